From an optimization exercise on the open Yosys and OpenROAD flow, aimed at small area; shortcuts taken in it are not production practice.
Function was checked by simulation only, so behaviour that the tests miss may differ from the original.
Runs are listed by start time; runs that overlapped did not see each other's results, and the first one shown may already differ from the original design.
Not every run is shown, and edits may drop behaviour that the tests do not exercise.
The clock port is modelled as an ideal driver; clocking choices that lean on that would not hold on a real chip.

### config.mk
export PLATFORM = sky130hd
export DESIGN_NAME = system_top
export DESIGN_NICKNAME = system_top
export VERILOG_FILES = /design/flow/design.v
export SDC_FILE = /design/flow/constraint.sdc
export NUM_CORES = 4
export LEC_CHECK = 0
export ABC_AREA = 1
export CAP_MARGIN = 20
export CORE_MARGIN = 2
export CORE_UTILIZATION = 40
export SLEW_MARGIN = 20
### constraint.sdc
create_clock -name core_clock -period 28.0 [get_ports {clk}]
set_input_delay 5.6000 -clock core_clock [delete_from_list [all_inputs] [get_ports {clk}]]
set_output_delay 5.6000 -clock core_clock [all_outputs]
set_load 0.01 [all_outputs]
### design.v
module system_top (
    input  clk,
    input  reset,
    input  serial_data_in,
    output serial_data_out,
    output parity_error,
    output frame_error
);
    wire line = serial_data_in;
    reg [7:0] rf [0:15];
    wire [7:0] A = rf[0];
    wire [7:0] B = rf[1];
    wire pe   = rf[2][0];            
    wire podd = rf[2][1];            
    wire p8   = rf[3][3];            
    wire p16  = rf[3][4];            
    reg        busy;       
    reg        txm;        
    reg        more;       
    reg        exec;       
    reg        calc;       
    reg [2:0]  cs;         
    reg [4:0]  cnt;        
    reg [3:0]  bitn;       
    reg        par;        
    reg [3:0]  arg;        
    reg [15:0] R;          
    localparam [2:0] C_IDLE = 3'd0, C_WADDR = 3'd1, C_WDATA = 3'd2,
                     C_RADDR = 3'd3, C_OPA = 3'd4, C_OPB = 3'd5,
                     C_FUNC = 3'd6;
    wire bit_end  = (&cnt[2:0]) & (p8 | cnt[3] & (p16 | cnt[4]));
    wire is_data  = ~bitn[3];
    wire is_start = bitn[3] & bitn[1];
    wire is_par   = bitn[3] & ~bitn[1] & ~bitn[0] & pe;
    wire is_last  = bitn[3] & ~bitn[1] & (bitn[0] | ~pe);
    wire [7:0] rbyte = R[15:8];      
    wire [3:0] f    = R[11:8];       
    wire c_div  = arg[0] & ~arg[2];  
    wire c_shr  = arg[2];            
    wire c_mul  = ~arg[0];           
    reg  [7:0] X, Y;
    reg        sub;
    always @(*) begin
        if (calc) begin
            X   = c_div ? R[14:7] : R[15:8];
            Y   = c_div ? B : (A & {8{R[0] & c_mul}});
            sub = c_div;
        end
        else begin
            X   = A;
            Y   = (f == 4'd14) ? A : B;
            sub = (f != 4'd0) & (f != 4'd14);
        end
    end
    wire [8:0] sum = {1'b0, X} + {1'b0, Y ^ {8{sub}}} + {8'b0, sub};
    wire [7:0] S = sum[7:0];
    wire       c = sum[8];
    wire       eq = (S == 8'd0);
    reg [15:0] V;                    
    always @(*) begin
        case (f)
            4'd0, 4'd14: V = {7'b0, c, S};
            4'd1:  V = {{8{~c}}, S};
            4'd2:  V = {8'b0, B};
            4'd3:  V = {8'b0, A};
            4'd4:  V = {8'h00, A & B};
            4'd5:  V = {8'h00, A | B};
            4'd6:  V = {8'hff, ~(A & B)};
            4'd7:  V = {8'hff, ~(A | B)};
            4'd8:  V = {8'h00, A ^ B};
            4'd9:  V = {8'hff, ~(A ^ B)};
            4'd10: V = {15'b0, eq};
            4'd11: V = {15'b0, c & ~eq};
            4'd12: V = {15'b0, ~c};
            default: V = {8'b0, A};      
        endcase
        if (cs == C_RADDR) V[7:0] = rf[rbyte[3:0]];
    end
    wire calc_last = c_shr | (&bitn[2:0]);
    wire q = R[15] | c;
    wire rx_start  = ~busy & ~line;
    wire fr_end    = busy & bit_end & is_last;
    wire perr      = busy & ~txm & bit_end & is_par & (par ^ line);
    wire ferr      = busy & ~txm & bit_end & is_last & ~line;
    wire rx_abort  = perr & p8;
    wire deliver   = fr_end & ~txm & (line | ~p8);
    wire f_none    = (f == 4'd15);
    wire f_calc    = (f == 4'd2) | (f == 4'd3) | (f == 4'd13);
    wire go_read   = exec & (cs == C_RADDR);
    wire go_func   = exec & (cs == C_FUNC);
    wire tx_start  = go_read | go_func & ~f_none & ~f_calc | calc & calc_last;
    wire tx_next   = fr_end & txm & more;
    assign parity_error    = perr;
    assign frame_error     = ferr;
    assign serial_data_out = ~txm | (is_data ? R[0] : is_par ? par : ~is_start);
    always @(posedge clk or negedge reset) begin
        if (~reset) begin
            busy <= 1'b0;
            txm  <= 1'b0;
            more <= 1'b0;
            exec <= 1'b0;
            calc <= 1'b0;
            cs   <= C_IDLE;
        end
        else begin
            exec <= deliver;
            if (rx_start | tx_start)
                busy <= 1'b1;
            else if (fr_end & ~tx_next | rx_abort)
                busy <= 1'b0;
            if (tx_start)
                txm <= 1'b1;
            else if (fr_end & ~more)
                txm <= 1'b0;
            if (tx_start)
                more <= ~go_read;
            else if (tx_next)
                more <= 1'b0;
            if (go_func & f_calc)
                calc <= 1'b1;
            else if (calc_last)
                calc <= 1'b0;
            if (exec) begin
                case (cs)
                    C_IDLE: begin
                        if (rbyte == 8'hAA) cs <= C_WADDR;
                        else if (rbyte == 8'hBB) cs <= C_RADDR;
                        else if (rbyte == 8'hCC) cs <= C_OPA;
                        else if (rbyte == 8'hDD) cs <= C_FUNC;
                    end
                    C_WADDR: cs <= C_WDATA;
                    C_OPA:   cs <= C_OPB;
                    C_OPB:   cs <= C_FUNC;
                    default: cs <= C_IDLE;
                endcase
            end
        end
    end
    integer i;
    always @(posedge clk or negedge reset) begin
        if (~reset) begin
            for (i = 0; i < 16; i = i + 1)
                rf[i] <= 8'h00;
            rf[2] <= 8'h01;
            rf[3] <= 8'h08;
        end
        else if (exec) begin
            if (cs == C_WDATA)
                rf[arg] <= rbyte;
            else if (cs == C_OPA)
                rf[0] <= rbyte;
            else if (cs == C_OPB)
                rf[1] <= rbyte;
        end
    end
    always @(posedge clk) begin
        if (busy)
            cnt <= cnt + 5'd1;
        else
            cnt <= {4'b0, ~line};
        if (rx_start | tx_start | tx_next)
            bitn <= 4'd15;
        else if (go_func)
            bitn <= 4'd8;
        else if (busy & bit_end | calc)
            bitn <= bitn + 4'd1;
        if (busy & bit_end) begin
            if (is_start)
                par <= podd;
            else if (is_data)
                par <= par ^ (txm ? R[0] : line);
        end
        if (exec & ((cs == C_WADDR) | (cs == C_FUNC)))
            arg <= f;
        if (busy & bit_end & is_data)
            R <= {line, R[15:1]};
        else if (go_read | go_func)
            R <= V;
        else if (calc) begin
            if (c_div)
                R <= {(q ? S : R[14:7]) & {8{~calc_last}}, R[6:0], q};
            else
                R <= {c, S, R[7:1]};
        end
    end
endmodule
### run.sh
#!/bin/bash
# synth_recipe.tcl (not shown) runs the flow's synth.tcl, then flattens the netlist and writes it again
# the make line also repeats each setting of config.mk as NAME=value (left out here)
make -C /OpenROAD-flow-scripts/flow DESIGN_CONFIG=/design/flow/config.mk WORK_HOME=/design/flow/orfs CLKGATE_MAP_FILE= SYNTH_SCRIPT=/design/flow/synth_recipe.tcl finish
==> impl_metrics.yaml, run 1 <==
status:
  status: "no timing/DRC/antenna violations"
timing:
  clock.fmax_ghz: 0.0785
  skew_ns: 0.0110
  min_period_over_period_pct: 45.5
  setup_viol: 0
  fin_setup_tns_ns: 0
  timing.final.ws_setup_ns: 15.25
  hold_viol: 0
  slew-limit-headroom_pct: 31.4
  tightest_slew_ns: 1.03
  fin_crit_ns: 12.75
  timing_max_transition_violations_final: 0
  rsz0062_at_grt: "false"
floorplanning:
  io-pin-count: 6
  core_area_um2: 22700
  die_w_um: 157
  rows: 55
  die_area_um2: 24500
  fp.dieH_um: 157
  initial_core_util_pct: 41.0
layout:
  diodes: 0
  fillers: 2330
  layout.area.seq_um2: 4220
  layout_commonest_cell: "nand2_1"
  multi_input_area_um2: 4490
  syn2layout_area_growth_pct: 8.97
  layout_common_cells: "nand2_1, o21ai_0, dfrtp_1"
  fin_area_um2: 10100
  utilization_pct: 44.6
  drive_above_1_share_pct: 6.80
  num-nets-final: 1165
detailed_routing:
  vias_per_cell: 5.93
  wl_um: 29200
  drtIter0Drc: 978
  antenna_left: 0
  first_pass_iters: 6
  route.detailed.drc: 0
  vias: 8497
  wl_per_cell_um: 20.4
synth:
  synth_cells: 1156
  synth_cell_types: 50
  syn_nets: 1187
  ys_ff_latch: 166
  yosysWarnings: 2
  ys_seq_area_share_pct: 45.3
  ys.flop_type: "dfrtp_1"
  synthArstFlopShare_pct: 81.9
  avgSynthCellArea_um2: 8.05
  syn_area_um2: 9300
  synth_edf_count: 21
hold_path:
  hold_class: "reg2reg"
global_routing:
  grt_pass1_vias: 7902
  grt_max_degree: 76
  grt_antenna_before_repair: 0
  grt_first_pass_wirelength_um: 46100
  grt_usage_pct: 24.9
  globalRoute.totalOverflow: 0
critical_path:
  crit_arrival_ns: 7.15
  required_ns: 22.40
  critPathKind: "in2out"
  worstPathMaxFanout: 4
  worst_setup_path_start_kind: "input port"
  worstSetupEndpointType: "output pin"
cts:
  cts_resized: 0
  clk-insertion-delay-late_ns: 0.44
  numCtsBuffers: 17
  htree_levels: 4
  cts_hold_buf: 0
  cts_sinks: 166
  cts_tree: "yes"
  root_buffer: "clkbuf_16"
  clk_path_buf_depth: 2
  clk_pin_slew_ns: 0.07
  postCtsSetupRepairBufs: 0
placement:
  pre_cts_ws_ns: 15.24
  port-buffer-count: 5
  placed_area_um2: 9530
  globalplace.congestion: 0.942
  dp_hpwl_um: 20300
flow_run:
  drv_cap: 0
-- layer usage --
| metal | track usage, % | wire length [um] |
|---|---|---|
| met4 | 9.17 | 854 |
| met5 | 0 | 0 |
| met2 | 37.1 | 12900 |
| met1 | 35.4 | 12900 |
| met3 | 5.95 | 2430 |
-- registers in the layout, indices dropped and copies added, names as in the netlist, 3 cells and up --
| register | cells |
|---|---|
| bitn | 4 |
| cnt | 5 |
| R | 16 |
| cs | 3 |
| rf | 128 |
| arg | 4 |
-- layout make-up --
| type | instances | area share, % |
|---|---|---|
| sequential | 166 | 41.6 |
| clock buffer | 19 | 4.27 |
| inverter | 102 | 3.78 |
| tap | 285 | 3.52 |
| clock inverter | 13 | 1.64 |
| timing repair buffer | 11 | 0.950 |
| multi-input combinational | 836 | 44.2 |
-- path summary, 6_finish.rpt --
path / from / end / slack, ns / depth (start not counted)
worst max-delay path: serial_data_in / parity_error / 15.25 / 4
worst min-delay path: cnt[4] / cnt[4] / 0.46 / 2
worst max register to register: R[9] / R[14] / 22.82 / 21
worst min register to register: cnt[4] / cnt[4] / 0.46 / 2
max in group asynchronous: reset / rf[14][5] / 21.53 / 2
min in group asynchronous: reset / rf[6][6] / 5.18 / 1
-- cells in the mapped netlist, drive strengths merged, types with 3 or more instances --
cell | n | area [um2]
o21ai | 194 | 975
nor3 | 10 | 60.1
a32o | 5 | 50.1
xor2 | 12 | 113
a22o | 9 | 78.8
dfrtp | 134 | 3350
dfxtp | 9 | 180
o211ai | 12 | 90.1
o22ai | 10 | 62.6
edfxtp | 21 | 631
nor4 | 3 | 18.8
clkbuf | 43 | 161
buf | 9 | 60.1
o32ai | 6 | 52.6
a21oi | 68 | 344
nand4 | 22 | 138
a221oi | 39 | 342
nand2 | 278 | 1080
nor2 | 74 | 303
inv | 102 | 383
nand3 | 47 | 260
ha | 27 | 338
-- through the flow --
stage,hold WS [ns],std cells
floorplan,0.436,1156
global placement,0.446,1400
detailed placement,0.458,1400
CTS,0.468,1432
global route,0.498,1432
finish,0.463,1432
-- logic make-up after synthesis --
kind of cell | after synthesis | share of synthesized area [%]
buffers and inverters | 154 | 6.50
adders and majority gates | 28 | 3.85
DFF | 166 | 45.3
xor gates and xnor gates | 14 | 1.40
and+or+nand+nor | 435 | 20.1
AOI/OAI and AO/OA | 359 | 22.8
-- worst max-delay path, stage by stage --
cell             delay [ns]
clkdlybuf4s50_1        0.47
xnor2_1                0.15
nor4_1                 0.32
clkdlybuf4s50_1        0.60
Power of run 1 is not shown: the default activity estimate is doubtful for this run.
==> run 2, diff against run 1 <==
--- a/design.v
+++ b/design.v
@@ -138,18 +138,11 @@
     end
+    wire [7:0] wd = rbyte & {8{reset}};
+    wire       wsel = exec & ((cs == C_WDATA) | (cs == C_OPA) | (cs == C_OPB));
+    wire [3:0] waddr = (cs == C_WDATA) ? arg : {3'b000, cs[0]};
     integer i;
-    always @(posedge clk or negedge reset) begin
-        if (~reset) begin
-            for (i = 0; i < 16; i = i + 1)
-                rf[i] <= 8'h00;
-            rf[2] <= 8'h01;
-            rf[3] <= 8'h08;
-        end
-        else if (exec) begin
-            if (cs == C_WDATA)
-                rf[arg] <= rbyte;
-            else if (cs == C_OPA)
-                rf[0] <= rbyte;
-            else if (cs == C_OPB)
-                rf[1] <= rbyte;
-        end
+    always @(posedge clk) begin
+        for (i = 0; i < 16; i = i + 1)
+            if (~reset | wsel & (waddr == i))
+                rf[i] <= (i == 2) ? {wd[7:1], wd[0] | ~reset} :
+                         (i == 3) ? {wd[7:4], wd[3] | ~reset, wd[2:0]} : wd;
     end
==> flow/run.sh (new file) <==
#!/bin/bash
# Own layout flow: the standard synthesis, then the combinational logic is
# re-mapped with an area-oriented ABC script (flip-flops are kept untouched:
# same instances, names and cell types), then the standard layout.
set -euo pipefail
here=$(pwd)
res=$here/orfs/results/$FLOW_PLATFORM/system_top/base

bash standard.sh synth > synth_standard.log 2>&1

lib=$FLOW_HOME/platforms/$FLOW_PLATFORM/lib/sky130_fd_sc_hd__tt_025C_1v80.lib
yosys_exe=$(command -v yosys || echo "$FLOW_HOME/../tools/install/yosys/bin/yosys")
cp "$res/1_2_yosys.v" "$here/1_2_yosys_standard.v"
LIB=$lib IN_V=$here/1_2_yosys_standard.v OUT_V=$here/1_2_yosys_resynth.v \
  ABC_SCRIPT=$here/flow/area.abc PLATFORM_CONFIG=$FLOW_HOME/platforms/$FLOW_PLATFORM/config.mk \
  "$yosys_exe" -c flow/resynth.tcl > resynth.log 2>&1
cp "$here/1_2_yosys_resynth.v" "$res/1_2_yosys.v"
touch "$res/1_2_yosys.v"
rm -f "$res/1_synth.odb"

bash standard.sh finish > layout.log 2>&1
==> flow/area.abc (new file) <==
strash
dc2
&get -n
&dch -f
&nf -a -R 1000
&put
==> flow/resynth.tcl (new file) <==
# Re-map the combinational logic of the standard synthesis netlist for area.
yosys -import
set lib $::env(LIB)

# the platform's don't-use cells
set dont_use {}
set fh [open $::env(PLATFORM_CONFIG) r]
set in_list 0
while {[gets $fh line] >= 0} {
  if {[regexp {^\s*export\s+DONT_USE_CELLS\s*\+?=} $line]} { set in_list 1 }
  if {$in_list} {
    foreach w [split [regsub -all {\\} $line " "] " \t"] {
      if {[string match "sky130_*" $w]} { lappend dont_use -dont_use $w }
    }
    if {![regexp {\\\s*$} $line]} { set in_list 0 }
  }
}
close $fh
puts "dont_use: $dont_use"

read_liberty -ignore_miss_func $lib
read_verilog $::env(IN_V)
hierarchy -top system_top
# flip-flops stay as they are
setattr -mod -set keep_hierarchy 1 sky130_fd_sc_hd__df* sky130_fd_sc_hd__edf*
flatten
opt_clean -purge
abc -liberty $lib {*}$dont_use -script $::env(ABC_SCRIPT)
opt_clean -purge
hilomap -singleton -hicell sky130_fd_sc_hd__conb_1 HI -locell sky130_fd_sc_hd__conb_1 LO
select system_top
write_verilog -noattr -nohex -nodec -selected $::env(OUT_V)

# check the result against the library's cells
design -reset
read_liberty -lib $lib
read_verilog $::env(OUT_V)
hierarchy -check -top system_top
check -assert -mapped
tee -o resynth_stat.txt stat -liberty $lib
==> standard.sh (new file) <==
#!/bin/bash
# synth_recipe.tcl (not shown) runs the flow's synth.tcl, then flattens the netlist and writes it again
# the make line also repeats each setting of config.mk as NAME=value (left out here)
make -C /OpenROAD-flow-scripts/flow DESIGN_CONFIG=/design/flow/config.mk WORK_HOME=/design/flow/orfs CLKGATE_MAP_FILE= SYNTH_SCRIPT=/design/flow/synth_recipe.tcl "${@:-finish}"
removed: run.sh
==> impl_metrics.yaml, run 2 <==
global_routing:
  grt_max_degree: 35
  grt_usage_pct: 24.0
  grt_pass1_vias: 5844
  grt_first_pass_wirelength_um: 36400
  grt_antenna_before_repair: 0
  globalRoute.totalOverflow: 0
hold_path:
  hold_class: "reg2reg"
timing:
  rsz0062_at_grt: "false"
  timing_max_transition_violations_final: 0
  hold_slack_ns: 0.472
  slew-limit-headroom_pct: 21.8
  fin_setup_tns_ns: 0
  skew_ns: 0.0118
  fin_crit_ns: 12.89
  clock.fmax_ghz: 0.0776
  hold_viol: 0
  tightest_slew_ns: 1.16
  setup_viol: 0
  min_period_over_period_pct: 46.0
detailed_routing:
  wl_per_cell_um: 24.3
  vias: 6495
  first_pass_iters: 6
  drtIter0Drc: 1093
  wl_um: 24400
  route.detailed.drc: 0
  antenna_left: 0
  vias_per_cell: 6.49
layout:
  fillers: 1785
  num-nets-final: 726
  layout_common_cells: "edfxtp_1, nand2_1, nor2_1"
  layout.area.seq_um2: 4850
  drive_above_1_share_pct: 7.74
  final_cell_count_no_fill: 1001
  diodes: 0
  reg.largest.list: "rf: 128 flops, R: 16 flops, cnt: 5 flops"
  syn2layout_area_growth_pct: 14.9
  layout_commonest_cell: "edfxtp_1"
  fin_area_um2: 9030
  largest_reg_flops: 128
  multi_input_area_um2: 2980
  top_register: "rf"
cts:
  postCtsSetupRepairBufs: 0
  cts_hold_buf: 0
  clk_path_buf_depth: 2
  root_buffer: "clkbuf_16"
  clk_pin_slew_ns: 0.06
  cts_sinks: 166
  numCtsBuffers: 17
  cts_tree: "yes"
  clk-insertion-delay-late_ns: 0.43
  htree_levels: 4
  cts_resized: 0
placement:
  dp_cells: 968
  placed_area_um2: 8410
  port-buffer-count: 5
  globalplace.congestion: 0.895
  dp_hpwl_um: 16400
critical_path:
  critPathKind: "in2out"
  required_ns: 22.40
  cp_cell_sequence: "clkdlybuf4s50_1 > xnor2_1 > nor4_1 > clkdlybuf4s50_1"
  slowest_stage: "clkdlybuf4s50_1"
  worstPathMaxFanout: 7
  worst_setup_path_start_kind: "input port"
  slowest_delay_ns: 0.61
  worstSetupEndpointType: "output pin"
  cp_common_cell: "clkdlybuf4s50_1"
  crit_arrival_ns: 7.29
flow_run:
  drv_cap: 0
synth:
  syn_area_um2: 7860
  synth_cells: 677
  yosysWarnings: 2
  avgSynthCellArea_um2: 11.6
  syn_nets: 680
floorplanning:
  core_area_um2: 19400
  io-pin-count: 6
  fp.dieH_um: 144
  rows: 51
  die_w_um: 144
  die_area_um2: 20800
  initial_core_util_pct: 40.5
status:
  status: "no timing/DRC/antenna violations"
[run 2: cell type report]
cell class,count,area share (%)
Clock buffer,18,4.75
Timing Repair Buffer,27,2.38
Clock inverter,14,1.91
Tap cell,265,3.67
Inverter,12,0.499
Sequential cell,166,53.8
Multi-Input combinational cell,499,33.0
[run 2: per-layer routing]
layer	vias to the layer above	track usage (%)	share of wire (%)
met3	66	3.64	9.4
met5	-	0	0
met4	0	8.43	3.1
met1	3211	34.0	41
li1	2828	-	-
met2	390	38.0	47
[run 2: final timing paths]
path                                     end  cells past startpoint            from  slack (ns)
min in group asynchronous               exec                      2           reset        5.53
worst min-delay path                  cnt[1]                      1          cnt[1]        0.47
worst min register to register        cnt[1]                      1          cnt[1]        0.47
max in group asynchronous               busy                      2           reset       22.22
worst max-delay path            parity_error                      4  serial_data_in       15.11
worst max register to register         R[15]                     16            R[8]       22.02
[run 2: critical path, delay by kind of cell]
kind / cells / cell delay (ns)
XOR/XNOR: 1 / 0.19
buffers and inverters: 2 / 1.17
AND/OR/NAND/NOR: 1 / 0.32
[run 2: through the flow]
step / setup slack (ns) / util, %
6_report: 15.11 / 46.5
5_1_grt: 15.04 / 46.5
4_1_cts: 15.11 / 46.5
3_5_place_dp: 15.12 / 43.4
3_3_place_gp: 15.16 / 43.3
2_1_floorplan: 16.22 / -
Power of run 2 is not shown: the default activity estimate is doubtful for this run.
==> run 3, diff against run 2 <==
--- a/config.mk
+++ b/config.mk
@@ -11,2 +11,3 @@
 export CORE_UTILIZATION = 40
+export CTS_BUF_LIST = sky130_fd_sc_hd__clkbuf_8
 export SLEW_MARGIN = 20
==> impl_metrics.yaml, run 3 <==
hold_path:
  worstHoldStart: "cnt[1]"
  hold_class: "reg2reg"
  holdPathEnd: "cnt[1]"
  worstHoldPathCells: 1
floorplanning:
  initial_core_util_pct: 40.5
  die_area_um2: 20800
  io-pin-count: 6
  core_area_um2: 19400
  fp.dieH_um: 144
  die_w_um: 144
  rows: 51
timing:
  clock.fmax_ghz: 0.0775
  timing_max_transition_violations_final: 0
  skew_ns: 0.0169
  fin_setup_tns_ns: 0
  rsz0062_at_grt: "false"
  tightest_slew_ns: 1.17
  fin_crit_ns: 12.90
  hold_viol: 0
  min_period_over_period_pct: 46.1
  setup_viol: 0
  slew-limit-headroom_pct: 21.9
cts:
  clk_path_buf_depth: 2
  htree_levels: 4
  cts_tree: "yes"
  cts_resized: 0
  root_buffer: "clkbuf_8"
  postCtsSetupRepairBufs: 0
  numCtsBuffers: 17
  cts_sinks: 166
  clk-insertion-delay-late_ns: 0.45
  clk_pin_slew_ns: 0.08
  cts_hold_buf: 0
layout:
  reg.largest.list: "rf: 128 flops, R: 16 flops, cnt: 5 flops"
  layout_commonest_cell: "edfxtp_1"
  syn2layout_area_growth_pct: 12.3
  diodes: 0
  largest_reg_flops: 128
  num-nets-final: 725
  drive_above_1_share_pct: 7.62
  top_register: "rf"
  fillers: 1812
  fin_area_um2: 8830
  layout_common_cells: "edfxtp_1, nand2_1, nor2_1"
synth:
  avgSynthCellArea_um2: 11.6
  synth_cells: 677
  syn_nets: 680
  yosysWarnings: 2
  syn_area_um2: 7860
detailed_routing:
  vias: 6365
  first_pass_iters: 6
  antenna_left: 0
  wl_per_cell_um: 24.2
  wl_um: 24200
  vias_per_cell: 6.37
  drtIter0Drc: 1107
  route.detailed.drc: 0
global_routing:
  grt_usage_pct: 24.0
  grt_max_degree: 35
  grt_antenna_before_repair: 0
  grt_first_pass_wirelength_um: 36300
  grt-busiest-layer: "met2"
  use_met3_pct: 4.01
  met2_usage_pct: 38.1
  globalRoute.totalOverflow: 0
  gr-usage-met1_pct: 33.5
  grt_pass1_vias: 5857
critical_path:
  r2r-start: "R[8]"
  worstPathMaxFanout: 7
  cp_common_cell: "clkdlybuf4s50_1"
  slowest_stage: "clkdlybuf4s50_1"
  slowest_delay_ns: 0.62
  reg2reg_depth: 16
  cp_cell_sequence: "clkdlybuf4s50_1 > xnor2_1 > nor4_1 > clkdlybuf4s50_1"
  reg2reg_slack_ns: 22.02
  crit_path_start: "serial_data_in"
  required_ns: 22.40
  worstSetupEndpointType: "output pin"
  critPathKind: "in2out"
  crit-reg2reg-capture: "R[15]"
  crit_arrival_ns: 7.30
  worst_setup_path_start_kind: "input port"
placement:
  dp_hpwl_um: 16400
  placed_area_um2: 8410
  port-buffer-count: 5
  globalplace.congestion: 0.895
flow_run:
  drv_cap: 0
status:
  status: "no timing/DRC/antenna violations"
run 3: cell count changes in the layout (fill, tap and decap cells not counted):
cell / change
clkbuf_16: -17
clkbuf_8: +17
buf_4: -1
clkbuf_1: -1
inv_1: +1
run 3: how the worst max path moves through the flow:
stage	endpoint	slack [ns]
after detailed placement	parity_error	15.12
final	parity_error	15.10
after global placement	parity_error	15.16
after CTS	parity_error	15.11
after floorplan	parity_error	16.22
after global routing	parity_error	15.04
run 3: per-layer routing:
metal / up-vias / wire, um
met1: 3075 / 9690
li1: 2821 / -
met5: - / 0
met2: 401 / 11300
met3: 68 / 2450
met4: 0 / 787
run 3: cell type report:
type                       count  area (um2)  share of cell area, %
sequential                   166        4850                   55.0
multi-input combinational    499        2980                   33.7
tap                          265         332                   3.76
clock buffer                  17         234                   2.65
timing repair buffer          26         208                   2.35
clock inverter                15         176                   2.00
inverter                      12        45.0                  0.510
run 3: critical path: cells and delay by family:
family                 cells  cell delay, ns
AND/OR/NAND/NOR            1            0.33
XOR/XNOR                   1            0.19
buffers and inverters      2            1.18
run 3: through the flow:
step                setup WS [ns]  hold slack (ns)  instances  util [%]
floorplan                   16.22            0.436        677         -
global placement            15.16            0.445        968      43.3
detailed placement          15.12            0.467        968      43.4
CTS                         15.11            0.476       1000      45.5
global route                15.04            0.513       1000      45.5
finish                      15.10            0.475       1000      45.5
Power of run 3 is not shown: the default activity estimate is doubtful for this run.
==> run 4, diff against run 3 <==
==> design.v (replaced) <==
module system_top (
    input  clk,
    input  reset,
    input  serial_data_in,
    output serial_data_out,
    output parity_error,
    output frame_error
);
    wire line = serial_data_in;
    reg [7:0] rf [0:1];              
    reg [7:0] ring [0:13];           
    reg [3:0] ph;                    
    reg       pe, podd, p8, p16;     
    reg       clr;                   
    reg       wp;                    
    reg       rp;                    
    wire [7:0] A = rf[0];
    wire [7:0] B = rf[1];
    reg        busy;       
    reg        txm;        
    reg        more;       
    reg        exec;       
    reg        calc;       
    reg [2:0]  cs;         
    reg [4:0]  cnt;        
    reg [3:0]  bitn;       
    reg        par;        
    reg        cy;         
    reg        dly;        
    reg [3:0]  arg;        
    reg [15:0] R;          
    localparam [2:0] C_IDLE = 3'd0, C_WADDR = 3'd1, C_WDATA = 3'd2,
                     C_RADDR = 3'd3, C_OPA = 3'd4, C_OPB = 3'd5,
                     C_FUNC = 3'd6;
    wire bit_end  = (&cnt[2:0]) & (p8 | cnt[3] & (p16 | cnt[4]));
    wire is_data  = ~bitn[3];
    wire is_start = bitn[3] & bitn[1];
    wire is_par   = bitn[3] & ~bitn[1] & ~bitn[0] & pe;
    wire is_last  = bitn[3] & ~bitn[1] & (bitn[0] | ~pe);
    wire [7:0] rbyte = R[15:8];      
    wire [3:0] f     = R[11:8];      
    wire o_sub  = (arg == 4'd1);
    wire o_mul  = (arg == 4'd2);
    wire o_div  = (arg == 4'd3);
    wire o_cmp  = (arg == 4'd10) | (arg == 4'd11) | (arg == 4'd12);
    wire o_shr  = (arg == 4'd13);
    wire o_shl  = (arg == 4'd14);
    wire o_arith = (arg == 4'd0) | o_sub | o_mul | o_cmp | o_shl;
    wire pass2  = o_cmp & cnt[0];    
    reg [3:0] tt;                    
    always @(*) begin
        case (arg)
            4'd4:  tt = 4'b1000;
            4'd5:  tt = 4'b1110;
            4'd6:  tt = 4'b0111;
            4'd7:  tt = 4'b0001;
            4'd8:  tt = 4'b0110;
            4'd9:  tt = 4'b1001;
            default: tt = 4'b1100;   
        endcase
    end
    wire ahi  = bitn[3];             
    wire a    = o_div ? ((bitn == 4'd0) ? R[7] : dly) :
                (o_mul ? R[8] : o_shr ? R[1] : R[0]) & ~ahi;
    wire b    = B[bitn[2:0]] & ~ahi & (~o_mul | R[0]);
    wire bb   = o_shl ? a : b ^ (o_sub | o_cmp | o_div & par);
    wire sum  = a ^ bb ^ cy;
    wire cyn  = a & bb | a & cy | bb & cy;
    wire cond = (arg[1:0] == 2'd2) ? par : (arg[1:0] == 2'd3) ? cy & ~par : ~cy;
    wire last_step = (cnt[2:0] == 3'd7);
    wire r    = pass2 ? (bitn == 4'd0) & cond :
                o_div ? sum & ~last_step :   
                o_arith ? sum : tt[{a, b}];
    wire md       = o_mul | o_div;
    wire mul_step = calc & md & (bitn == 4'd8);      
    wire pass_end = (bitn == 4'd15);
    wire calc_last = md ? mul_step & last_step :
                     pass_end & (~o_cmp | cnt[0]);
    wire rx_start  = ~busy & ~line;
    wire fr_end    = busy & bit_end & is_last;
    wire perr      = busy & ~txm & bit_end & is_par & (par ^ line);
    wire ferr      = busy & ~txm & bit_end & is_last & ~line;
    wire rx_abort  = perr & p8;
    wire deliver   = fr_end & ~txm & (line | ~p8);
    wire arg_ring  = arg[3] | arg[2] | arg[1];
    wire at_head   = (ph == arg);
    wire go_read   = rp & (~arg_ring | at_head);
    wire go_func   = exec & (cs == C_FUNC);
    wire tx_start  = go_read | calc & calc_last;
    wire tx_next   = fr_end & txm & more;
    assign parity_error    = perr;
    assign frame_error     = ferr;
    assign serial_data_out = ~txm | (is_data ? R[0] : is_par ? par : ~is_start);
    always @(posedge clk or negedge reset) begin
        if (~reset) begin
            busy <= 1'b0;
            txm  <= 1'b0;
            more <= 1'b0;
            exec <= 1'b0;
            calc <= 1'b0;
            rp   <= 1'b0;
            wp   <= 1'b0;
            cs   <= C_IDLE;
        end
        else begin
            exec <= deliver;
            if (exec & (cs == C_RADDR))
                rp <= 1'b1;
            else if (go_read)
                rp <= 1'b0;
            if (exec & (cs == C_WDATA) & arg_ring)
                wp <= 1'b1;
            else if (at_head)
                wp <= 1'b0;
            if (rx_start | tx_start)
                busy <= 1'b1;
            else if (fr_end & ~tx_next | rx_abort)
                busy <= 1'b0;
            if (tx_start)
                txm <= 1'b1;
            else if (fr_end & ~more)
                txm <= 1'b0;
            if (tx_start)
                more <= ~go_read;
            else if (tx_next)
                more <= 1'b0;
            if (go_func & (f != 4'd15))
                calc <= 1'b1;
            else if (calc_last)
                calc <= 1'b0;
            if (exec) begin
                case (cs)
                    C_IDLE: begin
                        if (rbyte == 8'hAA) cs <= C_WADDR;
                        else if (rbyte == 8'hBB) cs <= C_RADDR;
                        else if (rbyte == 8'hCC) cs <= C_OPA;
                        else if (rbyte == 8'hDD) cs <= C_FUNC;
                    end
                    C_WADDR: cs <= C_WDATA;
                    C_OPA:   cs <= C_OPB;
                    C_OPB:   cs <= C_FUNC;
                    default: cs <= C_IDLE;
                endcase
            end
        end
    end
    wire [7:0] wd = rbyte & {8{reset}};
    wire       wsel = exec & ((cs == C_WDATA) & ~arg_ring | (cs == C_OPA) | (cs == C_OPB));
    wire       waddr = (cs == C_WDATA) ? arg[0] : cs[0];
    wire       wcfg  = exec & (cs == C_WDATA) & (arg[3:1] == 3'b001);
    integer i;
    always @(posedge clk) begin
        for (i = 0; i < 2; i = i + 1)
            if (~reset | wsel & (waddr == i))
                rf[i] <= wd;
        if (~reset | wcfg & ~arg[0]) begin
            pe   <= wd[0] | ~reset;
            podd <= wd[1];
        end
        if (~reset | wcfg & arg[0]) begin
            p8   <= wd[3] | ~reset;
            p16  <= wd[4];
        end
    end
    always @(posedge clk or negedge reset) begin
        if (~reset) begin
            ph  <= 4'd2;
            clr <= 1'b1;
        end
        else begin
            ph <= (ph == 4'd15) ? 4'd2 : ph + 4'd1;
            if (ph == 4'd15)
                clr <= 1'b0;
        end
    end
    wire [7:0] ring_rst = {4'b0000, ph == 4'd3, 2'b00, ph == 4'd2};
    always @(posedge clk) begin
        for (i = 0; i < 13; i = i + 1)
            ring[i] <= ring[i + 1];
        ring[13] <= clr ? ring_rst : (wp & at_head) ? rbyte : ring[0];
    end
    always @(posedge clk) begin
        if (busy)
            cnt <= cnt + 5'd1;
        else if (calc & ~calc_last)
            cnt <= cnt + {4'd0, pass_end | mul_step};
        else
            cnt <= {4'b0, ~line};
        if (rx_start | tx_start | tx_next)
            bitn <= 4'd15;
        else if (go_func | mul_step)
            bitn <= 4'd0;
        else if (busy & bit_end | calc)
            bitn <= bitn + 4'd1;
        if (go_func)
            par <= 1'b1;
        else if (calc & o_div) begin
            if (mul_step)
                par <= ~sum;
        end
        else if (calc)
            par <= par & ~(r & ~pass2);
        else if (busy & bit_end) begin
            if (is_start)
                par <= podd;
            else if (is_data)
                par <= par ^ (txm ? R[0] : line);
        end
        if (go_func)
            cy <= (f == 4'd1) | (f == 4'd3) | (f == 4'd10) | (f == 4'd11) | (f == 4'd12);
        else if (calc & o_div & mul_step)
            cy <= ~sum;
        else if (calc & ~pass2)
            cy <= cyn;
        dly <= R[8];
        if (exec & ((cs == C_WADDR) | (cs == C_RADDR) | (cs == C_FUNC)))
            arg <= f;
        if (busy & bit_end & is_data)
            R <= {line, R[15:1]};
        else if (go_read)
            R[7:0] <= arg_ring ? ring[0] : rf[arg[0]];
        else if (go_func)
            R <= {8'h00, A};
        else if (calc) begin
            if (md & ~mul_step)
                R[15:8] <= {r, R[15:9]};
            else if (o_div)
                R[7:0] <= {R[6:0], ~sum};
            else
                R <= {r, R[15:1]};
        end
    end
endmodule
==> impl_metrics.yaml, run 4 <==
cts:
  clk_path_buf_depth: 2
  cts_sinks: 179
  numCtsBuffers: 17
  postCtsSetupRepairBufs: 0
  clk_pin_slew_ns: 0.09
  cts_resized: 0
  cts_tree: "yes"
  clk-insertion-delay-late_ns: 0.46
  root_buffer: "clkbuf_8"
  htree_levels: 4
  cts_hold_buf: 0
flow_run:
  drv_cap: 0
floorplanning:
  core_area_um2: 14600
  io-pin-count: 6
  die_w_um: 127
  fp.dieH_um: 127
  rows: 44
  initial_core_util_pct: 41.3
  die_area_um2: 16100
synth:
  synth_cells: 522
  avgSynthCellArea_um2: 11.6
  syn_nets: 525
  yosysWarnings: 3
  syn_area_um2: 6050
timing:
  setup_viol: 0
  clock.fmax_ghz: 0.0780
  rsz0062_at_grt: "false"
  timing_max_transition_violations_final: 0
  slew-limit-headroom_pct: 39.7
  skew_ns: 0.0171
  hold_viol: 0
  fin_setup_tns_ns: 0
  fin_crit_ns: 12.81
  tightest_slew_ns: 0.904
  min_period_over_period_pct: 45.8
critical_path:
  crit_arrival_ns: 7.21
  worstPathMaxFanout: 7
  r2r-start: "arg[1]"
  critPathKind: "in2out"
  worstSetupEndpointType: "output pin"
  worst_setup_path_start_kind: "input port"
  required_ns: 22.40
  reg2reg_slack_ns: 23.89
  crit_path_start: "serial_data_in"
global_routing:
  grt_first_pass_wirelength_um: 19700
  grt_pass1_vias: 3872
  grt_max_degree: 30
  grt-busiest-layer: "met2"
  met2_usage_pct: 24.3
  globalRoute.totalOverflow: 0
  gr-usage-met1_pct: 20.9
  grt_antenna_before_repair: 1
  grt_usage_pct: 15.8
  use_met3_pct: 4.48
layout:
  fillers: 1330
  layout_commonest_cell: "dfxtp_1"
  layout.area.seq_um2: 4070
  num-nets-final: 553
  multi_input_area_um2: 1940
  top_register: "ring"
  drive_above_1_share_pct: 6.93
  syn2layout_area_growth_pct: 11.9
  largest_reg_flops: 112
  reg.largest.list: "ring: 112 flops, R: 16 flops, rf: 16 flops"
  diodes: 0
  layout_common_cells: "dfxtp_1, nand2_1, edfxtp_1"
status:
  status: "no timing/DRC/antenna violations"
detailed_routing:
  vias: 3969
  antenna_left: 0
  route.detailed.drc: 0
  wl_per_cell_um: 16.0
  drtIter0Drc: 289
  vias_per_cell: 5.31
  wl_um: 11900
  first_pass_iters: 5
placement:
  globalplace.congestion: 0.871
  port-buffer-count: 5
  dp_hpwl_um: 8170
hold_path:
  worstHoldStart: "ring[2][1]"
  hold_class: "reg2reg"
==> run 4: path summary, 6_finish.rpt <==
check	cells past startpoint	end
max	5	parity_error
min in group asynchronous	2	busy
max reg2reg	12	R[15]
max in group asynchronous	2	clr
min reg2reg	0	ring[1][1]
min	0	ring[1][1]
==> run 4: layer usage <==
| layer | up-vias | part of all wire (%) |
|---|---|---|
| met4 | 2 | 2.9 |
| met5 | - | 0.11 |
| met1 | 1891 | 47 |
| li1 | 1926 | - |
| met2 | 113 | 45 |
| met3 | 37 | 5.3 |
==> run 4: final cells by class <==
class / count / area share (%)
well taps: 184 / 3.40
repair buffers: 9 / 1.18
multi-input cells: 332 / 28.7
flip-flops and latches: 179 / 60.1
clock inverters: 13 / 2.14
inverters: 11 / 0.610
clock buffers: 19 / 3.86
==> run 4: stage by stage <==
| stage | std cells | hold WS (ns) | utilization, % | instance area [um2] | worst slack [ns] |
|---|---|---|---|---|---|
| CTS | 747 | 0.329 | 46.2 | 6770 | 15.20 |
| global route | 747 | 0.331 | 46.2 | 6770 | 15.11 |
| detailed placement | 715 | 0.312 | 43.5 | 6360 | 15.20 |
| floorplan | 522 | 0.310 | - | 6050 | 16.37 |
| finish | 747 | 0.325 | 46.2 | 6770 | 15.19 |
| global placement | 715 | 0.310 | 43.5 | 6360 | 15.25 |
==> run 4: critical path: stages <==
cell	delay, ns
clkdlybuf4s50_1	0.62
xnor2_1	0.12
nor3_1	0.12
and3_1	0.21
clkdlybuf4s50_1	0.54
Power of run 4 is not shown: the default activity estimate is doubtful for this run.
==> run 5, diff against run 4 <==
--- a/flow/run.sh
+++ b/flow/run.sh
@@ -3,3 +3,4 @@
 # re-mapped with an area-oriented ABC script (flip-flops are kept untouched:
-# same instances, names and cell types), then the standard layout.
+# same instances, names and cell types), then the standard layout, with
+# clock tree synthesis told not to add dummy loads.
 set -euo pipefail
@@ -20,2 +21,3 @@
 
+export CTS_ARGS="-sink_clustering_enable -repair_clock_nets -dont_use_dummy_load -buf_list sky130_fd_sc_hd__clkbuf_8"
 bash standard.sh finish > layout.log 2>&1
--- a/config.mk
+++ b/config.mk
@@ -12,2 +12,3 @@
 export CTS_BUF_LIST = sky130_fd_sc_hd__clkbuf_8
+export GPL_TIMING_DRIVEN = 0
 export SLEW_MARGIN = 20
==> impl_metrics.yaml, run 5 <==
synth:
  syn_nets: 525
  syn_area_um2: 6050
  synth_cells: 522
  yosysWarnings: 3
  avgSynthCellArea_um2: 11.6
cts:
  numCtsBuffers: 17
  clk_pin_slew_ns: 0.09
  cts_sinks: 179
  cts_tree: "yes"
  clk_path_buf_depth: 2
  cts_hold_buf: 0
  root_buffer: "clkbuf_8"
  clk-insertion-delay-late_ns: 0.44
  cts_resized: 0
  htree_levels: 4
  postCtsSetupRepairBufs: 0
placement:
  port-buffer-count: 5
  dp_cells: 711
  globalplace.congestion: 0.873
  dp_hpwl_um: 8150
detailed_routing:
  first_pass_iters: 7
  wl_per_cell_um: 16.6
  vias: 3923
  drtIter0Drc: 362
  wl_um: 12100
  route.detailed.drc: 0
  vias_per_cell: 5.39
  antenna_left: 0
floorplanning:
  die_area_um2: 16100
  fp.dieH_um: 127
  core_area_um2: 14600
  rows: 44
  initial_core_util_pct: 41.3
  io-pin-count: 6
  die_w_um: 127
critical_path:
  worst_setup_path_start_kind: "input port"
  worstSetupEndpointType: "output pin"
  slowest_delay_ns: 0.56
  required_ns: 22.40
  worstPathMaxFanout: 7
  cp_cell_sequence: "clkdlybuf4s50_1 > xnor2_1 > nor3_1 > and3_1 > clkdlybuf4s50_1"
  critPathKind: "in2out"
  reg2reg_slack_ns: 23.95
  crit_arrival_ns: 7.22
  cp_common_cell: "clkdlybuf4s50_1"
  slowest_stage: "clkdlybuf4s50_1"
timing:
  tightest_slew_ns: 1.03
  slew-limit-headroom_pct: 31.0
  clock.fmax_ghz: 0.0780
  fin_setup_tns_ns: 0
  fin_crit_ns: 12.82
  rsz0062_at_grt: "false"
  timing_max_transition_violations_final: 0
  hold_viol: 0
  setup_viol: 0
  min_period_over_period_pct: 45.8
  skew_ns: 0.0282
layout:
  reg.largest.list: "ring: 112 flops, R: 16 flops, rf: 16 flops"
  diodes: 0
  top_register: "ring"
  drive_above_1_share_pct: 4.60
  final_cell_count_no_fill: 728
  layout_common_cells: "dfxtp_1, nand2_1, edfxtp_1"
  num-nets-final: 549
  largest_reg_flops: 112
  layout_commonest_cell: "dfxtp_1"
  syn2layout_area_growth_pct: 8.58
global_routing:
  grt_max_degree: 30
  globalRoute.totalOverflow: 0
  grt_usage_pct: 15.6
  grt_antenna_before_repair: 0
  grt_first_pass_wirelength_um: 19600
  grt_pass1_vias: 3793
hold_path:
  hold_class: "reg2reg"
status:
  status: "no timing/DRC/antenna violations"
flow_run:
  drv_cap: 0
## run 5: final cells by class
cell class	instances	area (um2)
Clock buffer	17	234
Tap cell	184	230
Multi-Input combinational cell	332	1950
Sequential cell	179	4070
Fill cell	1374	8070
Timing Repair Buffer	5	45.0
Inverter	11	41.3
## run 5: path summary, 6_finish.rpt
check                                to  cells past startpoint      startpoint
min in group asynchronous         cs[1]                      1           reset
min                          ring[4][1]                      0      ring[5][1]
max in group asynchronous          exec                      1           reset
max                        parity_error                      5  serial_data_in
max reg2reg                       R[15]                     12          arg[1]
min reg2reg                  ring[4][1]                      0      ring[5][1]
## run 5: per-stage QoR
step	area (um2)	hold WS (ns)	util (%)	worst slack, ns
floorplan	6050	0.310	-	16.37
global placement	6330	0.310	43.3	15.19
detailed placement	6340	0.312	43.3	15.18
CTS	6570	0.311	44.9	15.18
global route	6570	0.309	44.9	15.09
finish	6570	0.312	44.9	15.18
## run 5: worst max-delay path: cells and delay by family
| kind | cells | cell delay, ns |
|---|---|---|
| simple gates | 2 | 0.33 |
| xor+xnor | 1 | 0.20 |
| buf+inv | 2 | 1.09 |
## run 5: layer usage
metal  global-route usage (%)  wire [um]  part of all wire [%]
met4                     6.98        291                   2.4
met3                     3.89        670                   5.5
met2                     23.4       5230                    43
met1                     21.4       5890                    49
met5                        0          0                     0
Power of run 5 is not shown: the default activity estimate is doubtful for this run.
==> run 6, diff against run 5 <==
--- a/design.v
+++ b/design.v
@@ -9,4 +9,4 @@
     wire line = serial_data_in;
-    reg [7:0] rf [0:1];              
-    reg [7:0] ring [0:13];           
+    reg [7:0] B;                     
+    reg [7:0] ring [0:14];           
     reg [3:0] ph;                    
@@ -16,4 +16,3 @@
     reg       rp;                    
-    wire [7:0] A = rf[0];
-    wire [7:0] B = rf[1];
+    reg       fp;                    
     reg        busy;       
@@ -84,6 +83,6 @@
     wire deliver   = fr_end & ~txm & (line | ~p8);
-    wire arg_ring  = arg[3] | arg[2] | arg[1];
+    wire arg_ring  = (arg != 4'd1);
     wire at_head   = (ph == arg);
     wire go_read   = rp & (~arg_ring | at_head);
-    wire go_func   = exec & (cs == C_FUNC);
+    wire go_func   = fp & (ph == 4'd0);
     wire tx_start  = go_read | calc & calc_last;
@@ -102,2 +101,3 @@
             wp   <= 1'b0;
+            fp   <= 1'b0;
             cs   <= C_IDLE;
@@ -110,3 +110,3 @@
                 rp <= 1'b0;
-            if (exec & (cs == C_WDATA) & arg_ring)
+            if (exec & ((cs == C_WDATA) & arg_ring | (cs == C_OPA)))
                 wp <= 1'b1;
@@ -126,3 +126,7 @@
                 more <= 1'b0;
-            if (go_func & (f != 4'd15))
+            if (exec & (cs == C_FUNC) & (f != 4'd15))
+                fp <= 1'b1;
+            else if (go_func)
+                fp <= 1'b0;
+            if (go_func)
                 calc <= 1'b1;
@@ -147,4 +151,3 @@
     wire [7:0] wd = rbyte & {8{reset}};
-    wire       wsel = exec & ((cs == C_WDATA) & ~arg_ring | (cs == C_OPA) | (cs == C_OPB));
-    wire       waddr = (cs == C_WDATA) ? arg[0] : cs[0];
+    wire       wsel = exec & ((cs == C_WDATA) & ~arg_ring | (cs == C_OPB));
     wire       wcfg  = exec & (cs == C_WDATA) & (arg[3:1] == 3'b001);
@@ -152,5 +155,4 @@
     always @(posedge clk) begin
-        for (i = 0; i < 2; i = i + 1)
-            if (~reset | wsel & (waddr == i))
-                rf[i] <= wd;
+        if (~reset | wsel)
+            B <= wd;
         if (~reset | wcfg & ~arg[0]) begin
@@ -166,3 +168,3 @@
         if (~reset) begin
-            ph  <= 4'd2;
+            ph  <= 4'd0;
             clr <= 1'b1;
@@ -170,3 +172,3 @@
         else begin
-            ph <= (ph == 4'd15) ? 4'd2 : ph + 4'd1;
+            ph <= (ph == 4'd15) ? 4'd0 : (ph == 4'd0) ? 4'd2 : ph + 4'd1;
             if (ph == 4'd15)
@@ -177,5 +179,5 @@
     always @(posedge clk) begin
-        for (i = 0; i < 13; i = i + 1)
+        for (i = 0; i < 14; i = i + 1)
             ring[i] <= ring[i + 1];
-        ring[13] <= clr ? ring_rst : (wp & at_head) ? rbyte : ring[0];
+        ring[14] <= clr ? ring_rst : (wp & at_head) ? rbyte : ring[0];
     end
@@ -209,3 +211,3 @@
         if (go_func)
-            cy <= (f == 4'd1) | (f == 4'd3) | (f == 4'd10) | (f == 4'd11) | (f == 4'd12);
+            cy <= o_sub | o_div | o_cmp;
         else if (calc & o_div & mul_step)
@@ -217,2 +219,4 @@
             arg <= f;
+        else if (exec & (cs == C_OPA))
+            arg <= 4'd0;
         if (busy & bit_end & is_data)
@@ -220,5 +224,5 @@
         else if (go_read)
-            R[7:0] <= arg_ring ? ring[0] : rf[arg[0]];
+            R[7:0] <= arg_ring ? ring[0] : B;
         else if (go_func)
-            R <= {8'h00, A};
+            R <= {8'h00, ring[0]};
         else if (calc) begin
==> impl_metrics.yaml, run 6 <==
status:
  status: "no timing/DRC/antenna violations"
layout:
  layout_commonest_cell: "dfxtp_1"
  reg.largest.list: "ring: 120 flops, R: 16 flops, B: 8 flops"
  final_cell_count_no_fill: 719
  diodes: 0
  largest_reg_flops: 120
  drive_above_1_share_pct: 4.49
  top_register: "ring"
  layout_common_cells: "dfxtp_1, nand2_1, nor2_1"
  fillers: 1376
  num-nets-final: 540
  syn2layout_area_growth_pct: 8.89
  utilization_pct: 44.5
timing:
  hold_viol: 0
  fin_crit_ns: 13.06
  skew_ns: 0.0331
  clock.fmax_ghz: 0.0766
  rsz0062_at_grt: "false"
  timing_max_transition_violations_final: 0
  fin_setup_tns_ns: 0
  min_period_over_period_pct: 46.6
  setup_viol: 0
  slew-limit-headroom_pct: 25.0
  timing.final.ws_setup_ns: 14.94
  tightest_slew_ns: 1.11
hold_path:
  hold_class: "reg2reg"
  worstHoldPathCells: 0
cts:
  postCtsSetupRepairBufs: 0
  htree_levels: 4
  numCtsBuffers: 17
  clk-insertion-delay-late_ns: 0.46
  clk_path_buf_depth: 2
  cts_tree: "yes"
  cts_resized: 0
  clk_pin_slew_ns: 0.10
  cts_hold_buf: 0
  cts_sinks: 180
  root_buffer: "clkbuf_8"
detailed_routing:
  first_pass_iters: 6
  vias_per_cell: 5.39
  wl_um: 11700
  drtIter0Drc: 336
  wl_per_cell_um: 16.2
  antenna_left: 0
  route.detailed.drc: 0
  vias: 3878
critical_path:
  slowest_stage: "clkdlybuf4s50_1"
  worstPathMaxFanout: 7
  cp_common_cell: "clkdlybuf4s50_1"
  endpoint: "parity_error"
  reg2reg_depth: 13
  cp_cell_sequence: "clkdlybuf4s50_1 > o21ai_0 > a2111oi_0 > clkdlybuf4s50_1"
  critPathKind: "in2out"
  crit_arrival_ns: 7.46
  worst_setup_path_start_kind: "input port"
  slowest_delay_ns: 0.64
  crit_path_start: "serial_data_in"
  worstSetupEndpointType: "output pin"
  reg2reg_slack_ns: 23.95
  crit-reg2reg-capture: "R[15]"
  required_ns: 22.40
  r2r-start: "arg[1]"
global_routing:
  grt_pass1_vias: 3669
  grt_antenna_before_repair: 0
  grt_usage_pct: 15.5
  grt_first_pass_wirelength_um: 19100
  grt_max_degree: 30
  globalRoute.totalOverflow: 0
synth:
  avgSynthCellArea_um2: 11.6
  synth_cells: 512
  syn_area_um2: 5940
  yosysWarnings: 2
  syn_nets: 515
floorplanning:
  core_area_um2: 14500
  fp.dieH_um: 126
  die_w_um: 126
  rows: 44
  initial_core_util_pct: 40.9
  io-pin-count: 6
  die_area_um2: 15800
flow_run:
  drv_cap: 0
placement:
  globalplace.congestion: 0.870
  dp_cells: 702
  pre_cts_ws_ns: 14.95
  dp_hpwl_um: 7730
  port-buffer-count: 5
-- run 6: how the worst min path moves through the flow --
| stage | start | endpoint | slack (ns) |
|---|---|---|---|
| 3_3_place_gp | ring[10][4] | ring[9][4] | 0.31 |
| 2_1_floorplan | ring[1][0] | ring[0][0] | 0.31 |
| 3_5_place_dp | ring[12][5] | ring[11][5] | 0.31 |
| 6_report | ring[3][1] | ring[2][1] | 0.31 |
| 5_1_grt | ring[3][1] | ring[2][1] | 0.31 |
| 4_1_cts | ring[12][6] | ring[11][6] | 0.31 |
-- run 6: final cells by class --
cell class | count | area, um2 | share of cell area, %
sequential | 180 | 4020 | 62.1
multi-input combinational | 321 | 1890 | 29.3
clock buffer | 17 | 234 | 3.62
tap | 184 | 230 | 3.56
timing repair buffer | 6 | 52.6 | 0.813
inverter | 11 | 41.3 | 0.638
-- run 6: stage by stage --
step | cell area (um2) | hold slack [ns]
after floorplan | 5940 | 0.310
after global placement | 6220 | 0.310
after detailed placement | 6230 | 0.312
after CTS | 6460 | 0.310
after global routing | 6470 | 0.315
final | 6470 | 0.309
-- run 6: metal layers --
layer	part of all wire (%)	track usage (%)	vias up
met3	5.3	4.76	26
met2	45	23.1	96
met4	2.4	6.46	0
met1	48	21.2	1886
met5	0	0	-
li1	-	-	1870
-- run 6: worst max-delay path, delay by kind of cell --
family                 cells  cell delay (ns)
buffers and inverters      2             1.27
AOI/OAI and AO/OA          2             0.59
Power of run 6 is not shown: the default activity estimate is doubtful for this run.
==> run 7, diff against run 6 <==
--- a/flow/run.sh
+++ b/flow/run.sh
@@ -2,3 +2,3 @@
 # Own layout flow: the standard synthesis, then the combinational logic is
-# re-mapped with an area-oriented ABC script (flip-flops are kept untouched:
+# re-mapped with an area-oriented ABC script (AIG resynthesis with &deepsyn) (flip-flops are kept untouched:
 # same instances, names and cell types), then the standard layout, with
==> flow/area.abc (replaced) <==
strash
&get -n
&deepsyn -I 10 -J 100 -T 900
&dch -f
&nf -a -R 1000
&put
==> impl_metrics.yaml, run 7 <==
synth:
  yosysWarnings: 2
  synth_cells: 455
  avgSynthCellArea_um2: 12.3
  syn_area_um2: 5580
  syn_nets: 458
critical_path:
  cp_cell_sequence: "clkdlybuf4s50_1 > xnor2_1 > nor4_1 > clkdlybuf4s50_1"
  path_delay_family: "buffers and inverters"
  worstSetupEndpointType: "output pin"
  cp_common_cell: "clkdlybuf4s50_1"
  crit_arrival_ns: 7.25
  required_ns: 22.40
  slowest_stage: "clkdlybuf4s50_1"
  slowest_delay_ns: 0.61
  critPathKind: "in2out"
  worstPathMaxFanout: 5
  worst_setup_path_start_kind: "input port"
  cp_num_buf_inv: 2
timing:
  rsz0062_at_grt: "false"
  slew-limit-headroom_pct: 35.1
  min_period_over_period_pct: 45.9
  clock.fmax_ghz: 0.0778
  skew_ns: 0.0352
  setup_viol: 0
  fin_setup_tns_ns: 0
  timing_max_transition_violations_final: 0
  tightest_slew_ns: 0.964
  hold_viol: 0
  fin_crit_ns: 12.85
detailed_routing:
  wl_per_cell_um: 15.0
  vias_per_cell: 5.09
  first_pass_iters: 5
  antenna_left: 0
  vias: 3348
  wl_um: 9840
  route.detailed.drc: 0
  drtIter0Drc: 289
cts:
  cts_hold_buf: 0
  cts_tree: "yes"
  root_buffer: "clkbuf_8"
  clk_pin_slew_ns: 0.07
  postCtsSetupRepairBufs: 0
  htree_levels: 4
  cts_sinks: 180
  clk_path_buf_depth: 2
  clk-insertion-delay-late_ns: 0.45
  numCtsBuffers: 17
  cts_resized: 0
layout:
  largest_reg_flops: 120
  drive_above_1_share_pct: 4.18
  diodes: 0
  layout_commonest_cell: "dfxtp_1"
  final_cell_count_no_fill: 658
  utilization_pct: 44.2
  layout_common_cells: "dfxtp_1, nand2_1, edfxtp_1"
  num-nets-final: 483
  syn2layout_area_growth_pct: 9.12
  top_register: "ring"
  reg.largest.list: "ring: 120 flops, R: 16 flops, B: 8 flops"
global_routing:
  grt_antenna_before_repair: 0
  grt_usage_pct: 14.4
  globalRoute.totalOverflow: 0
  grt_pass1_vias: 3155
  grt_max_degree: 30
  grt_first_pass_wirelength_um: 16100
placement:
  port-buffer-count: 5
  globalplace.congestion: 0.845
  dp_cells: 641
  dp_hpwl_um: 6730
flow_run:
  drv_cap: 0
floorplanning:
  fp.dieH_um: 122
  io-pin-count: 6
  initial_core_util_pct: 40.5
  core_area_um2: 13800
  die_w_um: 122
  rows: 43
  die_area_um2: 14900
hold_path:
  hold_class: "reg2reg"
status:
  status: "no timing/DRC/antenna violations"
run 7: cell count changes in the layout (fill, tap and decap cells not counted), sizes merged, moves of 9 or more:
cell and change:
o21ai -14, a21oi -10, o22ai +14, nand2 -18
nand3 +9, mux2i -13, nor2 -15
run 7: worst paths after layout:
path / slack [ns] / end / from / cells past startpoint
worst max-delay path: 15.15 / parity_error / serial_data_in / 4
worst min-delay path: 0.30 / ring[0][1] / ring[1][1] / 0
worst max register to register: 24.46 / R[15] / arg[2] / 13
worst min register to register: 0.30 / ring[0][1] / ring[1][1] / 0
max in group asynchronous: 22.41 / txm / reset / 1
min in group asynchronous: 5.17 / ph[1] / reset / 1
run 7: metal layers:
metal	share of wire, %	up-vias	GRT usage (%)
met5	0	-	0
met4	1.2	0	5.60
met2	45	65	21.1
met1	48	1615	19.7
li1	-	1661	-
met3	5.0	7	4.96
run 7: cell type report:
| class | instances | area (um2) |
|---|---|---|
| clock buffer | 17 | 234 |
| sequential | 180 | 4020 |
| tap | 180 | 225 |
| timing repair buffer | 6 | 50.0 |
| inverter | 15 | 56.3 |
| multi-input combinational | 260 | 1510 |
| fill | 1306 | 7680 |
run 7: worst register-to-register path, delay by kind of cell (launching register included):
kind | cells | cell delay, ns
compound gates | 5 | 1.31
xor+xnor | 2 | 0.36
buf+inv | 1 | 0.09
flops | 1 | 0.53
simple gates | 5 | 1.03
run 7: per-stage QoR:
step | hold slack (ns) | setup slack, ns | cell area [um2]
2_1_floorplan | 0.310 | 16.22 | 5580
3_5_place_dp | 0.312 | 15.15 | 5860
3_3_place_gp | 0.310 | 15.16 | 5860
4_1_cts | 0.310 | 15.14 | 6090
6_report | 0.304 | 15.15 | 6090
5_1_grt | 0.311 | 15.01 | 6090
Power of run 7 is not shown: the default activity estimate is doubtful for this run.
==> run 8, diff against run 7 <==
--- a/flow/run.sh
+++ b/flow/run.sh
@@ -21,3 +21,3 @@
 
-export CTS_ARGS="-sink_clustering_enable -repair_clock_nets -dont_use_dummy_load -buf_list sky130_fd_sc_hd__clkbuf_8"
+export CTS_ARGS="-sink_clustering_enable -repair_clock_nets -dont_use_dummy_load -buf_list sky130_fd_sc_hd__clkbuf_16 -sink_clustering_size 30"
 bash standard.sh finish > layout.log 2>&1
==> impl_metrics.yaml, run 8 <==
timing:
  skew_ns: 0.0262
  slew-limit-headroom_pct: 37.2
  clock.fmax_ghz: 0.0778
  fin_crit_ns: 12.86
  tightest_slew_ns: 0.933
  hold_viol: 0
  hold_slack_ns: 0.308
  fin_setup_tns_ns: 0
  min_period_over_period_pct: 45.9
  setup_viol: 0
  rsz0062_at_grt: "false"
  timing_max_transition_violations_final: 0
cts:
  cts_tree: "yes"
  clk-insertion-delay-late_ns: 0.42
  root_buffer: "clkbuf_16"
  numCtsBuffers: 17
  clk_path_buf_depth: 2
  postCtsSetupRepairBufs: 0
  cts_sinks: 180
  htree_levels: 4
  cts_hold_buf: 0
  cts_resized: 0
  clk_pin_slew_ns: 0.05
global_routing:
  grt_antenna_before_repair: 0
  globalRoute.totalOverflow: 0
  grt_usage_pct: 14.6
  grt_first_pass_wirelength_um: 16300
  grt-busiest-layer: "met2"
  met2_usage_pct: 21.8
  grt_pass1_vias: 3184
  grt_max_degree: 30
  use_met3_pct: 4.82
  gr-usage-met1_pct: 19.7
detailed_routing:
  route.detailed.drc: 0
  vias_per_cell: 5.10
  antenna_left: 0
  vias: 3358
  drtIter0Drc: 326
  first_pass_iters: 5
  wl_um: 10000
  wl_per_cell_um: 15.2
critical_path:
  required_ns: 22.40
  slowest_stage: "clkdlybuf4s50_1"
  critPathKind: "in2out"
  worst_setup_path_start_kind: "input port"
  worstSetupEndpointType: "output pin"
  slowest_delay_ns: 0.62
  crit_arrival_ns: 7.26
  cp_cell_sequence: "clkdlybuf4s50_1 > xnor2_1 > nor4_1 > clkdlybuf4s50_1"
  cp_common_cell: "clkdlybuf4s50_1"
  worstPathMaxFanout: 5
floorplanning:
  fp.dieH_um: 122
  die_area_um2: 14900
  rows: 43
  io-pin-count: 6
  core_area_um2: 13800
  die_w_um: 122
  initial_core_util_pct: 40.5
synth:
  syn_area_um2: 5580
  avgSynthCellArea_um2: 12.3
  syn_nets: 458
  synth_cells: 455
  yosysWarnings: 2
layout:
  top_register: "ring"
  diodes: 0
  largest_reg_flops: 120
  layout_common_cells: "dfxtp_1, nand2_1, edfxtp_1"
  drive_above_1_share_pct: 4.18
  layout_commonest_cell: "dfxtp_1"
  syn2layout_area_growth_pct: 12.5
  num-nets-final: 483
  reg.largest.list: "ring: 120 flops, R: 16 flops, B: 8 flops"
status:
  status: "no timing/DRC/antenna violations"
placement:
  port-buffer-count: 5
  dp_hpwl_um: 6730
  globalplace.congestion: 0.845
flow_run:
  drv_cap: 0
hold_path:
  hold_class: "reg2reg"
-- run 8: final timing paths --
check                                from           end  slack, ns  cells after the start
max                        serial_data_in  parity_error      15.14                      4
min                            ring[1][1]    ring[0][1]       0.31                      0
max reg2reg                        arg[2]         R[15]      24.43                     13
min reg2reg                    ring[1][1]    ring[0][1]       0.31                      0
max in group asynchronous           reset          busy      22.38                      1
min in group asynchronous           reset         ph[1]       5.20                      1
-- run 8: final cells by class --
| cell class | instances | area [um2] |
|---|---|---|
| fillers | 1283 | 7490 |
| flip-flops and latches | 180 | 4020 |
| multi-input cells | 260 | 1510 |
| clock buffers | 17 | 425 |
| well taps | 180 | 225 |
| inverters | 15 | 56.3 |
| repair buffers | 6 | 50.0 |
-- run 8: critical path: cells and delay by family --
family,cells,cell delay [ns]
XOR/XNOR,1,0.18
buffers and inverters,2,1.14
AND/OR/NAND/NOR,1,0.34
-- run 8: routing by layer --
metal,up-vias,part of all wire (%)
met2,78,45
li1,1661,-
met4,0,1.3
met1,1608,49
met5,-,0
met3,11,4.6
-- run 8: per-stage QoR --
stage          utilization (%)  setup WS, ns  cell area (um2)  std cells
6_report                  45.6         15.14             6280        658
5_1_grt                   45.6         15.01             6280        658
4_1_cts                   45.6         15.14             6280        658
3_5_place_dp              42.5         15.15             5860        641
3_3_place_gp              42.5         15.16             5860        640
2_1_floorplan                -         16.22             5580        455
Power of run 8 is not shown: the default activity estimate is doubtful for this run.
==> run 9, diff against run 8 <==
--- a/design.v
+++ b/design.v
@@ -14,5 +14,2 @@
     reg       clr;                   
-    reg       wp;                    
-    reg       rp;                    
-    reg       fp;                    
     reg        busy;       
@@ -21,3 +18,3 @@
     reg        exec;       
-    reg        calc;       
+    wire       calc = ~busy & txm;
     reg [2:0]  cs;         
@@ -27,3 +24,2 @@
     reg        cy;         
-    reg        dly;        
     reg [3:0]  arg;        
@@ -61,3 +57,3 @@
     wire ahi  = bitn[3];             
-    wire a    = o_div ? ((bitn == 4'd0) ? R[7] : dly) :
+    wire a    = o_div ? ((bitn == 4'd0) ? R[7] : more) :
                 (o_mul ? R[8] : o_shr ? R[1] : R[0]) & ~ahi;
@@ -77,3 +73,3 @@
                      pass_end & (~o_cmp | cnt[0]);
-    wire rx_start  = ~busy & ~line;
+    wire rx_start  = ~busy & ~txm & ~line;
     wire fr_end    = busy & bit_end & is_last;
@@ -83,6 +79,11 @@
     wire deliver   = fr_end & ~txm & (line | ~p8);
-    wire arg_ring  = (arg != 4'd1);
-    wire at_head   = (ph == arg);
-    wire go_read   = rp & (~arg_ring | at_head);
-    wire go_func   = fp & (ph == 4'd0);
+    wire [3:0] target = (cs == C_WDATA) ? arg : (cs == C_RADDR) ? f : 4'd0;
+    wire at_head   = (ph == target);
+    wire in_ring   = (target != 4'd1);
+    wire waits     = in_ring & ((cs == C_WDATA) | (cs == C_OPA) | (cs == C_RADDR) |
+                                (cs == C_FUNC) & (f != 4'd15));
+    wire step      = exec & (~waits | at_head);      
+    wire ring_wr   = step & in_ring & ((cs == C_WDATA) | (cs == C_OPA));
+    wire go_read   = step & (cs == C_RADDR);
+    wire go_func   = step & (cs == C_FUNC) & (f != 4'd15);
     wire tx_start  = go_read | calc & calc_last;
@@ -91,3 +92,3 @@
     assign frame_error     = ferr;
-    assign serial_data_out = ~txm | (is_data ? R[0] : is_par ? par : ~is_start);
+    assign serial_data_out = ~(busy & txm) | (is_data ? R[0] : is_par ? par : ~is_start);
     always @(posedge clk or negedge reset) begin
@@ -98,6 +99,2 @@
             exec <= 1'b0;
-            calc <= 1'b0;
-            rp   <= 1'b0;
-            wp   <= 1'b0;
-            fp   <= 1'b0;
             cs   <= C_IDLE;
@@ -105,11 +102,3 @@
         else begin
-            exec <= deliver;
-            if (exec & (cs == C_RADDR))
-                rp <= 1'b1;
-            else if (go_read)
-                rp <= 1'b0;
-            if (exec & ((cs == C_WDATA) & arg_ring | (cs == C_OPA)))
-                wp <= 1'b1;
-            else if (at_head)
-                wp <= 1'b0;
+            exec <= deliver | exec & ~step;
             if (rx_start | tx_start)
@@ -118,3 +107,3 @@
                 busy <= 1'b0;
-            if (tx_start)
+            if (tx_start | go_func)
                 txm <= 1'b1;
@@ -126,11 +115,5 @@
                 more <= 1'b0;
-            if (exec & (cs == C_FUNC) & (f != 4'd15))
-                fp <= 1'b1;
-            else if (go_func)
-                fp <= 1'b0;
-            if (go_func)
-                calc <= 1'b1;
-            else if (calc_last)
-                calc <= 1'b0;
-            if (exec) begin
+            else if (calc)
+                more <= R[8];
+            if (step) begin
                 case (cs)
@@ -151,4 +134,4 @@
     wire [7:0] wd = rbyte & {8{reset}};
-    wire       wsel = exec & ((cs == C_WDATA) & ~arg_ring | (cs == C_OPB));
-    wire       wcfg  = exec & (cs == C_WDATA) & (arg[3:1] == 3'b001);
+    wire       wsel = step & ((cs == C_WDATA) & (arg == 4'd1) | (cs == C_OPB));
+    wire       wcfg  = step & (cs == C_WDATA) & (arg[3:1] == 3'b001);
     integer i;
@@ -181,3 +164,3 @@
             ring[i] <= ring[i + 1];
-        ring[14] <= clr ? ring_rst : (wp & at_head) ? rbyte : ring[0];
+        ring[14] <= clr ? ring_rst : ring_wr ? rbyte : ring[0];
     end
@@ -210,4 +193,4 @@
         end
-        if (go_func)
-            cy <= o_sub | o_div | o_cmp;
+        if (go_func)     
+            cy <= (f == 4'd1) | (f == 4'd3) | (f == 4'd10) | (f == 4'd11) | (f == 4'd12);
         else if (calc & o_div & mul_step)
@@ -216,7 +199,4 @@
             cy <= cyn;
-        dly <= R[8];
-        if (exec & ((cs == C_WADDR) | (cs == C_RADDR) | (cs == C_FUNC)))
+        if (step & ((cs == C_WADDR) | (cs == C_FUNC)))
             arg <= f;
-        else if (exec & (cs == C_OPA))
-            arg <= 4'd0;
         if (busy & bit_end & is_data)
@@ -224,3 +204,3 @@
         else if (go_read)
-            R[7:0] <= arg_ring ? ring[0] : B;
+            R[7:0] <= in_ring ? ring[0] : B;
         else if (go_func)
--- a/flow/run.sh
+++ b/flow/run.sh
@@ -2,5 +2,6 @@
 # Own layout flow: the standard synthesis, then the combinational logic is
-# re-mapped with an area-oriented ABC script (AIG resynthesis with &deepsyn) (flip-flops are kept untouched:
-# same instances, names and cell types), then the standard layout, with
-# clock tree synthesis told not to add dummy loads.
+# re-mapped with an area-oriented ABC script (AIG resynthesis with &deepsyn;
+# flip-flops are kept untouched: same instances, names and cell types), then
+# the standard layout, with clock tree synthesis told not to add dummy
+# loads and the port buffers made with the smallest buffer cell.
 set -euo pipefail
@@ -21,3 +22,5 @@
 
-export CTS_ARGS="-sink_clustering_enable -repair_clock_nets -dont_use_dummy_load -buf_list sky130_fd_sc_hd__clkbuf_16 -sink_clustering_size 30"
+# ports are buffered as in the standard flow, with the smallest buffer
+export BUFFER_PORTS_ARGS="-buffer_cell sky130_fd_sc_hd__buf_1"
+export CTS_ARGS="-sink_clustering_enable -repair_clock_nets -dont_use_dummy_load -buf_list sky130_fd_sc_hd__clkbuf_8"
 bash standard.sh finish > layout.log 2>&1
==> impl_metrics.yaml, run 9 <==
synth:
  syn_area_um2: 5520
  synth_cells: 454
  avgSynthCellArea_um2: 12.2
  syn_nets: 457
  yosysWarnings: 2
hold_path:
  holdPathEnd: "ring[8][6]"
  worstHoldPathCells: 0
  worstHoldStart: "ring[9][6]"
  hold_class: "reg2reg"
timing:
  clock.fmax_ghz: 0.0816
  fin_crit_ns: 12.26
  slew-limit-headroom_pct: 27.9
  fin_setup_tns_ns: 0
  timing_max_transition_violations_final: 0
  rsz0062_at_grt: "false"
  skew_ns: 0.0229
  hold_viol: 0
  tightest_slew_ns: 1.07
  setup_viol: 0
  min_period_over_period_pct: 43.8
layout:
  reg.largest.list: "ring: 120 flops, R: 16 flops, B: 8 flops"
  syn2layout_area_growth_pct: 8.80
  top_register: "ring"
  largest_reg_flops: 120
  layout_common_cells: "dfxtp_1, nand2_1, edfxtp_1"
  diodes: 0
  fillers: 1238
  layout_commonest_cell: "dfxtp_1"
  num-nets-final: 482
  drive_above_1_share_pct: 4.40
detailed_routing:
  antenna_left: 0
  vias: 3459
  first_pass_iters: 7
  wl_um: 10300
  wl_per_cell_um: 15.8
  vias_per_cell: 5.30
  route.detailed.drc: 0
  drtIter0Drc: 299
critical_path:
  cp_num_buf_inv: 2
  critPathKind: "in2out"
  worst_setup_path_start_kind: "input port"
  cp_cell_sequence: "buf_1 > nand2b_1 > nor2_1 > a21oi_1 > nor3_1 > buf_1"
  reg2reg_slack_ns: 23.55
  worstPathMaxFanout: 6
  crit_arrival_ns: 6.66
  crit-reg2reg-capture: "R[5]"
  path_delay_family: "simple AND/OR/NAND/NOR gates"
  required_ns: 22.40
  cp_common_cell: "buf_1"
  reg2reg_depth: 12
  slowest_stage: "buf_1"
  r2r-start: "cs[0]"
  worstSetupEndpointType: "output pin"
  slowest_delay_ns: 0.29
placement:
  port-buffer-count: 5
  globalplace.congestion: 0.874
  dp_hpwl_um: 7020
floorplanning:
  die_w_um: 121
  die_area_um2: 14700
  core_area_um2: 13300
  initial_core_util_pct: 41.3
  rows: 42
  io-pin-count: 6
  fp.dieH_um: 121
global_routing:
  grt-busiest-layer: "met2"
  met2_usage_pct: 22.6
  use_met3_pct: 4.46
  grt_antenna_before_repair: 0
  grt_max_degree: 26
  grt_first_pass_wirelength_um: 16900
  gr-usage-met1_pct: 20.4
  globalRoute.totalOverflow: 0
  grt_usage_pct: 15.3
  grt_pass1_vias: 3269
cts:
  clk-insertion-delay-late_ns: 0.43
  postCtsSetupRepairBufs: 0
  cts_resized: 0
  clk_path_buf_depth: 2
  numCtsBuffers: 17
  cts_hold_buf: 0
  cts_tree: "yes"
  root_buffer: "clkbuf_8"
  cts_sinks: 175
  clk_pin_slew_ns: 0.08
  htree_levels: 4
flow_run:
  drv_cap: 0
status:
  status: "no timing/DRC/antenna violations"
==> run 9: how the worst max path moves through the flow <==
stage | cells past startpoint | endpoint | start | slack (ns)
6_report | 6 | parity_error | serial_data_in | 15.74
5_1_grt | 6 | parity_error | serial_data_in | 15.65
4_1_cts | 6 | parity_error | serial_data_in | 15.76
3_5_place_dp | 6 | parity_error | serial_data_in | 15.77
3_3_place_gp | 6 | parity_error | serial_data_in | 15.78
2_1_floorplan | 4 | parity_error | serial_data_in | 16.28
==> run 9: layer usage <==
layer,share of wire [%],wire length [um]
met5,0,0
met3,6.6,681
met1,47,4820
met4,2.3,238
met2,44,4550
==> run 9: stage by stage <==
stage          instance area, um2  util [%]  cells  worst slack, ns  hold WS, ns
2_1_floorplan                5520         -    454            16.28        0.310
3_3_place_gp                 5760      43.1    635            15.78        0.310
3_5_place_dp                 5770      43.2    636            15.77        0.312
4_1_cts                      6000      45.0    653            15.76        0.312
5_1_grt                      6000      45.0    653            15.65        0.316
6_report                     6000      45.0    653            15.74        0.308
==> run 9: final cells by class <==
type / instances / area (um2) / share of cell area (%)
flip-flops and latches: 175 / 3890 / 64.9
multi-input cells: 267 / 1580 / 26.4
clock buffers: 17 / 234 / 3.90
well taps: 176 / 220 / 3.67
inverters: 12 / 45.0 / 0.750
repair buffers: 6 / 25.0 / 0.417
Power of run 9 is not shown: the default activity estimate is doubtful for this run.
==> run 10, diff against run 9 <==
--- a/design.v
+++ b/design.v
@@ -93,3 +93,3 @@
     assign serial_data_out = ~(busy & txm) | (is_data ? R[0] : is_par ? par : ~is_start);
-    always @(posedge clk or negedge reset) begin
+    always @(posedge clk) begin
         if (~reset) begin
@@ -149,3 +149,3 @@
     end
-    always @(posedge clk or negedge reset) begin
+    always @(posedge clk) begin
         if (~reset) begin
--- a/flow/run.sh
+++ b/flow/run.sh
@@ -24,3 +24,3 @@
 export BUFFER_PORTS_ARGS="-buffer_cell sky130_fd_sc_hd__buf_1"
-export CTS_ARGS="-sink_clustering_enable -repair_clock_nets -dont_use_dummy_load -buf_list sky130_fd_sc_hd__clkbuf_8"
+export CTS_ARGS="-sink_clustering_enable -repair_clock_nets -dont_use_dummy_load -buf_list sky130_fd_sc_hd__clkbuf_8 -root_buf sky130_fd_sc_hd__clkbuf_4"
 bash standard.sh finish > layout.log 2>&1
--- a/flow/area.abc
+++ b/flow/area.abc
@@ -6 +6,7 @@
 &put
+mfs2 -a
+strash
+&get -n
+&dch -f
+&nf -a -R 1000
+&put
==> impl_metrics.yaml, run 10 <==
detailed_routing:
  antenna_left: 0
  route.detailed.drc: 0
  wl_per_cell_um: 15.8
  first_pass_iters: 6
  vias_per_cell: 5.35
  vias: 3568
  wl_um: 10500
  drtIter0Drc: 332
floorplanning:
  rows: 42
  initial_core_util_pct: 41.1
  io-pin-count: 6
  fp.dieH_um: 121
  die_w_um: 121
  core_area_um2: 13300
  die_area_um2: 14700
layout:
  reg.largest.list: "ring: 120 flops, R: 16 flops, B: 8 flops"
  layout_common_cells: "dfxtp_1, nand2_1, nor2_1"
  num-nets-final: 495
  top_register: "ring"
  drive_above_1_share_pct: 3.47
  multi_input_area_um2: 1630
  fillers: 1275
  layout.area.seq_um2: 3830
  utilization_pct: 44.7
  largest_reg_flops: 120
  layout_commonest_cell: "dfxtp_1"
  syn2layout_area_growth_pct: 8.54
global_routing:
  grt_usage_pct: 15.3
  grt_pass1_vias: 3263
  grt_max_degree: 24
  grt_first_pass_wirelength_um: 16900
  globalRoute.totalOverflow: 0
  grt_antenna_before_repair: 1
synth:
  yosysWarnings: 2
  synth_cells: 468
  syn_nets: 471
  avgSynthCellArea_um2: 11.7
  syn_area_um2: 5490
timing:
  timing.final.ws_setup_ns: 15.93
  tightest_slew_ns: 1.05
  min_period_over_period_pct: 43.1
  timing_max_transition_violations_final: 0
  skew_ns: 0.0227
  hold_viol: 0
  fin_setup_tns_ns: 0
  setup_viol: 0
  rsz0062_at_grt: "false"
  fin_crit_ns: 12.07
  clock.fmax_ghz: 0.0828
  slew-limit-headroom_pct: 29.8
cts:
  cts_hold_buf: 0
  cts_resized: 0
  clk_path_buf_depth: 2
  root_buffer: "clkbuf_4"
  cts_sinks: 175
  htree_levels: 4
  cts_tree: "yes"
  clk_pin_slew_ns: 0.08
  postCtsSetupRepairBufs: 0
  clk-insertion-delay-late_ns: 0.57
  numCtsBuffers: 17
critical_path:
  crit-reg2reg-capture: "R[7]"
  worst_setup_path_start_kind: "input port"
  reg2reg_depth: 12
  worstPathMaxFanout: 5
  crit_arrival_ns: 6.47
  required_ns: 22.40
  worstSetupEndpointType: "output pin"
  critPathKind: "in2out"
  reg2reg_slack_ns: 23.55
  r2r-start: "arg[2]"
placement:
  port-buffer-count: 5
  dp_hpwl_um: 7240
  globalplace.congestion: 0.882
  pre_cts_ws_ns: 15.95
hold_path:
  hold_class: "reg2reg"
  worstHoldStart: "ring[10][2]"
  holdPathEnd: "ring[9][2]"
  worstHoldPathCells: 0
status:
  status: "no timing/DRC/antenna violations"
flow_run:
  drv_cap: 0
## run 10: worst max path at each step
stage	to	from	slack, ns	cells past startpoint
final	parity_error	serial_data_in	15.93	4
after global routing	parity_error	serial_data_in	15.83	4
after CTS	parity_error	serial_data_in	15.94	4
after detailed placement	parity_error	serial_data_in	15.95	4
after global placement	parity_error	serial_data_in	15.98	4
after floorplan	parity_error	serial_data_in	16.24	2
## run 10: layer usage
| layer | wire (um) | global-route usage (%) | part of all wire [%] | vias to the layer above |
|---|---|---|---|---|
| li1 | - | - | - | 1730 |
| met1 | 4820 | 20.5 | 46 | 1697 |
| met2 | 4740 | 22.6 | 45 | 124 |
| met3 | 737 | 4.56 | 7.0 | 17 |
| met4 | 208 | 7.40 | 2.0 | 0 |
| met5 | 0 | 0 | 0 | - |
## run 10: layout make-up
type                            instances  share of cell area (%)
Clock buffer                           17                    3.82
Tap cell                              176                    3.69
Multi-Input combinational cell        286                    27.4
Antenna cell                            1                  0.0420
Timing Repair Buffer                    5                   0.315
Sequential cell                       175                    64.3
Inverter                                7                   0.441
## run 10: critical path, stage by stage
cell	delay, ns
buf_1	0.27
xnor2_1	0.15
nor4_1	0.27
buf_1	0.18
## run 10: metrics by stage
step / cells / hold WS (ns) / instance area [um2]
after floorplan: 468 / 0.310 / 5490
after global placement: 649 / 0.310 / 5730
after detailed placement: 649 / 0.312 / 5730
after CTS: 666 / 0.306 / 5960
after global routing: 667 / 0.318 / 5960
final: 667 / 0.305 / 5960
Power of run 10 is not shown: the default activity estimate is doubtful for this run.
==> run 11, diff against run 10 <==
--- a/design.v
+++ b/design.v
@@ -43,3 +43,2 @@
     wire o_arith = (arg == 4'd0) | o_sub | o_mul | o_cmp | o_shl;
-    wire pass2  = o_cmp & cnt[0];    
     reg [3:0] tt;                    
@@ -65,3 +64,3 @@
     wire last_step = (cnt[2:0] == 3'd7);
-    wire r    = pass2 ? (bitn == 4'd0) & cond :
+    wire r    = o_cmp ? 1'b0 :
                 o_div ? sum & ~last_step :   
@@ -71,4 +70,3 @@
     wire pass_end = (bitn == 4'd15);
-    wire calc_last = md ? mul_step & last_step :
-                     pass_end & (~o_cmp | cnt[0]);
+    wire calc_last = md ? mul_step & last_step : pass_end;
     wire rx_start  = ~busy & ~txm & ~line;
@@ -170,3 +168,3 @@
         else if (calc & ~calc_last)
-            cnt <= cnt + {4'd0, pass_end | mul_step};
+            cnt <= cnt + {4'd0, mul_step};
         else
@@ -186,3 +184,3 @@
         else if (calc)
-            par <= par & ~(r & ~pass2);
+            par <= par & ~sum;
         else if (busy & bit_end) begin
@@ -197,3 +195,3 @@
             cy <= ~sum;
-        else if (calc & ~pass2)
+        else if (calc)
             cy <= cyn;
@@ -213,3 +211,3 @@
             else
-                R <= {r, R[15:1]};
+                R <= {r, R[15:2], (o_cmp & pass_end) ? cond : R[1]};
         end
==> impl_metrics.yaml, run 11 <==
critical_path:
  path_delay_family: "buffers and inverters"
  required_ns: 22.40
  cp_cell_sequence: "buf_1 > a21oi_1 > o2111ai_1 > nor2_1 > buf_1"
  critPathKind: "in2out"
  slowest_delay_ns: 0.19
  worstPathMaxFanout: 7
  crit_arrival_ns: 6.40
  worst_setup_path_start_kind: "input port"
  slowest_stage: "buf_1"
  worstSetupEndpointType: "output pin"
  cp_num_buf_inv: 2
  cp_common_cell: "buf_1"
detailed_routing:
  wl_um: 10100
  drtIter0Drc: 218
  route.detailed.drc: 0
  first_pass_iters: 4
  wl_per_cell_um: 15.4
  vias: 3423
  antenna_left: 0
  vias_per_cell: 5.23
timing:
  hold_viol: 0
  fin_crit_ns: 12.00
  timing_max_transition_violations_final: 0
  setup_viol: 0
  fin_setup_tns_ns: 0
  min_period_over_period_pct: 42.9
  tightest_slew_ns: 1.03
  clock.fmax_ghz: 0.0833
  rsz0062_at_grt: "false"
  skew_ns: 0.0352
  slew-limit-headroom_pct: 31.0
layout:
  layout.area.seq_um2: 3830
  utilization_pct: 44.6
  num-nets-final: 484
  largest_reg_flops: 120
  fillers: 1254
  final_cell_count_no_fill: 655
  drive_above_1_share_pct: 3.55
  layout_common_cells: "dfxtp_1, nor2_1, edfxtp_1"
  multi_input_area_um2: 1570
  diodes: 0
  layout_commonest_cell: "dfxtp_1"
  top_register: "ring"
  reg.largest.list: "ring: 120 flops, R: 16 flops, B: 8 flops"
  syn2layout_area_growth_pct: 8.58
cts:
  cts_resized: 0
  cts_sinks: 175
  postCtsSetupRepairBufs: 0
  cts_tree: "yes"
  cts_hold_buf: 0
  clk_path_buf_depth: 2
  htree_levels: 4
  clk_pin_slew_ns: 0.07
  numCtsBuffers: 17
  root_buffer: "clkbuf_4"
  clk-insertion-delay-late_ns: 0.58
global_routing:
  globalRoute.totalOverflow: 0
  grt_usage_pct: 15.1
  grt_pass1_vias: 3340
  grt_first_pass_wirelength_um: 16800
  grt_max_degree: 27
  grt_antenna_before_repair: 0
floorplanning:
  fp.dieH_um: 121
  die_area_um2: 14500
  rows: 42
  die_w_um: 121
  io-pin-count: 6
  core_area_um2: 13200
  initial_core_util_pct: 41.1
synth:
  synth_cells: 457
  yosysWarnings: 2
  syn_nets: 460
  avgSynthCellArea_um2: 11.9
  syn_area_um2: 5440
placement:
  port-buffer-count: 5
  globalplace.congestion: 0.892
  dp_hpwl_um: 6820
  dp_cells: 638
hold_path:
  hold_class: "reg2reg"
status:
  status: "no timing/DRC/antenna violations"
flow_run:
  drv_cap: 0
## run 11: changes by cell type in the layout (fill, tap and decap cells not counted), sizes merged, moves of 4 or more
cell    delta
a21oi      +4
nor3       -6
o22ai     +16
clkinv     +4
and3       -4
nand2     -16
a222oi     -6
mux2i      +5
## run 11: worst register-to-register path, cell delays in order, from the launching register on
cell and delay (ns):
dfxtp_1 0.61, mux2i_1 0.36, o22ai_1 0.12, a21oi_1 0.12, a21oi_1 0.07, o21ai_0 0.25, and2_0 0.32, nand2_1 0.20
nor3_1 0.82, nor2_1 0.21, a21oi_1 0.65, a211oi_1 0.14, a221oi_1 0.26, o21ai_0 0.13
## run 11: per-stage QoR
stage                     hold WS [ns]  instance area, um2  setup slack [ns]
after floorplan                  0.310                5440             16.39
after global placement           0.311                5680             16.03
after detailed placement         0.312                5680             16.02
after CTS                        0.316                5910             16.02
after global routing             0.313                5910             15.89
final                            0.312                5910             16.00
## run 11: path summary, 6_finish.rpt
path	end	slack [ns]	cells after the start	startpoint
max	parity_error	16.00	5	serial_data_in
min	ring[3][5]	0.31	0	ring[4][5]
max reg2reg	R[0]	23.47	13	cs[0]
min reg2reg	ring[3][5]	0.31	0	ring[4][5]
## run 11: metal layers
| layer | share of wire, % | track usage (%) | vias up |
|---|---|---|---|
| li1 | - | - | 1680 |
| met1 | 47 | 19.8 | 1619 |
| met2 | 44 | 22.5 | 98 |
| met3 | 6.5 | 4.48 | 26 |
| met4 | 2.5 | 8.07 | 0 |
| met5 | 0 | 0 | - |
## run 11: final cells by class
| class | count | area share, % |
|---|---|---|
| timing repair buffer | 5 | 0.318 |
| multi-input combinational | 271 | 26.5 |
| sequential | 175 | 64.9 |
| tap | 176 | 3.73 |
| clock buffer | 17 | 3.86 |
| inverter | 11 | 0.699 |
Power of run 11 is not shown: the default activity estimate is doubtful for this run.
==> run 12, diff against run 11 <==
--- a/design.v
+++ b/design.v
@@ -91,4 +91,11 @@
     assign serial_data_out = ~(busy & txm) | (is_data ? R[0] : is_par ? par : ~is_start);
-    always @(posedge clk) begin
-        if (~reset) begin
+    reg rst_n;
+    always @(posedge clk or negedge reset) begin
+        if (~reset)
+            rst_n <= 1'b0;
+        else
+            rst_n <= 1'b1;
+    end
+    always @(posedge clk) begin
+        if (~rst_n) begin
             busy <= 1'b0;
@@ -131,3 +138,3 @@
     end
-    wire [7:0] wd = rbyte & {8{reset}};
+    wire [7:0] wd = rbyte & {8{rst_n}};
     wire       wsel = step & ((cs == C_WDATA) & (arg == 4'd1) | (cs == C_OPB));
@@ -136,10 +143,10 @@
     always @(posedge clk) begin
-        if (~reset | wsel)
+        if (~rst_n | wsel)
             B <= wd;
-        if (~reset | wcfg & ~arg[0]) begin
-            pe   <= wd[0] | ~reset;
+        if (~rst_n | wcfg & ~arg[0]) begin
+            pe   <= wd[0] | ~rst_n;
             podd <= wd[1];
         end
-        if (~reset | wcfg & arg[0]) begin
-            p8   <= wd[3] | ~reset;
+        if (~rst_n | wcfg & arg[0]) begin
+            p8   <= wd[3] | ~rst_n;
             p16  <= wd[4];
@@ -148,3 +155,3 @@
     always @(posedge clk) begin
-        if (~reset) begin
+        if (~rst_n) begin
             ph  <= 4'd0;
==> impl_metrics.yaml, run 12 <==
floorplanning:
  io-pin-count: 6
  initial_core_util_pct: 41.4
  core_area_um2: 13300
  die_w_um: 122
  die_area_um2: 14800
  fp.dieH_um: 122
  rows: 42
global_routing:
  grt_pass1_vias: 3481
  grt_max_degree: 27
  grt_first_pass_wirelength_um: 17600
  grt_usage_pct: 15.8
  grt_antenna_before_repair: 1
  globalRoute.totalOverflow: 0
timing:
  fin_setup_tns_ns: 0
  timing_max_transition_violations_final: 0
  min_period_over_period_pct: 43.4
  tightest_slew_ns: 0.865
  slew-limit-headroom_pct: 42.3
  clock.fmax_ghz: 0.0823
  rsz0062_at_grt: "false"
  hold_viol: 0
  setup_viol: 0
  skew_ns: 0.0197
  timing.final.ws_setup_ns: 15.86
  fin_crit_ns: 12.14
synth:
  syn_nets: 471
  synth_cells: 468
  yosysWarnings: 2
  avgSynthCellArea_um2: 11.8
  syn_area_um2: 5520
detailed_routing:
  antenna_left: 0
  wl_per_cell_um: 16.2
  drtIter0Drc: 326
  vias: 3555
  vias_per_cell: 5.33
  wl_um: 10800
  first_pass_iters: 5
  route.detailed.drc: 0
cts:
  cts_resized: 0
  postCtsSetupRepairBufs: 0
  cts_sinks: 176
  clk_path_buf_depth: 2
  htree_levels: 4
  clk-insertion-delay-late_ns: 0.57
  cts_tree: "yes"
  numCtsBuffers: 17
  root_buffer: "clkbuf_4"
  clk_pin_slew_ns: 0.09
  cts_hold_buf: 0
hold_path:
  hold_class: "reg2reg"
  worstHoldStart: "ring[8][0]"
layout:
  utilization_pct: 45.0
  multi_input_area_um2: 1640
  drive_above_1_share_pct: 3.67
  reg.largest.list: "ring: 120 flops, R: 16 flops, B: 8 flops"
  layout.area.seq_um2: 3860
  syn2layout_area_growth_pct: 8.63
  num-nets-final: 495
  layout_common_cells: "dfxtp_1, nor2_1, nand2_1"
  layout_commonest_cell: "dfxtp_1"
  largest_reg_flops: 120
  top_register: "ring"
  fillers: 1278
critical_path:
  critPathKind: "in2out"
  r2r-start: "arg[0]"
  endpoint: "parity_error"
  crit_path_start: "serial_data_in"
  crit_arrival_ns: 6.54
  worstSetupEndpointType: "output pin"
  reg2reg_depth: 12
  worst_setup_path_start_kind: "input port"
  worstPathMaxFanout: 6
  reg2reg_slack_ns: 23.94
  crit-reg2reg-capture: "R[0]"
  required_ns: 22.40
placement:
  dp_hpwl_um: 7340
  pre_cts_ws_ns: 15.88
  port-buffer-count: 5
  globalplace.congestion: 0.907
flow_run:
  drv_cap: 0
status:
  status: "no timing/DRC/antenna violations"
==> run 12: worst min-delay path by stage <==
stage	endpoint	slack [ns]	depth (start not counted)
floorplan	ring[0][0]	0.31	0
global placement	ring[11][0]	0.31	0
detailed placement	ring[10][1]	0.31	0
CTS	ring[7][0]	0.32	0
global route	ring[7][0]	0.31	0
finish	ring[7][0]	0.31	0
==> run 12: through the flow <==
stage / hold slack [ns] / cell area, um2 / cells
6_report: 0.309 / 6000 / 667
5_1_grt: 0.311 / 6000 / 667
4_1_cts: 0.317 / 6000 / 666
3_5_place_dp: 0.312 / 5770 / 649
3_3_place_gp: 0.310 / 5760 / 649
2_1_floorplan: 0.310 / 5520 / 468
==> run 12: routing by layer <==
metal,wire (um),track usage (%),vias up
met5,0,0,-
met4,155,7.54,0
met3,467,4.37,13
met2,4860,23.8,94
met1,5320,21.1,1730
li1,-,-,1718
==> run 12: cell type report <==
class                   instances  area share [%]
flip-flops and latches        176            64.3
repair buffers                  5           0.313
multi-input cells             282            27.3
diodes                          1          0.0417
inverters                      10           0.626
clock buffers                  17            3.79
well taps                     176            3.67
==> run 12: critical path, cell delays in order <==
cell     delay [ns]
buf_1          0.29
xnor2_1        0.14
nor4_1         0.31
buf_1          0.20
Power of run 12 is not shown: the default activity estimate is doubtful for this run.
==> run 13, diff against run 12 <==
--- a/flow/run.sh
+++ b/flow/run.sh
@@ -5,3 +5,4 @@
 # the standard layout, with clock tree synthesis told not to add dummy
-# loads and the port buffers made with the smallest buffer cell.
+# loads and to use clkbuf_4 where the clock slew allows it (flow/post_cts.tcl),
+# and the port buffers made with the smallest buffer cell.
 set -euo pipefail
@@ -24,3 +25,5 @@
 export BUFFER_PORTS_ARGS="-buffer_cell sky130_fd_sc_hd__buf_1"
-export CTS_ARGS="-sink_clustering_enable -repair_clock_nets -dont_use_dummy_load -buf_list sky130_fd_sc_hd__clkbuf_8 -root_buf sky130_fd_sc_hd__clkbuf_4"
+export CTS_ARGS="-sink_clustering_enable -repair_clock_nets -dont_use_dummy_load -buf_list sky130_fd_sc_hd__clkbuf_4 -root_buf sky130_fd_sc_hd__clkbuf_4"
+# clock buffers that drive too much load for a clkbuf_4 are made clkbuf_8
+export POST_CTS_TCL=$here/flow/post_cts.tcl
 bash standard.sh finish > layout.log 2>&1
==> flow/post_cts.tcl (new file) <==
# Run by ORFS after clock tree synthesis (POST_CTS_TCL). The clock tree is
# built from clkbuf_4; each clock buffer whose loads would see a clock slew
# above 100 ps (placement estimate) is made a clkbuf_8, then the placement
# is legalized again.
estimate_parasitics -placement
set upsized 0
foreach inst [get_cells *] {
  set m [get_property $inst ref_name]
  if {$m ne "sky130_fd_sc_hd__clkbuf_4"} { continue }
  set worst 0
  set out [get_pins -of_objects $inst -filter "direction == output"]
  foreach pin [get_pins -of_objects [get_nets -of_objects $out] -filter "direction == input"] {
    set s [get_property $pin slew_max]
    if {$s > $worst} { set worst $s }
  }
  if {$worst > 0.100} {
    replace_cell $inst sky130_fd_sc_hd__clkbuf_8
    incr upsized
  }
}
puts "post_cts: made $upsized clock buffers clkbuf_8"
detailed_placement
check_placement -verbose
estimate_parasitics -placement
--- a/config.mk
+++ b/config.mk
@@ -10,5 +10,6 @@
 export CORE_MARGIN = 2
-export CORE_UTILIZATION = 40
+export CORE_UTILIZATION = 55
 export CTS_BUF_LIST = sky130_fd_sc_hd__clkbuf_8
 export GPL_TIMING_DRIVEN = 0
+export PLACE_DENSITY = 0.8
 export SLEW_MARGIN = 20
==> impl_metrics.yaml, run 13 <==
status:
  status: "no timing/DRC/antenna violations"
critical_path:
  path_delay_family: "buffers and inverters"
  slowest_delay_ns: 0.33
  reg2reg_slack_ns: 24.05
  slowest_stage: "nor4_1"
  crit-reg2reg-capture: "R[0]"
  reg2reg_depth: 12
  worstPathMaxFanout: 6
  cp_cell_sequence: "buf_1 > xnor2_1 > nor4_1 > buf_1"
  cp_common_cell: "buf_1"
  critPathKind: "in2out"
  cp_num_buf_inv: 2
  crit_arrival_ns: 6.55
  worst_setup_path_start_kind: "input port"
  worstSetupEndpointType: "output pin"
  path_depth: 4
  required_ns: 22.40
  r2r-start: "arg[0]"
synth:
  syn_area_um2: 5520
  syn_nets: 471
  yosysWarnings: 2
  avgSynthCellArea_um2: 11.8
  synth_cells: 468
detailed_routing:
  first_pass_iters: 5
  vias: 3579
  wl_um: 9970
  drtIter0Drc: 296
  wl_per_cell_um: 16.0
  route.detailed.drc: 0
  vias_per_cell: 5.74
  antenna_left: 0
timing:
  fin_crit_ns: 12.15
  timing.final.ws_setup_ns: 15.85
  hold_viol: 0
  clock.fmax_ghz: 0.0823
  fin_setup_tns_ns: 0
  setup_viol: 0
  min_period_over_period_pct: 43.4
  slew-limit-headroom_pct: 47.0
  rsz0062_at_grt: "false"
  skew_ns: 0.0329
  tightest_slew_ns: 0.795
  timing_max_transition_violations_final: 0
cts:
  cts_tree: "yes"
  clk_pin_slew_ns: 0.10
  cts_sinks: 176
  clk-insertion-delay-late_ns: 0.43
hold_path:
  holdPathEnd: "ring[7][4]"
  hold_class: "reg2reg"
  worstHoldPathCells: 0
  worstHoldStart: "ring[8][4]"
layout:
  final_cell_count_no_fill: 623
  layout_common_cells: "dfxtp_1, nor2_1, nand2_1"
  top_register: "ring"
  reg.largest.list: "ring: 120 flops, R: 16 flops, B: 8 flops"
  syn2layout_area_growth_pct: 7.04
  largest_reg_flops: 120
  drive_above_1_share_pct: 3.67
  layout_commonest_cell: "dfxtp_1"
  fin_area_um2: 5910
  diodes: 0
  num-nets-final: 495
floorplanning:
  rows: 36
  die_w_um: 104
  die_area_um2: 10900
  core_area_um2: 9770
  fp.dieH_um: 104
  initial_core_util_pct: 56.5
  io-pin-count: 6
global_routing:
  grt_antenna_before_repair: 0
  grt_pass1_vias: 3251
  grt_usage_pct: 19.4
  grt_first_pass_wirelength_um: 16300
  globalRoute.totalOverflow: 0
  grt_max_degree: 27
placement:
  dp_hpwl_um: 6910
  placed_area_um2: 5720
  pre_cts_ws_ns: 15.83
  dp_cells: 606
  globalplace.congestion: 0.909
  port-buffer-count: 5
flow_run:
  drv_cap: 0
run 13: worst register-to-register path, stage by stage, from the launching register on:
cell and delay [ns]:
edfxtp_1 0.74, nand2_1 0.23, o211ai_1 0.22, o21a_1 0.18
a32o_1 0.22, and2_0 0.40, nand2_1 0.22, nor2_1 0.47
nor2_1 0.25, a21oi_1 0.37, nor3_1 0.11, a221oi_1 0.23
nand2_1 0.09
run 13: metal layers:
layer | part of all wire, % | up-vias | global-route usage [%] | wire length, um
met4 | 1.6 | 0 | 6.95 | 161
met5 | 0 | - | 0 | 0
met1 | 47 | 1683 | 27.6 | 4650
met2 | 44 | 156 | 28.1 | 4430
met3 | 7.4 | 18 | 5.76 | 734
li1 | - | 1722 | - | -
run 13: how the worst max path moves through the flow:
stage / startpoint / endpoint
2_1_floorplan: serial_data_in / parity_error
3_3_place_gp: serial_data_in / parity_error
3_5_place_dp: serial_data_in / parity_error
5_1_grt: serial_data_in / parity_error
6_report: serial_data_in / parity_error
run 13: per-stage QoR:
step / hold WS, ns / util, %
floorplan: 0.310 / -
global placement: 0.310 / 58.4
detailed placement: 0.312 / 58.5
global route: 0.298 / 60.5
finish: 0.299 / 60.5
run 13: final cells by class:
class | instances | area (um2)
Inverter | 10 | 37.5
Multi-Input combinational cell | 282 | 1640
Fill cell | 809 | 3860
Tap cell | 133 | 166
Sequential cell | 176 | 3860
Clock buffer | 17 | 196
Timing Repair Buffer | 5 | 18.8
Power of run 13 is not shown: the default activity estimate is doubtful for this run.
==> run 14, diff against run 13 <==
--- a/design.v
+++ b/design.v
@@ -91,11 +91,4 @@
     assign serial_data_out = ~(busy & txm) | (is_data ? R[0] : is_par ? par : ~is_start);
-    reg rst_n;
-    always @(posedge clk or negedge reset) begin
-        if (~reset)
-            rst_n <= 1'b0;
-        else
-            rst_n <= 1'b1;
-    end
-    always @(posedge clk) begin
-        if (~rst_n) begin
+    always @(posedge clk) begin
+        if (~reset) begin
             busy <= 1'b0;
@@ -138,3 +131,3 @@
     end
-    wire [7:0] wd = rbyte & {8{rst_n}};
+    wire [7:0] wd = rbyte & {8{reset}};
     wire       wsel = step & ((cs == C_WDATA) & (arg == 4'd1) | (cs == C_OPB));
@@ -143,10 +136,10 @@
     always @(posedge clk) begin
-        if (~rst_n | wsel)
+        if (~reset | wsel)
             B <= wd;
-        if (~rst_n | wcfg & ~arg[0]) begin
-            pe   <= wd[0] | ~rst_n;
+        if (~reset | wcfg & ~arg[0]) begin
+            pe   <= wd[0] | ~reset;
             podd <= wd[1];
         end
-        if (~rst_n | wcfg & arg[0]) begin
-            p8   <= wd[3] | ~rst_n;
+        if (~reset | wcfg & arg[0]) begin
+            p8   <= wd[3] | ~reset;
             p16  <= wd[4];
@@ -155,3 +148,3 @@
     always @(posedge clk) begin
-        if (~rst_n) begin
+        if (~reset) begin
             ph  <= 4'd0;
==> impl_metrics.yaml, run 14 <==
timing:
  tightest_slew_ns: 1.01
  skew_ns: 0.0284
  rsz0062_at_grt: "false"
  slew-limit-headroom_pct: 32.7
  timing_max_transition_violations_final: 0
  setup_viol: 0
  timing.final.ws_setup_ns: 16.06
  fin_setup_tns_ns: 0
  min_period_over_period_pct: 42.7
  clock.fmax_ghz: 0.0837
  hold_viol: 0
  fin_crit_ns: 11.94
layout:
  layout_common_cells: "dfxtp_1, nor2_1, edfxtp_1"
  top_register: "ring"
  multi_input_area_um2: 1570
  fin_area_um2: 5820
  diodes: 0
  fillers: 769
  syn2layout_area_growth_pct: 6.90
  reg.largest.list: "ring: 120 flops, R: 16 flops, B: 8 flops"
  final_cell_count_no_fill: 612
  drive_above_1_share_pct: 3.55
  layout.area.seq_um2: 3830
  layout_commonest_cell: "dfxtp_1"
  num-nets-final: 484
  largest_reg_flops: 120
floorplanning:
  die_area_um2: 10700
  initial_core_util_pct: 56.2
  die_w_um: 103
  io-pin-count: 6
  rows: 36
  fp.dieH_um: 103
  core_area_um2: 9680
placement:
  placed_area_um2: 5630
  pre_cts_ws_ns: 16.06
  port-buffer-count: 5
  globalplace.congestion: 0.895
  dp_hpwl_um: 6890
  dp_cells: 595
detailed_routing:
  first_pass_iters: 7
  vias_per_cell: 5.77
  drtIter0Drc: 263
  vias: 3534
  route.detailed.drc: 0
  wl_um: 10100
  wl_per_cell_um: 16.6
  antenna_left: 0
critical_path:
  worstPathMaxFanout: 7
  crit-reg2reg-capture: "R[0]"
  slowest_stage: "buf_1"
  reg2reg_slack_ns: 23.58
  cp_num_buf_inv: 2
  required_ns: 22.40
  worstSetupEndpointType: "output pin"
  reg2reg_depth: 13
  path_depth: 5
  cp_cell_sequence: "buf_1 > a21oi_1 > o2111ai_1 > nor2_1 > buf_1"
  r2r-start: "cs[0]"
  crit_arrival_ns: 6.34
  cp_common_cell: "buf_1"
  critPathKind: "in2out"
  worst_setup_path_start_kind: "input port"
  slowest_delay_ns: 0.17
  path_delay_family: "buffers and inverters"
synth:
  syn_area_um2: 5440
  avgSynthCellArea_um2: 11.9
  syn_nets: 460
  yosysWarnings: 2
  synth_cells: 457
hold_path:
  worstHoldStart: "ring[8][3]"
  worstHoldPathCells: 0
  hold_class: "reg2reg"
  holdPathEnd: "ring[7][3]"
cts:
  clk-insertion-delay-late_ns: 0.42
  cts_sinks: 175
  cts_tree: "yes"
  clk_pin_slew_ns: 0.09
global_routing:
  grt_pass1_vias: 3348
  grt_max_degree: 27
  globalRoute.totalOverflow: 0
  grt_usage_pct: 21.0
  grt_first_pass_wirelength_um: 16800
  grt_antenna_before_repair: 0
status:
  status: "no timing/DRC/antenna violations"
flow_run:
  drv_cap: 0
[run 14: per-stage QoR]
stage / util [%] / hold slack [ns]
floorplan: - / 0.310
global placement: 58.1 / 0.311
detailed placement: 58.1 / 0.312
global route: 60.1 / 0.304
finish: 60.1 / 0.303
[run 14: area by class of cell]
class                   count  share of cell area [%]
flip-flops and latches    175                    65.9
repair buffers              5                   0.323
clock buffers              17                    3.27
well taps                 133                    2.86
inverters                  11                   0.710
multi-input cells         271                    26.9
[run 14: layer usage]
layer | global-route usage [%] | wire length [um] | up-vias
met5 | 0 | 0 | -
met4 | 8.70 | 145 | 0
met3 | 5.71 | 630 | 13
met2 | 32.1 | 4760 | 128
met1 | 28.5 | 4610 | 1711
li1 | - | - | 1682
[run 14: worst max path at each step]
stage	from	end
3_5_place_dp	serial_data_in	parity_error
6_report	serial_data_in	parity_error
2_1_floorplan	serial_data_in	parity_error
5_1_grt	serial_data_in	parity_error
3_3_place_gp	serial_data_in	parity_error
Power of run 14 is not shown: the default activity estimate is doubtful for this run.
==> run 15, diff against run 14 <==
--- a/flow/post_cts.tcl
+++ b/flow/post_cts.tcl
@@ -2,3 +2,3 @@
 # built from clkbuf_4; each clock buffer whose loads would see a clock slew
-# above 100 ps (placement estimate) is made a clkbuf_8, then the placement
+# above 112 ps (placement estimate) is made a clkbuf_8, then the placement
 # is legalized again.
@@ -15,3 +15,3 @@
   }
-  if {$worst > 0.100} {
+  if {$worst > 0.112} {
     replace_cell $inst sky130_fd_sc_hd__clkbuf_8
==> impl_metrics.yaml, run 15 <==
status:
  status: "no timing/DRC/antenna violations"
timing:
  hold_viol: 0
  fin_crit_ns: 11.95
  setup_viol: 0
  hold_slack_ns: 0.311
  timing_max_transition_violations_final: 0
  clock.fmax_ghz: 0.0837
  fin_setup_tns_ns: 0
  min_period_over_period_pct: 42.7
  skew_ns: 0.0263
  rsz0062_at_grt: "false"
  tightest_slew_ns: 1.00
  slew-limit-headroom_pct: 33.3
hold_path:
  worstHoldStart: "ring[4][3]"
  worstHoldPathCells: 0
  hold_class: "reg2reg"
  holdPathEnd: "ring[3][3]"
global_routing:
  grt_first_pass_wirelength_um: 16800
  grt_max_degree: 27
  grt_usage_pct: 21.0
  globalRoute.totalOverflow: 0
  grt_antenna_before_repair: 0
  grt_pass1_vias: 3347
critical_path:
  reg2reg_depth: 13
  worstSetupEndpointType: "output pin"
  critPathKind: "in2out"
  r2r-start: "cs[0]"
  reg2reg_slack_ns: 23.51
  crit_arrival_ns: 6.35
  crit_path_start: "serial_data_in"
  crit-reg2reg-capture: "R[0]"
  worstPathMaxFanout: 7
  required_ns: 22.40
  worst_setup_path_start_kind: "input port"
synth:
  synth_cells: 457
  syn_area_um2: 5440
  yosysWarnings: 2
  avgSynthCellArea_um2: 11.9
  syn_nets: 460
floorplanning:
  initial_core_util_pct: 56.2
  die_area_um2: 10700
  die_w_um: 103
  fp.dieH_um: 103
  core_area_um2: 9680
  rows: 36
  io-pin-count: 6
layout:
  multi_input_area_um2: 1570
  drive_above_1_share_pct: 3.55
  layout_common_cells: "dfxtp_1, nor2_1, edfxtp_1"
  reg.largest.list: "ring: 120 flops, R: 16 flops, B: 8 flops"
  syn2layout_area_growth_pct: 6.44
  layout.area.seq_um2: 3830
  largest_reg_flops: 120
  diodes: 0
  num-nets-final: 484
  layout_commonest_cell: "dfxtp_1"
  top_register: "ring"
  fillers: 775
detailed_routing:
  drtIter0Drc: 249
  vias_per_cell: 5.82
  route.detailed.drc: 0
  wl_per_cell_um: 16.7
  antenna_left: 0
  first_pass_iters: 6
  wl_um: 10200
  vias: 3564
cts:
  clk-insertion-delay-late_ns: 0.42
  clk_pin_slew_ns: 0.09
  cts_tree: "yes"
  cts_sinks: 175
placement:
  port-buffer-count: 5
  globalplace.congestion: 0.895
  dp_hpwl_um: 6890
flow_run:
  drv_cap: 0
-- run 15: per-layer routing --
layer  up-vias  track usage [%]  part of all wire [%]
met4         0             8.70                   2.1
met3        23             5.51                   7.5
met2       178             32.2                    46
li1       1683                -                     -
met1      1680             28.5                    44
met5         -                0                     0
-- run 15: worst max-delay path, cell delays in order --
cell,delay [ns]
buf_1,0.18
a21oi_1,0.17
o2111ai_1,0.14
nor2_1,0.11
buf_1,0.15
-- run 15: final cells by class --
class | instances | share of cell area [%]
sequential | 175 | 66.2
multi-input combinational | 271 | 27.0
tap | 133 | 2.87
clock buffer | 17 | 2.85
inverter | 11 | 0.713
timing repair buffer | 5 | 0.324
-- run 15: worst max path at each step --
| stage | endpoint | slack, ns | depth (start not counted) |
|---|---|---|---|
| detailed placement | parity_error | 16.06 | 5 |
| global route | parity_error | 15.93 | 5 |
| global placement | parity_error | 16.05 | 5 |
| floorplan | parity_error | 16.39 | 3 |
| finish | parity_error | 16.05 | 5 |
-- run 15: stage by stage --
stage               setup WS, ns  instances  cell area [um2]  utilization (%)
global placement           16.05        595             5630             58.1
detailed placement         16.06        595             5630             58.1
floorplan                  16.39        457             5440                -
global route               15.93        612             5790             59.8
finish                     16.05        612             5790             59.8
Power of run 15 is not shown: the default activity estimate is doubtful for this run.
==> run 16, diff against run 15 <==
--- a/config.mk
+++ b/config.mk
@@ -10,6 +10,6 @@
 export CORE_MARGIN = 2
-export CORE_UTILIZATION = 55
+export CORE_UTILIZATION = 60
 export CTS_BUF_LIST = sky130_fd_sc_hd__clkbuf_8
 export GPL_TIMING_DRIVEN = 0
-export PLACE_DENSITY = 0.8
+export PLACE_DENSITY = 0.9
 export SLEW_MARGIN = 20
==> impl_metrics.yaml, run 16 <==
status:
  status: "no timing/DRC/antenna violations"
critical_path:
  worstPathMaxFanout: 7
  cp_cell_sequence: "buf_1 > a21oi_1 > o2111ai_1 > nor2_1 > buf_1"
  crit-reg2reg-capture: "R[0]"
  crit_arrival_ns: 6.36
  worstSetupEndpointType: "output pin"
  r2r-start: "R[8]"
  required_ns: 22.40
  worst_setup_path_start_kind: "input port"
  critPathKind: "in2out"
  cp_common_cell: "buf_1"
  reg2reg_depth: 13
  slowest_delay_ns: 0.17
  reg2reg_slack_ns: 23.64
  slowest_stage: "buf_1"
hold_path:
  hold_class: "reg2reg"
  worstHoldPathCells: 0
  worstHoldStart: "ring[6][7]"
  holdPathEnd: "ring[5][7]"
floorplanning:
  core_area_um2: 8760
  initial_core_util_pct: 62.1
  io-pin-count: 6
  fp.dieH_um: 99.2
  rows: 34
  die_w_um: 99.2
  die_area_um2: 9840
detailed_routing:
  vias_per_cell: 6.07
  wl_um: 10200
  first_pass_iters: 5
  wl_per_cell_um: 17.5
  vias: 3561
  drtIter0Drc: 255
  route.detailed.drc: 0
  antenna_left: 0
timing:
  rsz0062_at_grt: "false"
  fin_setup_tns_ns: 0
  hold_viol: 0
  timing_max_transition_violations_final: 0
  slew-limit-headroom_pct: 37.6
  clock.fmax_ghz: 0.0836
  skew_ns: 0.0282
  min_period_over_period_pct: 42.7
  timing.final.ws_setup_ns: 16.04
  tightest_slew_ns: 0.936
  fin_crit_ns: 11.96
  setup_viol: 0
synth:
  yosysWarnings: 2
  syn_nets: 460
  synth_cells: 457
  avgSynthCellArea_um2: 11.9
  syn_area_um2: 5440
layout:
  diodes: 0
  layout.area.seq_um2: 3830
  reg.largest.list: "ring: 120 flops, R: 16 flops, B: 8 flops"
  top_register: "ring"
  fillers: 635
  syn2layout_area_growth_pct: 6.09
  drive_above_1_share_pct: 3.55
  num-nets-final: 484
  layout_common_cells: "dfxtp_1, nor2_1, edfxtp_1"
  largest_reg_flops: 120
  multi_input_area_um2: 1570
  layout_commonest_cell: "dfxtp_1"
cts:
  cts_sinks: 175
  clk-insertion-delay-late_ns: 0.42
  cts_tree: "yes"
  clk_pin_slew_ns: 0.09
flow_run:
  drv_cap: 0
global_routing:
  grt_pass1_vias: 3504
  grt_usage_pct: 22.5
  grt_max_degree: 27
  grt_first_pass_wirelength_um: 17200
  globalRoute.totalOverflow: 0
  grt_antenna_before_repair: 0
placement:
  globalplace.congestion: 0.970
  port-buffer-count: 5
  pre_cts_ws_ns: 16.07
  dp_hpwl_um: 6920
==> run 16: cell type report <==
cell class	count	share of cell area [%]
Sequential cell	175	66.4
Multi-Input combinational cell	271	27.1
Clock buffer	17	3.08
Tap cell	108	2.34
Inverter	11	0.715
Timing Repair Buffer	5	0.325
==> run 16: worst max path at each step <==
stage / depth (start not counted) / to / startpoint
2_1_floorplan: 3 / parity_error / serial_data_in
3_3_place_gp: 5 / parity_error / serial_data_in
3_5_place_dp: 5 / parity_error / serial_data_in
5_1_grt: 5 / parity_error / serial_data_in
6_report: 5 / parity_error / serial_data_in
==> run 16: metrics by stage <==
step / cells / area [um2] / utilization, % / hold slack [ns]
6_report: 587 / 5770 / 65.9 / 0.309
2_1_floorplan: 457 / 5440 / - / 0.310
3_3_place_gp: 570 / 5590 / 63.8 / 0.311
5_1_grt: 587 / 5770 / 65.9 / 0.314
3_5_place_dp: 570 / 5590 / 63.8 / 0.312
==> run 16: per-layer routing <==
| metal | GRT usage [%] | part of all wire, % |
|---|---|---|
| met5 | 0 | 0 |
| met4 | 8.01 | 1.0 |
| met3 | 7.80 | 7.7 |
| met2 | 34.6 | 48 |
| met1 | 29.9 | 43 |
==> run 16: critical path, delay by kind of cell <==
| family | cells | cell delay [ns] |
|---|---|---|
| simple gates | 1 | 0.12 |
| compound gates | 2 | 0.31 |
| buf+inv | 2 | 0.33 |
Power of run 16 is not shown: the default activity estimate is doubtful for this run.
==> run 17, diff against run 16 <==
--- a/design.v
+++ b/design.v
@@ -40,4 +40,4 @@
     wire o_cmp  = (arg == 4'd10) | (arg == 4'd11) | (arg == 4'd12);
-    wire o_shr  = (arg == 4'd13);
-    wire o_shl  = (arg == 4'd14);
+    wire o_shr  = arg[3] & arg[2] & arg[0];      
+    wire o_shl  = arg[3] & arg[2] & arg[1];      
     wire o_arith = (arg == 4'd0) | o_sub | o_mul | o_cmp | o_shl;
@@ -192,3 +192,3 @@
         if (go_func)     
-            cy <= (f == 4'd1) | (f == 4'd3) | (f == 4'd10) | (f == 4'd11) | (f == 4'd12);
+            cy <= f[0] | f[3] & ~(f[2] & f[1]);      
         else if (calc & o_div & mul_step)
--- a/config.mk
+++ b/config.mk
@@ -10,6 +10,6 @@
 export CORE_MARGIN = 2
-export CORE_UTILIZATION = 60
+export CORE_UTILIZATION = 55
 export CTS_BUF_LIST = sky130_fd_sc_hd__clkbuf_8
 export GPL_TIMING_DRIVEN = 0
-export PLACE_DENSITY = 0.9
+export PLACE_DENSITY = 0.8
 export SLEW_MARGIN = 20
==> impl_metrics.yaml, run 17 <==
cts:
  cts_sinks: 175
  clk-insertion-delay-late_ns: 0.43
  cts_tree: "yes"
  clk_pin_slew_ns: 0.10
timing:
  tightest_slew_ns: 1.02
  fin_setup_tns_ns: 0
  timing_max_transition_violations_final: 0
  skew_ns: 0.0238
  min_period_over_period_pct: 42.9
  clock.fmax_ghz: 0.0833
  setup_viol: 0
  slew-limit-headroom_pct: 31.2
  hold_viol: 0
  rsz0062_at_grt: "false"
  fin_crit_ns: 12.01
floorplanning:
  core_area_um2: 9640
  rows: 36
  die_area_um2: 10600
  die_w_um: 103
  initial_core_util_pct: 56.1
  fp.dieH_um: 103
  io-pin-count: 6
synth:
  syn_area_um2: 5410
  avgSynthCellArea_um2: 12.2
  yosysWarnings: 2
  syn_nets: 448
  synth_cells: 445
detailed_routing:
  drtIter0Drc: 297
  first_pass_iters: 5
  wl_met3_um: 673
  antenna_left: 0
  wl_met1_um: 4600
  topRoutingLayerUsed: "met4"
  vias: 3403
  wl_per_cell_um: 16.7
  wl_met2_um: 4640
  vias_per_cell: 5.67
  route.detailed.drc: 0
  wl_um: 10000
global_routing:
  grt_pass1_vias: 3300
  globalRoute.totalOverflow: 0
  grt_antenna_before_repair: 0
  grt_first_pass_wirelength_um: 16000
  grt_usage_pct: 20.3
  grt_max_degree: 21
layout:
  syn2layout_area_growth_pct: 6.71
  layout_common_cells: "dfxtp_1, nand2_1, edfxtp_1"
  layout_commonest_cell: "dfxtp_1"
  multi_input_area_um2: 1550
  diodes: 0
  layout.area.seq_um2: 3830
  reg.largest.list: "ring: 120 flops, R: 16 flops, B: 8 flops"
  fillers: 828
  top_register: "ring"
  largest_reg_flops: 120
  drive_above_1_share_pct: 3.64
  num-nets-final: 472
placement:
  port-buffer-count: 5
  dp_hpwl_um: 6790
  globalplace.congestion: 0.896
critical_path:
  path_delay_family: "simple AND/OR/NAND/NOR gates"
  cp_num_buf_inv: 2
  critPathKind: "in2out"
  worst_setup_path_start_kind: "input port"
  worstSetupEndpointType: "output pin"
  crit_arrival_ns: 6.41
  required_ns: 22.40
  slowest_delay_ns: 0.21
  slowest_stage: "and3b_1"
  cp_common_cell: "buf_1"
  cp_cell_sequence: "buf_1 > xnor2_1 > nor2_1 > and3b_1 > buf_1"
  worstPathMaxFanout: 4
status:
  status: "no timing/DRC/antenna violations"
hold_path:
  hold_class: "reg2reg"
flow_run:
  drv_cap: 0
run 17: cell type report:
type / instances / area share (%)
clock buffers: 17 / 3.08
repair buffers: 5 / 0.325
inverters: 8 / 0.520
well taps: 133 / 2.88
multi-input cells: 262 / 26.8
flip-flops and latches: 175 / 66.4
run 17: path summary, 6_finish.rpt:
check                                    start      endpoint  slack [ns]  cells past startpoint
worst min-delay path                ring[7][6]    ring[6][6]        0.31                      0
worst max-delay path            serial_data_in  parity_error       15.99                      5
worst max register to register          arg[1]          R[1]       23.84                     13
worst min register to register      ring[7][6]    ring[6][6]        0.31                      0
run 17: through the flow:
step | setup slack [ns] | cells | hold slack [ns] | utilization, % | area [um2]
after floorplan | 16.38 | 445 | 0.310 | - | 5410
after global placement | 16.03 | 583 | 0.311 | 58.1 | 5600
after detailed placement | 16.00 | 583 | 0.312 | 58.1 | 5600
after global routing | 15.95 | 600 | 0.311 | 59.9 | 5770
final | 15.99 | 600 | 0.307 | 59.9 | 5770
run 17: metal layers:
metal	global-route usage (%)	vias to the layer above
met5	0	-
met4	8.70	0
met3	5.98	11
met2	32.0	127
met1	26.3	1608
li1	-	1657
Power of run 17 is not shown: the default activity estimate is doubtful for this run.
==> run 18, diff against run 17 <==
--- a/design.v
+++ b/design.v
@@ -36,21 +36,14 @@
     wire [3:0] f     = R[11:8];      
-    wire o_sub  = (arg == 4'd1);
-    wire o_mul  = (arg == 4'd2);
-    wire o_div  = (arg == 4'd3);
-    wire o_cmp  = (arg == 4'd10) | (arg == 4'd11) | (arg == 4'd12);
+    wire md     = ~arg[3] & ~arg[2] & arg[1];    
+    wire o_mul  = md & ~arg[0];                  
+    wire o_div  = md & arg[0];                   
+    wire o_cmp  = arg[3] & (arg[2] ? ~arg[1] & ~arg[0] : arg[1]);   
     wire o_shr  = arg[3] & arg[2] & arg[0];      
     wire o_shl  = arg[3] & arg[2] & arg[1];      
-    wire o_arith = (arg == 4'd0) | o_sub | o_mul | o_cmp | o_shl;
-    reg [3:0] tt;                    
-    always @(*) begin
-        case (arg)
-            4'd4:  tt = 4'b1000;
-            4'd5:  tt = 4'b1110;
-            4'd6:  tt = 4'b0111;
-            4'd7:  tt = 4'b0001;
-            4'd8:  tt = 4'b0110;
-            4'd9:  tt = 4'b1001;
-            default: tt = 4'b1100;   
-        endcase
-    end
+    wire o_arith = ~arg[3] & ~arg[2] | arg[3] & arg[1];
+    wire o_subtr = arg[3] | arg[0] & (~arg[1] | par);
+    wire [3:0] tt = {~arg[3] & ~arg[1] | arg[3] & arg[0],
+                     ~arg[3] & (arg[1] ^ arg[0]) | arg[3] & (~arg[0] | arg[2]),
+                     ~arg[3] & (arg[1] ^ arg[0]) | arg[3] & ~arg[0],
+                     ~arg[3] & arg[1] | arg[3] & ~arg[2] & arg[0]};
     wire ahi  = bitn[3];             
@@ -59,3 +52,3 @@
     wire b    = B[bitn[2:0]] & ~ahi & (~o_mul | R[0]);
-    wire bb   = o_shl ? a : b ^ (o_sub | o_cmp | o_div & par);
+    wire bb   = o_shl ? a : b ^ o_subtr;
     wire sum  = a ^ bb ^ cy;
@@ -67,3 +60,2 @@
                 o_arith ? sum : tt[{a, b}];
-    wire md       = o_mul | o_div;
     wire mul_step = calc & md & (bitn == 4'd8);      
==> impl_metrics.yaml, run 18 <==
status:
  status: "no timing/DRC/antenna violations"
critical_path:
  slowest_stage: "nor3_1"
  slowest_delay_ns: 0.27
  critPathKind: "in2out"
  cp_common_cell: "buf_1"
  required_ns: 22.40
  worst_setup_path_start_kind: "input port"
  cp_num_buf_inv: 3
  worstPathMaxFanout: 6
  path_delay_family: "buffers and inverters"
  cp_cell_sequence: "buf_1 > clkinv_1 > nor2_1 > o21ai_0 > nor3_1 > buf_1"
  crit_arrival_ns: 6.69
  worstSetupEndpointType: "output pin"
detailed_routing:
  wl_per_cell_um: 15.9
  antenna_left: 0
  drtIter0Drc: 367
  vias_per_cell: 5.68
  first_pass_iters: 5
  wl_um: 9960
  vias: 3553
  route.detailed.drc: 0
hold_path:
  hold_class: "reg2reg"
floorplanning:
  die_area_um2: 10700
  io-pin-count: 6
  die_w_um: 103
  initial_core_util_pct: 56.1
  core_area_um2: 9680
  rows: 36
  fp.dieH_um: 103
timing:
  timing_max_transition_violations_final: 0
  rsz0062_at_grt: "false"
  fin_crit_ns: 12.29
  setup_viol: 0
  min_period_over_period_pct: 43.9
  fin_setup_tns_ns: 0
  hold_viol: 0
  clock.fmax_ghz: 0.0814
  tightest_slew_ns: 0.932
  slew-limit-headroom_pct: 37.4
  skew_ns: 0.0298
global_routing:
  grt_pass1_vias: 3225
  grt_antenna_before_repair: 0
  use_met3_pct: 5.51
  grt_max_degree: 23
  gr-usage-met1_pct: 26.7
  globalRoute.totalOverflow: 0
  grt_usage_pct: 20.2
  grt-busiest-layer: "met2"
  grt_first_pass_wirelength_um: 16100
  met2_usage_pct: 31.5
layout:
  layout.area.seq_um2: 3830
  top_register: "ring"
  syn2layout_area_growth_pct: 6.56
  reg.largest.list: "ring: 120 flops, R: 16 flops, B: 8 flops"
  num-nets-final: 498
  multi_input_area_um2: 1550
  drive_above_1_share_pct: 3.45
  largest_reg_flops: 120
  diodes: 0
  layout_common_cells: "dfxtp_1, nand2_1, nor2_1"
  fillers: 793
  layout_commonest_cell: "dfxtp_1"
synth:
  yosysWarnings: 2
  syn_nets: 474
  syn_area_um2: 5430
  avgSynthCellArea_um2: 11.5
  synth_cells: 471
cts:
  clk_pin_slew_ns: 0.10
  cts_sinks: 175
  clk-insertion-delay-late_ns: 0.43
  cts_tree: "yes"
placement:
  port-buffer-count: 5
  globalplace.congestion: 0.912
  dp_hpwl_um: 6950
flow_run:
  drv_cap: 0
==> run 18: path summary, 6_finish.rpt <==
kind	end	depth (start not counted)	slack, ns	from
max	parity_error	6	15.71	serial_data_in
min	ring[1][2]	0	0.30	ring[2][2]
max reg2reg	R[7]	11	24.03	cs[0]
min reg2reg	ring[1][2]	0	0.30	ring[2][2]
==> run 18: cell type report <==
cell class                 instances  share of cell area, %
tap                              133                   2.87
inverter                          14                  0.908
timing repair buffer               5                  0.324
sequential                       175                   66.2
clock buffer                      17                   2.96
multi-input combinational        282                   26.7
==> run 18: layer usage <==
metal  part of all wire [%]  up-vias
met5                      0        -
met4                    2.1        0
met3                    6.8       23
met2                     47      134
met1                     44     1679
li1                       -     1717
==> run 18: metrics by stage <==
stage	instances	setup slack [ns]	utilization, %	hold WS [ns]	area, um2
floorplan	471	16.21	-	0.310	5430
global placement	609	15.80	58.0	0.311	5620
detailed placement	609	15.75	58.0	0.312	5620
global route	626	15.57	59.8	0.295	5790
finish	626	15.71	59.8	0.300	5790
Power of run 18 is not shown: the default activity estimate is doubtful for this run.

-- afterwards: timing with drivers on the ports --
In the flow no input, the clock included, has a driving cell. The finished layouts below were timed again as built, in two steps. Step 1, drivers: a clkbuf_16 drives clk and a buf_2 each remaining input, both assumed. Step 2 moves the port delays by t, midway between the first and last clock arrival at a register: inputs arrive t later, outputs are due t later. That takes back most of the time a late clock gives input paths. a / b / c = no drivers / after step 1 / after step 2; a / b = the first two.
run | t (ns) | setup slack, ns | worst hold slack (ns)
run 1 | 0.483 | 15.255 / 15.231 / 15.231 | 0.463 / 0.463 / 0.463
run 2 | 0.476 | 15.111 / 15.090 / 15.090 | 0.472 / 0.472 / 0.472
run 3 | 0.481 | 15.102 / 15.081 / 15.081 | 0.475 / 0.475 / 0.475
run 4 | 0.486 | 15.187 / 15.160 / 15.160 | 0.325 / 0.325 / 0.325
run 5 | 0.463 | 15.176 / 15.148 / 15.148 | 0.312 / 0.312 / 0.312
run 6 | 0.478 | 14.942 / 14.918 / 14.918 | 0.309 / 0.309 / 0.309
run 7 | 0.465 | 15.150 / 15.127 / 15.127 | 0.304 / 0.304 / 0.304
run 8 | 0.447 | 15.142 / 15.119 / 15.119 | 0.308 / 0.308 / 0.308
run 9 | 0.455 | 15.738 / 15.714 / 15.714 | 0.308 / 0.308 / 0.308
run 10 | 0.593 | 15.929 / 15.908 / 15.908 | 0.305 / 0.305 / 0.305
run 11 | 0.591 | 15.998 / 15.979 / 15.979 | 0.312 / 0.312 / 0.312
run 12 | 0.597 | 15.856 / 15.832 / 15.832 | 0.309 / 0.309 / 0.309
run 13 | 0.445 | 15.851 / 15.829 / 15.829 | 0.299 / 0.299 / 0.299
run 14 | 0.441 | 16.055 / 16.034 / 16.034 | 0.303 / 0.303 / 0.303
run 15 | 0.440 | 16.052 / 16.031 / 16.031 | 0.311 / 0.311 / 0.311
run 16 | 0.430 | 16.042 / 16.021 / 16.021 | 0.309 / 0.309 / 0.309
run 17 | 0.446 | 15.994 / 15.969 / 15.969 | 0.307 / 0.307 / 0.307
run 18 | 0.443 | 15.711 / 15.685 / 15.685 | 0.300 / 0.300 / 0.300
After both steps setup and hold are still met in every run listed. For run 5, which loses most, drivers alone change the setup slack by -0.028 ns; drivers and shift together by -0.028 ns.
